Background: an optimization exercise with open tools, aiming at small area. Do not read the settings as production practice. The RTL was checked by simulation tests, not by an equivalence proof against the original design. Order is by start time. A run may have started before the one above it ended, and the first run may already hold edits. Some runs may be left out. An edit can pass the tests and still lose a function that they never use. The clock port is modelled as an ideal driver; clocking choices that lean on that would not hold on a real chip. Power figures rest on the tool's default switching activity, not on a simulated workload.

**config.mk**
```make
export PLATFORM = sky130hd
export DESIGN_NAME = dataPath
export DESIGN_NICKNAME = dataPath
export VERILOG_FILES = /design/flow/design.v
export SDC_FILE = /design/flow/constraint.sdc
export NUM_CORES = 4
export LEC_CHECK = 0
export CAP_MARGIN = 20
export CORE_MARGIN = 2
export CORE_UTILIZATION = 40
export PLACE_DENSITY = 0.6
export SETUP_SLACK_MARGIN = 0.3
export SLEW_MARGIN = 20
```
**constraint.sdc**
```tcl
create_clock -name core_clock -period 8.0 [get_ports {clk}]
set_input_delay 1.6000 -clock core_clock [delete_from_list [all_inputs] [get_ports {clk}]]
set_output_delay 1.6000 -clock core_clock [all_outputs]
set_load 0.01 [all_outputs]
```
**design.v**
```verilog
module alu_ctrl_ckt(input [1:0] aluOp, input ff, output reg [1:0] finalaluOp);
	always@(aluOp, ff)  
		if(aluOp == 2'b11)
			if(ff == 1'b0) finalaluOp = 2'b10;
			else finalaluOp = 2'b11;
		else
			finalaluOp = aluOp;
endmodule
module alu(input [1:0] aluOp, input[31:0] in1, input[31:0] in2, output reg [31:0] res, output reg n_flag, z_flag, c_flag, o_flag);
	always@(aluOp, in1, in2)
	begin
		n_flag = 1'b0;
		z_flag = 1'b0;
		o_flag = 1'b0;
		c_flag = 1'b0;
		case(aluOp)
			2'b00:
			begin
				res = 32'd0;
			end
			2'b01:
			begin
				{c_flag, res} = in1+in2;
				n_flag = res[31];
				if(res == 32'd0) z_flag = 1'b1;
				if(in1[31] == in2[31] && in1[31] != res[31]) o_flag = 1'b1;
			end
			2'b10:
			begin
				{c_flag, res} = in1-in2;
				n_flag = res[31];
				if(res == 32'd0) z_flag = 1'b1;
				if((in1[31] != in2[31]) && (in1[31] != res[31])) o_flag = 1'b1;
			end
			2'b11:
			begin
				{c_flag, res} = in1 << in2;
				n_flag = res[31];
				if(res == 32'd0) z_flag = 1'b1;
			end
		endcase
	end
endmodule
module CtrlCkt(input [6:0] opcode1, input [4:0] opcode2, output reg regWrite1, output reg regWrite2,
               output reg g1DstReg, output reg [1:0] aluSrc1, output reg [1:0] aluSrc2, output reg [1:0] aluOp, 
               output reg memRd, output reg memWr, output reg branch, output reg jump, output reg flagWrite1, output reg flagWrite2,  
               output reg invalid, output reg cause);
	reg invalid1, invalid2;
	always @ (*)
	begin
		invalid = invalid1 | invalid2;
		cause = ~(invalid1 | invalid2);
	end
	always @ (opcode1)
	begin
		invalid1 = 1'b0;
		regWrite1 = 1'b0;
		flagWrite1 = 1'b0;
		g1DstReg = 1'b0;
		aluSrc1 = 2'b00;
		aluSrc2 = 2'b00;
		aluOp = 2'b00;
		case(opcode1[6:2])
			5'b00100:  
			begin
				regWrite1 = 1'b1;
				flagWrite1 = 1'b1;
				g1DstReg = 1'b0;
				aluSrc1 = 2'b00;  
				aluSrc2 = 2'b10;  
				aluOp = 2'b01;
			end
			5'b00011:  
			begin
				regWrite1 = 1'b1;
				flagWrite1 = 1'b1;
				g1DstReg = 1'b1;
				aluSrc1 = 2'b01;  
				aluSrc2 = 2'b00;  
				aluOp = 2'b10;
			end
			5'b01000:  
			begin
				regWrite1 = 1'b0;  
				if(opcode1[1:0]==2'b01)  
				begin
					regWrite1 = 1'b1;
				end
				flagWrite1 = 1'b1;
				g1DstReg = 1'b1;
				aluSrc1 = 2'b10;  
				aluSrc2 = 2'b01;  
				aluOp = 2'b11;
			end
			5'b00000:
			begin
				regWrite1 = 1'b0;
				flagWrite1 = 1'b0;
				aluSrc1 = 2'b00;
				aluSrc2 = 2'b00;
				aluOp = 2'b00;
			end
			default:
			begin
				regWrite1 = 1'b0;
				flagWrite1 = 1'b0;
				invalid1 = 1'b1;
			end
		endcase
	end
	always @ (opcode2)
	begin
		invalid2 = 1'b0;
		regWrite2 = 1'b0;
		flagWrite2 = 1'b0;
		memRd = 1'b0;
		memWr = 1'b0;
		branch = 1'b0;
		jump = 1'b0;
		case(opcode2)
			5'b10001:
			begin
				regWrite2 = 1'b1;
				flagWrite2 = 1'b1;
				memRd = 1'b1;
				memWr = 1'b0;
				branch = 1'b0;
				jump = 1'b0;		
			end
			5'b10000:
			begin
				regWrite2 = 1'b0;
				flagWrite2 = 1'b0;
				memRd = 1'b0;
				memWr = 1'b1;
				branch = 1'b0;
				jump = 1'b0;
			end
			5'b11100:
			begin
				regWrite2 = 1'b0;
				flagWrite2 = 1'b0;
				memRd = 1'b0;
				memWr = 1'b0;
				branch = 1'b0;
				jump = 1'b1;
			end
			5'b11010:
			begin
				regWrite2 = 1'b0;
				flagWrite2 = 1'b0;
				memRd = 1'b0;
				memWr = 1'b0;
				branch = 1'b1;
				jump = 1'b0;
			end
			5'b00000:
			begin
				regWrite2 = 1'b0;
				flagWrite2 = 1'b0;
				memWr = 1'b0;
				memRd = 1'b0;
				branch = 1'b0;
				jump = 1'b0;
			end
			default:
			begin
				regWrite2 = 1'b0;
				flagWrite2 = 1'b0;
				memWr = 1'b0;
				memRd = 1'b0;
				invalid2 = 1'b1;
			end
		endcase
	end
endmodule
module forwarding(input [2:0] rd_sw, input [2:0] lw_sw_sel, input [2:0] add_sel, input [2:0] sub_rm_sel,
	input [2:0] sub_rn_sel, input [2:0] cmp_shft_rd, input [2:0] EXMEM_rd1, input [2:0] MEMWB_rd1, input [2:0] MEMWB_rd2, 
	input EXMEM_regWrite1, input MEMWB_regWrite1, input MEMWB_regWrite2, input [1:0] ALUsrc1, input [1:0] ALUsrc2,
	input EXMEM_flagWrite1, input EXMEM_flagWrite2, input EXMEM_n_flag, output reg sel_n_flag, 
	output reg [1:0] sel_ALUsrc1, output reg [1:0] sel_ALUsrc2, output reg [1:0] sel_StoreData, output reg [1:0] sel_lw_sw_sel);
	always @(*)
	begin
		sel_ALUsrc1 = 2'b00;
		sel_ALUsrc2 = 2'b00;
		sel_lw_sw_sel = 2'b00;
		sel_n_flag = 1'b0;
		sel_StoreData = 2'b00;
		if((EXMEM_regWrite1==1'b1) && (EXMEM_rd1==rd_sw)) sel_StoreData = 2'b01;
		else
		begin
			if((MEMWB_regWrite1==1'b1) && (MEMWB_rd1==rd_sw)) sel_StoreData = 2'b10;			
			if((MEMWB_regWrite2==1'b1) && (MEMWB_rd2==rd_sw)) sel_StoreData = 2'b11;
		end
		if((EXMEM_regWrite1==1'b1) && (EXMEM_rd1==lw_sw_sel)) sel_lw_sw_sel = 2'b01;
		else
		begin
			if((MEMWB_regWrite1==1'b1) && (MEMWB_rd1==lw_sw_sel)) sel_lw_sw_sel = 2'b10;			
			if((MEMWB_regWrite2==1'b1) && (MEMWB_rd2==lw_sw_sel)) sel_lw_sw_sel = 2'b11;
		end
		if((EXMEM_regWrite1==1'b1) && ((ALUsrc1==2'b00 && EXMEM_rd1==add_sel) || 
		   (ALUsrc1==2'b01 && EXMEM_rd1==sub_rn_sel) || 
		   (ALUsrc1==2'b10 && EXMEM_rd1==cmp_shft_rd))) sel_ALUsrc1 = 2'b01; 
		else
		begin
			if((MEMWB_regWrite1==1'b1) && ((ALUsrc1==2'b00 && MEMWB_rd1==add_sel) || 
			   (ALUsrc1==2'b01 && MEMWB_rd1==sub_rn_sel) || 
			   (ALUsrc1==2'b10 && MEMWB_rd1==cmp_shft_rd))) sel_ALUsrc1 = 2'b10; 
			if((MEMWB_regWrite2==1'b1) && ((ALUsrc1==2'b00 && MEMWB_rd2==add_sel) || 
			   (ALUsrc1==2'b01 && MEMWB_rd2==sub_rn_sel) || 
			   (ALUsrc1==2'b10 && MEMWB_rd2==cmp_shft_rd))) sel_ALUsrc1 = 2'b11; 
		end
		if((EXMEM_regWrite1==1'b1) && ((ALUsrc2==2'b00 && EXMEM_rd1==sub_rm_sel) ||
		   (ALUsrc2==2'b01 && EXMEM_rd1==sub_rn_sel))) sel_ALUsrc2 = 2'b01; 
		else
		begin
			if((MEMWB_regWrite1==1'b1) && ((ALUsrc2==2'b00 && MEMWB_rd1==sub_rm_sel) || 
			  (ALUsrc2==2'b01 && MEMWB_rd1==sub_rn_sel))) sel_ALUsrc2 = 2'b10; 
			if((MEMWB_regWrite2==1'b1) && ((ALUsrc2==2'b00 && MEMWB_rd2==sub_rm_sel) || 
			  (ALUsrc2==2'b01 && MEMWB_rd2==sub_rn_sel))) sel_ALUsrc2 = 2'b11; 
		end
		if((EXMEM_flagWrite1==1'b1) && ((EXMEM_n_flag==1'b1) || (EXMEM_flagWrite2==1'b0))) sel_n_flag = 1'b1;  
	end
endmodule
module hazard_detection_ckt (input [15:0] opcodeg2, input[15:0] opcodeg1, input IDEX_MemRead,
	input EXMEM_MemRead, input IDEX_flagWrite1, input [2:0] IDEX_rd, input EXMEM_n_flag,
	output reg PCWrite, output reg IFWrite, output reg IDEX_ctrl_flush);
	always@(opcodeg1, opcodeg2, IDEX_MemRead, EXMEM_MemRead, IDEX_flagWrite1, IDEX_rd, EXMEM_n_flag)
	begin
		PCWrite = 1'b1;
		IFWrite = 1'b1;
		IDEX_ctrl_flush = 1'b0;
		if(IDEX_MemRead == 1'b1)
		begin
			if( (opcodeg1[15:11] == 5'b00100 && IDEX_rd == opcodeg1[10:8]) ||  
				(opcodeg1[15:11] == 5'b00011 && (IDEX_rd == opcodeg1[8:6] || IDEX_rd == opcodeg1[5:3])) ||  
				(opcodeg1[15:11] == 5'b01000 && (IDEX_rd == opcodeg1[5:3] || IDEX_rd == opcodeg1[2:0])) ||  
				(opcodeg2[15:11] == 5'b10001 && IDEX_rd == opcodeg2[5:3]) ||  
				(opcodeg2[15:11] == 5'b10000 && (IDEX_rd == opcodeg2[5:3] || IDEX_rd == opcodeg2[2:0])) ||  
				(opcodeg2[15:11] == 5'b11010)  
				)	
			begin
				PCWrite = 1'b0;
				IFWrite = 1'b0;
				IDEX_ctrl_flush = 1'b1;
			end
		end
		else if(opcodeg2[15:11] == 5'b11010)
		begin
			if( (EXMEM_MemRead == 1'b1 && EXMEM_n_flag == 1'b0) ||  
				(IDEX_flagWrite1 == 1'b1)  
				)
			begin
				PCWrite = 1'b0;
				IFWrite = 1'b0;
				IDEX_ctrl_flush = 1'b1;
			end
		end
	end
endmodule
module mux_4_1_32_bit(input [31:0] in1, in2, in3, in4, input [1:0] sel, output reg [31:0] muxout);
  always @ (in1 or in2 or in3 or in4 or sel)
  begin
    case(sel)
      2'b00: muxout = in1;
      2'b01: muxout = in2;
      2'b10: muxout = in3;
      2'b11: muxout = in4;
    endcase
  end
endmodule
module prio_Enc(input invalid_overflow,input branch,input jump,output reg [1:0] to_pc_sel);
  always @(invalid_overflow, branch, jump)
  begin
			if(invalid_overflow==1'b1)	
				to_pc_sel=2'b11;
			else if(branch==1'b1)
					to_pc_sel=2'b10;
			else if(jump==1'b1)
					to_pc_sel=2'b01;	
			else
				to_pc_sel=2'b00;	
    end  
  endmodule
module setflag(input [31:0] loadData, input memRd, output reg z_flag2, output reg n_flag2);
  always @(loadData, memRd)
  begin
    if(memRd==0)
    begin
        n_flag2 = 1'b0;
        z_flag2 = 1'b0;
    end
    else
    begin
        n_flag2 = loadData[31];
        z_flag2 = (loadData == 32'd0);
    end 
  end
endmodule
module mux_2_1_1_bit(input in1, input in2, input sel, output reg muxout);
  always @(in1 or in2 or sel)
  begin
    case(sel)
      1'b0: muxout = in1;
      1'b1: muxout = in2;
    endcase
  end
endmodule
module mux_2_1_3_bit(input [2:0] in1, input [2:0] in2, input sel, output reg [2:0] muxout);
  always @(in1 or in2 or sel)
  begin
    case(sel)
      1'b0: muxout = in1;
      1'b1: muxout = in2;
    endcase
  end
endmodule
module signExt_lw_sw(input [4:0] in, output reg [31:0] out);
  always @ (in)
    out = {{27{in[4]}}, in};
endmodule
module signExt_add_branch(input [7:0] in, output reg [31:0] out);
  always @ (in)
    out = {{24{in[7]}}, in};
endmodule
module signExt_jump(input [10:0] in, output reg [31:0] out);
  always @ (in)
    out = {{21{in[10]}}, in};
endmodule
module left_shift_2bit(input [31:0] in, output reg [31:0] out);
  always @(in)
    out = in << 2;
endmodule
module left_shift_1bit_branch(input [31:0] in, output reg [31:0] out);
  always @(in)
    out = in << 1;
endmodule
module left_shift_1bit_jump(input [10:0] in, output reg [11:0] out);
  always @ (in)
    out = {in[10:0], 1'b0};
endmodule
module concat(input [11:0] in1, input [19:0] in2, output reg [31:0] out);
  always @ (in1 or in2)
    out = {in2, in1};
endmodule
module D_ff_registers( input clk, input reset, input regWrite1, input regWrite2, input decOut1b1, input decOut1b2, input d1, input d2, output reg q);
		always @ (posedge clk)
			begin						  
				if(reset==1)
					q<=0;
				else
				   if(regWrite1 == 1 && decOut1b1==1)
									q<=d1;
					if(regWrite2 == 1 && decOut1b2==1)
									q<=d2;
			 end
endmodule
module register32bit_registerfile( input clk, input reset, input regWrite1, input regWrite2,
 input decOut1b1, input decOut1b2, input [31:0] writeData1, input [31:0] writeData2,
 output [31:0] outR );
  D_ff_registers d[31:0](clk, reset, regWrite1,regWrite2, decOut1b1, decOut1b2, writeData1, writeData2, outR);
endmodule
module registerSet( input clk, input reset, input regWrite1, input regWrite2, input [7:0] decOut1,
  input [7:0] decOut2, input [31:0] writeData1, input [31:0] writeData2,
  output [31:0] outR0, output [31:0] outR1, output [31:0] outR2, output [31:0] outR3,
  output [31:0] outR4, output [31:0] outR5, output [31:0] outR6, output [31:0] outR7);
		register32bit_registerfile r0 (clk, reset, regWrite1, regWrite2, decOut1[0], decOut2[0], writeData1, writeData2 , outR0 );
		register32bit_registerfile r1 (clk, reset, regWrite1, regWrite2, decOut1[1], decOut2[1], writeData1, writeData2 , outR1 );
		register32bit_registerfile r2 (clk, reset, regWrite1, regWrite2, decOut1[2], decOut2[2], writeData1, writeData2 , outR2 );
		register32bit_registerfile r3 (clk, reset, regWrite1, regWrite2, decOut1[3], decOut2[3], writeData1, writeData2 , outR3 );
		register32bit_registerfile r4 (clk, reset, regWrite1, regWrite2, decOut1[4], decOut2[4], writeData1, writeData2 , outR4 );
		register32bit_registerfile r5 (clk, reset, regWrite1, regWrite2, decOut1[5], decOut2[5], writeData1, writeData2 , outR5 );
		register32bit_registerfile r6 (clk, reset, regWrite1, regWrite2, decOut1[6], decOut2[6], writeData1, writeData2 , outR6 );
		register32bit_registerfile r7 (clk, reset, regWrite1, regWrite2, decOut1[7], decOut2[7], writeData1, writeData2 , outR7 );
endmodule
module decoder3to8( input [2:0] destReg, output reg [7:0] decOut);
	always@(destReg)
	case(destReg)
				3'b000: decOut=8'b00000001;
				3'b001: decOut=8'b00000010;
				3'b010: decOut=8'b00000100;
				3'b011: decOut=8'b00001000;
				3'b100: decOut=8'b00010000;
				3'b101: decOut=8'b00100000;
				3'b110: decOut=8'b01000000;
				3'b111: decOut=8'b10000000;
			endcase
endmodule
module mux2to1_3bits(input [2:0] in1, input [2:0] in2, input sel, output reg [2:0] muxout);
	always @(in1 or in2 or sel)
		case(sel)				
				1'b0: muxout=in1;
				1'b1: muxout=in2;	
		endcase	
endmodule
module mux8to1( input [31:0] outR0,outR1,outR2,outR3,outR4,outR5,outR6,outR7, input [2:0] Sel, output reg [31:0] outBus );
	always@(outR0 or outR1 or outR2 or outR3 or outR4 or outR5 or outR6 or outR7 or Sel)
	case (Sel)
				3'b000 : outBus=outR0;
				3'b001 : outBus=outR1;
				3'b010 : outBus=outR2;
				3'b011 : outBus=outR3;
				3'b100 : outBus=outR4;
				3'b101 : outBus=outR5;
				3'b110 : outBus=outR6;
				3'b111 : outBus=outR7;
	endcase
endmodule
module D_ff_flag (input clk, input reset, input regWrite, input d, output reg q);
	always @ (posedge clk)
	begin
	if(reset==1'b1)
		q<=0;
	else
		if(regWrite == 1'b1)
		 begin
		  q<=d;
		 end
	end
endmodule
module flagRegisterSet(input clk, input reset, input p3_n_flag, input p3_z_flag, input p3_c_flag, input p3_o_flag, input flagWrite1, input flagWrite2, output n, output z, output c, output o);
	D_ff_flag n_flag(clk, reset, flagWrite1 | flagWrite2, p3_n_flag, n);
	D_ff_flag z_flag(clk, reset, flagWrite1 | flagWrite2, p3_z_flag, z);
	D_ff_flag c_flag(clk, reset, flagWrite1, p3_c_flag, c);
	D_ff_flag o_flag(clk, reset, flagWrite1, p3_o_flag, o);
endmodule
module registerFile(input clk, input reset, input regWrite1, input regWrite2,
  input [2:0] storeDataSel, input [2:0] loadStoreAdd,input [2:0] cmpShift,input [2:0] cmpShiftSub, input [2:0] subSrc ,input [2:0] addSrc, 
  input [2:0] destReg1,input [2:0] destReg2,  input [31:0] writeData1, input [31:0] writeData2,
  output [31:0] outBus1,output [31:0] outBus2,output [31:0] outBus3,
  output [31:0] outBus4,output [31:0] outBus5,output [31:0] outBus6);
	  wire [7:0] decOut1;
	  wire [7:0] decOut2;
	  wire [31:0] outR0, outR1, outR2, outR3, outR4, outR5, outR6, outR7;
		decoder3to8 dec1(destReg1, decOut1);
		decoder3to8 dec2(destReg2, decOut2);
		registerSet regSet( clk, reset, regWrite1, regWrite2, decOut1, decOut2, writeData1, writeData2, outR0, outR1, outR2, outR3, outR4, outR5, outR6, outR7);
		mux8to1 muxStoreData( outR0,outR1,outR2,outR3,outR4,outR5,outR6,outR7, storeDataSel, outBus1 );
		mux8to1 muxLoadStoreAdd( outR0,outR1,outR2,outR3,outR4,outR5,outR6,outR7, loadStoreAdd, outBus2 );
		mux8to1 muxcmpShift( outR0,outR1,outR2,outR3,outR4,outR5,outR6,outR7, cmpShift, outBus3 );
		mux8to1 muxcmpShiftSub( outR0,outR1,outR2,outR3,outR4,outR5,outR6,outR7, cmpShiftSub, outBus4 );
		mux8to1 muxSubSrc( outR0,outR1,outR2,outR3,outR4,outR5,outR6,outR7, subSrc, outBus5 );
		mux8to1 muxAddSrc(outR0,outR1,outR2,outR3,outR4,outR5,outR6,outR7, addSrc, outBus6 );
endmodule
module D_ff_Mem (input clk, input reset, input regWrite, input decOut1b,input init, input d, output reg q);
	always @ (negedge clk)
	if(reset==1)
		q<=init;
	else
		if(regWrite == 1 && decOut1b==1) q<=d;
endmodule
module register_Mem(input clk,input reset,input regWrite,input decOut1b,input [31:0]init, input [31:0] d_in, output [31:0] q_out);
	D_ff_Mem dMem[31:0] (clk,reset,regWrite,decOut1b,init,d_in,q_out);
endmodule
module Mem(input clk, input reset,input memWrite,input memRead, input [31:0] pc, input [31:0] dataIn,
	output [31:0] IR );
	wire [31:0] Qout0, Qout1, Qout2, Qout3, Qout4, Qout5, Qout6, Qout7,
	Qout8, Qout9, Qout10, Qout11, Qout12, Qout13, Qout14, Qout15;
	wire [15:0] decOut;
	decoder4to16 dec0( pc[5:2], decOut);
	register_Mem r0(clk,reset,memWrite,decOut[0],	32'b 00100_000_00001010__10001_00011_001_001,	dataIn,Qout0);
	register_Mem r1(clk,reset,memWrite,decOut[1],	32'b 00011_01_010_000_000__11010_000_00010000,	dataIn,Qout1);
	register_Mem r2(clk,reset,memWrite,decOut[2],	32'b 0000000000000000__0000000000000000,		dataIn,Qout2);
	register_Mem r3(clk,reset,memWrite,decOut[3],	32'b 00100_001_00000010__11100_00000001100,		dataIn,Qout3);
	register_Mem r4(clk,reset,memWrite,decOut[4],	32'b 0000000000000000__0000000000000000,		dataIn,Qout4);
	register_Mem r5(clk,reset,memWrite,decOut[5],	32'b 0000000000000000__0000000000000000,		dataIn,Qout5);
	register_Mem r6(clk,reset,memWrite,decOut[6],	32'b 01000_01000_001_001__10001_00000_011_100,	dataIn,Qout6);
	register_Mem r7(clk,reset,memWrite,decOut[7],	32'b 01000_00001_000_001__10000_00000_000_001,	dataIn,Qout7);
	register_Mem r8(clk,reset,memWrite,decOut[8],	32'b 00011_01_000_001_000__11010_000_00000100,	dataIn,Qout8);	
	register_Mem r9(clk,reset,memWrite,decOut[9],	32'b 0000000000000000__0000000000000000,		dataIn,Qout9);
	register_Mem r10(clk,reset,memWrite,decOut[10],	32'b 0000000000000000__0000000000000000,		dataIn,Qout10);
	register_Mem r11(clk,reset,memWrite,decOut[11],	32'b 00100_000_00000110__0000000000000000,		dataIn,Qout11);
	register_Mem r12(clk,reset,memWrite,decOut[12],	32'b 00100_001_00000010__100000000000001,		dataIn,Qout12);
	register_Mem r13(clk,reset,memWrite,decOut[13],	32'b 00100_000_11111111__0000000000000000,		dataIn,Qout13);
	register_Mem r14(clk,reset,memWrite,decOut[14],	32'b 0000000000000000__0000000000000000,		dataIn,Qout14);
	register_Mem r15(clk,reset,memWrite,decOut[15],	32'b 0000000000000000__0000000000000000,		dataIn,Qout15);
	mux16to1 mMem (Qout0,Qout1,Qout2,Qout3,Qout4,Qout5,Qout6,Qout7,Qout8,Qout9,Qout10,Qout11,Qout12,Qout13,Qout14,Qout15,pc[5:2],IR);
endmodule
module mux16to1( input [31:0] outR0,outR1,outR2,outR3,outR4,outR5,outR6,outR7,outR8,outR9,outR10,outR11,outR12,outR13,outR14,outR15, input [3:0] Sel, output reg [31:0] outBus );
	always@(outR0 or outR1 or outR2 or outR3 or outR4 or outR5 or outR6 or outR7 or outR8 or outR9 or outR10 or outR11 or outR12 or outR13 or outR14 or outR15 or Sel)
		case (Sel)
			4'b0000: outBus=outR0;
			4'b0001: outBus=outR1;
			4'b0010: outBus=outR2;
			4'b0011: outBus=outR3;
			4'b0100: outBus=outR4;
			4'b0101: outBus=outR5;
			4'b0110: outBus=outR6;
			4'b0111: outBus=outR7;
			4'b1000: outBus=outR8;
			4'b1001: outBus=outR9;
			4'b1010: outBus=outR10;
			4'b1011: outBus=outR11;
			4'b1100: outBus=outR12;
			4'b1101: outBus=outR13;
			4'b1110: outBus=outR14;
			4'b1111: outBus=outR15;
		endcase
endmodule
module decoder4to16( input [3:0] destReg, output reg [15:0] decOut);
	always@(destReg)
		case(destReg)
			4'b0000: decOut=16'b0000000000000001; 
			4'b0001: decOut=16'b0000000000000010;
			4'b0010: decOut=16'b0000000000000100;
			4'b0011: decOut=16'b0000000000001000;
			4'b0100: decOut=16'b0000000000010000;
			4'b0101: decOut=16'b0000000000100000;
			4'b0110: decOut=16'b0000000001000000;
			4'b0111: decOut=16'b0000000010000000;
			4'b1000: decOut=16'b0000000100000000; 
			4'b1001: decOut=16'b0000001000000000;
			4'b1010: decOut=16'b0000010000000000;
			4'b1011: decOut=16'b0000100000000000;
			4'b1100: decOut=16'b0001000000000000;
			4'b1101: decOut=16'b0010000000000000;
			4'b1110: decOut=16'b0100000000000000;
			4'b1111: decOut=16'b1000000000000000;
		endcase
endmodule
module D_ff_pipeline (input clk, input reset, input regWrite, input d, output reg q);
	always @ (negedge clk)
	begin
	if(reset==1'b1)
		q<=0;
	else
		if(regWrite == 1'b1) begin q<=d; end
	end
endmodule
module register16bit( input clk, input reset, input regWrite, input [15:0] writeData, output  [15:0] outR );
	D_ff_pipeline d[15:0] (clk, reset, regWrite, writeData, outR);
endmodule
module register32bit( input clk, input reset, input regWrite, input [31:0] writeData, output  [31:0] outR );
	D_ff_pipeline d[31:0] (clk, reset, regWrite, writeData, outR);
endmodule
module register4bit( input clk, input reset, input regWrite, input [3:0] writeData, output  [3:0] outR );
	D_ff_pipeline d[3:0](clk, reset, regWrite, writeData, outR);
endmodule
module register1bit( input clk, input reset, input regWrite, input writeData, output outR );
	D_ff_pipeline d0(clk, reset, regWrite, writeData, outR);
endmodule
module register2bit( input clk, input reset, input regWrite, input [1:0]writeData, output [1:0] outR );
	D_ff_pipeline d[1:0](clk, reset, regWrite, writeData, outR);	
endmodule
module register3bit( input clk, input reset, input regWrite, input [2:0]writeData, output [2:0] outR );
	D_ff_pipeline d[2:0](clk, reset, regWrite, writeData, outR);
endmodule
module IF_ID(input clk, input reset, input flush,input IF_Write,
  input [15:0] instr_set1,input [15:0] instr_set2,input [31:0] pc, 
  output [15:0] p0_intr1,output [15:0] p0_intr2,output [31:0] p0_pc);
	register16bit set1( clk, reset|flush, IF_Write,  instr_set1, p0_intr1 );  
	register16bit set2( clk, reset|flush, IF_Write,  instr_set2, p0_intr2 );  
	register32bit pc_pipe( clk, reset|flush, IF_Write,  pc, p0_pc );  
endmodule
module ID_EX(input clk, input reset, input flush, input ID_Write, input [2:0] loadStoreAddSel, input [2:0] cmpShiftSubSel, input [2:0] subSrcSel,
  input [31:0] storeData, input [31:0] loadStoreAdd,input [31:0] cmpShift, input [31:0] cmpShiftSub, input [31:0] subSrc ,input [31:0] addSrc,
  input [31:0] sExtOut_loadstore,input [31:0] sExtOut_add, input [31:0] p0_pc, input [2:0] rd_add,input [2:0] rd_load,input [2:0] rd_remain, 
  input [1:0]ctr_aluSrcA,input [1:0]ctr_aluSrcB,input [1:0] ctr_aluOp, input ctr_g1regDst, input ctr_memRead,
  input ctr_memWrite,input ctr_regWrite1,input ctr_regWrite2,input cause, input invalid, input ctr_flagWrite1, input ctr_flagWrite2,
  output [2:0] p1_loadStoreAddSel, output [2:0] p1_cmpShiftSubSel, output [2:0] p1_subSrcSel,output [31:0] p1_storeData,
  output [31:0] p1_loadStoreAdd, output [31:0] p1_cmpShift, output [31:0] p1_cmpShiftSub, output [31:0] p1_subSrc ,
  output [31:0] p1_addSrc, output [31:0] p1_sExtOut_loadstore, output [31:0] p1_sExtOut_add, output [2:0] p1_rd_add, output [2:0] p1_rd_load, 
  output [2:0] p1_rd_remain, output [1:0] p1_aluSrcA, output [1:0] p1_aluSrcB, output [1:0] p1_aluOp, output p1_g1regDst, output p1_memRead, 
  output p1_memWrite, output p1_regWrite1, output p1_regWrite2, output p1_cause, output p1_invalid, output [31:0] p1_pc,
  output p1_flagWrite1, output p1_flagWrite2);
	register32bit r1(  clk,  reset|flush,  ID_Write, storeData, p1_storeData );
	register32bit r2(  clk,  reset|flush,  ID_Write, loadStoreAdd, p1_loadStoreAdd);
	register32bit r3(  clk,  reset|flush,  ID_Write, cmpShift,  p1_cmpShift );
	register32bit r4(  clk,  reset|flush,  ID_Write, cmpShiftSub, p1_cmpShiftSub);
	register32bit r5(  clk,  reset|flush,  ID_Write, subSrc ,  p1_subSrc );
	register32bit r6(  clk,  reset|flush,  ID_Write, addSrc, p1_addSrc );
	register32bit r7(  clk,  reset|flush,  ID_Write, sExtOut_loadstore, p1_sExtOut_loadstore );
	register32bit r8(  clk,  reset|flush,  ID_Write, sExtOut_add, p1_sExtOut_add);
	register3bit r9( clk, reset|flush,  ID_Write, rd_add,  p1_rd_add );
	register3bit r10(  clk,  reset|flush,  ID_Write, rd_load,  p1_rd_load );
	register3bit r11(  clk,  reset|flush,  ID_Write, rd_remain,  p1_rd_remain );
	register3bit r12(  clk,  reset|flush,  ID_Write, loadStoreAddSel,  p1_loadStoreAddSel );
	register3bit r13(  clk,  reset|flush,  ID_Write, cmpShiftSubSel,  p1_cmpShiftSubSel );
	register3bit r14(  clk,  reset|flush,  ID_Write, subSrcSel,  p1_subSrcSel );		
	register2bit r15(  clk,  reset|flush,  ID_Write, ctr_aluSrcA,  p1_aluSrcA );
	register2bit r16(  clk,  reset|flush,  ID_Write, ctr_aluSrcB,  p1_aluSrcB );
	register2bit r17(  clk,  reset|flush,  ID_Write, ctr_aluOp,  p1_aluOp );		
	register1bit r18(  clk,  reset|flush, ID_Write, ctr_g1regDst, p1_g1regDst );
	register1bit r19(  clk,  reset|flush, ID_Write,  ctr_memRead,p1_memRead);
	register1bit r20(  clk,  reset|flush, ID_Write,  ctr_memWrite, p1_memWrite);
	register1bit r21(  clk,  reset|flush, ID_Write,  ctr_regWrite1, p1_regWrite1);
	register1bit r22(  clk,  reset|flush, ID_Write,  ctr_regWrite2, p1_regWrite2);
	register1bit r23(  clk,  reset|flush, ID_Write,  ctr_flagWrite1, p1_flagWrite1);
	register1bit r24(  clk,  reset|flush, ID_Write,  ctr_flagWrite2, p1_flagWrite2);
	register1bit r25(  clk,  reset|flush, ID_Write,  cause, p1_cause);
	register1bit r26(  clk,  reset|flush, ID_Write,  invalid, p1_invalid);
	register32bit r27( clk,  reset|flush,  ID_Write, p0_pc, p1_pc );
endmodule	
module EX_MEM( input clk, input reset, input flush, input EX_MEMregWrite, input [31:0] aluOut,input [31:0] address_lw_sw,input [31:0] p1_storeData,
   input [2:0] g1destreg, input [2:0] p1_rd_load, input p1_memRead, input p1_memWrite, input p1_regWrite1, input p1_regWrite2,
   input g1z_flag,input g1c_flag,input g1n_flag,input g1o_flag, input p1_flagWrite1, input p1_flagWrite2, 
   output [31:0] p2_aluOut,output [31:0] p2_address_lw_sw, output [31:0] p2_storeData, output[2:0] p2_g1destreg,output[2:0] p2_rd_load,
   output p2_memRead, output p2_memWrite, output p2_regWrite1, output p2_regWrite2, output p2_g1z_flag, output p2_g1c_flag, 
   output p2_g1n_flag,output p2_g1o_flag, output p2_flagWrite1, output p2_flagWrite2);
	register32bit r1(clk, reset|flush, EX_MEMregWrite, aluOut, p2_aluOut);
	register32bit r2(clk, reset|flush, EX_MEMregWrite, address_lw_sw, p2_address_lw_sw);  
	register32bit r3(clk, reset|flush, EX_MEMregWrite, p1_storeData, p2_storeData);
	register3bit  r4(clk, reset|flush, EX_MEMregWrite, g1destreg, p2_g1destreg);
	register3bit  r5(clk, reset|flush, EX_MEMregWrite, p1_rd_load, p2_rd_load);
	register1bit r6(clk, reset|flush, EX_MEMregWrite, p1_memRead, p2_memRead);
	register1bit r7(clk, reset|flush, EX_MEMregWrite, p1_memWrite, p2_memWrite);
	register1bit r8(clk, reset|flush, EX_MEMregWrite, g1z_flag, p2_g1z_flag);
	register1bit r9(clk, reset|flush, EX_MEMregWrite, g1c_flag, p2_g1c_flag);
	register1bit r10(clk, reset|flush, EX_MEMregWrite, g1n_flag, p2_g1n_flag);
	register1bit r11(clk, reset|flush, EX_MEMregWrite, g1o_flag, p2_g1o_flag);
	register1bit r12(clk, reset|flush, EX_MEMregWrite, p1_regWrite1, p2_regWrite1);
	register1bit r13(clk, reset|flush, EX_MEMregWrite, p1_regWrite2, p2_regWrite2);
	register1bit r14(clk, reset|flush, EX_MEMregWrite, p1_flagWrite1, p2_flagWrite1);
	register1bit r15(clk, reset|flush, EX_MEMregWrite, p1_flagWrite2, p2_flagWrite2);
endmodule
module MEM_WB(input clk, input reset, input flush, input MEM_WBregWrite, input [31:0] p2_aluOut, input [31:0] loadData,
   input [2:0] p2_g1destreg, input [2:0] p2_rd_load, input p2_regWrite1, input p2_regWrite2, input p2_g1z_flag, input p2_g1c_flag,
   input p2_g1n_flag, input p2_g1o_flag, input p2_flagWrite1, input p2_flagWrite2,  
   output [31:0] p3_aluOut, output [31:0] p3_loadData, output [2:0] p3_g1destreg, output[2:0] p3_rd_load,
   output p3_regWrite1, output p3_regWrite2, output p3_g1z_flag, output p3_g1c_flag, output p3_g1n_flag, output p3_g1o_flag,
   output p3_flagWrite1, output p3_flagWrite2);
	register32bit r1(clk, reset|flush, MEM_WBregWrite, p2_aluOut, p3_aluOut);
	register32bit r2(clk, reset|flush, MEM_WBregWrite, loadData, p3_loadData);
	register1bit r3(clk, reset|flush, MEM_WBregWrite, p2_g1z_flag, p3_g1z_flag);
	register1bit r4(clk, reset|flush, MEM_WBregWrite, p2_g1c_flag, p3_g1c_flag);
	register1bit r5(clk, reset|flush, MEM_WBregWrite, p2_g1n_flag, p3_g1n_flag);
	register1bit r6(clk, reset|flush, MEM_WBregWrite, p2_g1o_flag, p3_g1o_flag);
	register1bit r7(clk, reset|flush, MEM_WBregWrite, p2_regWrite1, p3_regWrite1);
	register1bit r8(clk, reset|flush, MEM_WBregWrite, p2_regWrite2, p3_regWrite2);
	register1bit r9(clk, reset|flush, MEM_WBregWrite, p2_flagWrite1, p3_flagWrite1);
	register1bit r10(clk, reset|flush, MEM_WBregWrite, p2_flagWrite2, p3_flagWrite2);
	register3bit r11(clk, reset|flush, MEM_WBregWrite, p2_g1destreg, p3_g1destreg);
	register3bit r12(clk, reset|flush, MEM_WBregWrite, p2_rd_load, p3_rd_load);
endmodule
module adder(input [31:0] in1, input [31:0] in2, output reg [31:0] adder_out);
	always@(in1 or in2)
		adder_out = in1 +in2;
endmodule
module dataPath(input clk, input reset,
  output [31:0] imem_addr, input [31:0] imem_data,
  output wb1_en, output [2:0] wb1_rd, output [31:0] wb1_data,
  output wb2_en, output [2:0] wb2_rd, output [31:0] wb2_data,
  output dm_we, output [31:0] dm_addr, output [31:0] dm_wdata,
  output [3:0] flags);
  wire [31:0] pc_in, pc_out, p0_pc, p1_pc;
  wire [31:0] new_pc_value, jumpAddress, branchAddress, osAddress;
  wire [31:0] instr32;
  wire [15:0] p0_intr1, p0_intr2;
  wire PCWrite, IF_Write, IF_flush, id_ex_flush;
  wire [31:0] store_data, loadStore_address, add_value, sub_rm_value, subCmpShift_value, cmpShift_value;
  wire [31:0] aluSrc1_out, aluSrc2_out, aluSrc1_out_new, aluSrc2_out_new, loadStore_address_new, store_data_new;
  wire regWrite1, regWrite2, regWrite1_out, regWrite2_out, p1_regWrite1, p1_regWrite2, p2_regWrite1,
		p2_regWrite2, p3_regWrite1, p3_regWrite2, flagWrite1, flagWrite2,
       flagWrite1_out, flagWrite2_out, p1_flagWrite1, p1_flagWrite2, p2_flagWrite1, p2_flagWrite2,
	   p3_flagWrite1, p3_flagWrite2,
       memRd, memWr, memRd_out, memWr_out, p1_memRd, p1_memWr, p2_memRd, p2_memWr;
  wire [1:0] frwrd_aluSrc1_sel, frwrd_aluSrc2_sel, frwrd_lw_sw_address_sel, frwrd_store_data_sel;
  wire sel_n_flag;
  wire [31:0] load_data;
  wire n, z, c, o ;
  wire g1DstReg,  p1_g1DstReg;
  wire [1:0] aluSrc1, aluSrc2, aluOp, p1_aluSrc1, p1_aluSrc2, p1_aluOp, finalaluOp;
  wire n_flag, z_flag, c_flag, o_flag, n_flag_out, p2_n_flag, p2_z_flag, p2_c_flag, p2_o_flag, n_flag2,
	z_flag2, p3_n_flag, p3_z_flag, p3_c_flag, p3_o_flag;
  wire branch, jump;
  wire cause, invalid, p1_cause, p1_invalid;
  wire [31:0] signExtforlw_sw, signExtforadd, signExtforbranch;
  wire [31:0] leftShiftforlw_sw, leftShiftforbranch;
  wire [11:0] leftShiftforjump;
  wire [2:0] p1_loadStoreAddSel, p1_cmpShiftSubSel, p1_subSrcSel, p1_rd_add, p1_rd_load, p1_rd_remain;
  wire [31:0] p1_store_data, p1_loadStore_address, p1_cmpShift_value, p1_subCmpShift_value, p1_sub_rm_value,
	p1_add_value, p1_signExtforlw_sw, p1_signExtforadd;
  wire [1:0] to_pc_sel;
  wire [2:0] g1destreg, p2_g1destreg, p2_rd_load, p3_g1destreg, p3_rd_load;
  wire real_cause, cause_out;
  wire[31:0] aluOut, p2_aluOut, p2_address_lw_sw, p2_storeData, p3_aluOut, p3_load_data, epc_out, address_lw_sw;
  prio_Enc p_enc(invalid|o_flag, branch&n_flag_out  , jump, to_pc_sel);
  mux_4_1_32_bit mux_pc(new_pc_value, jumpAddress, branchAddress, 32'd1603, to_pc_sel, pc_in);
  register32bit pc(clk, reset, PCWrite, pc_in, pc_out);
  assign imem_addr = pc_out;
  assign instr32 = imem_data;
  adder increment_pc(pc_out, 32'd4, new_pc_value);
  IF_ID if_id(clk, reset, invalid | o_flag, IF_Write, instr32[31:16], instr32[15:0], new_pc_value, p0_intr1,
	p0_intr2, p0_pc);
  registerFile regF(clk, reset, p3_regWrite1, p3_regWrite2, p0_intr2[2:0], p0_intr2[5:3], p0_intr1[10:8],
	p0_intr1[8:6], 
  p0_intr1[5:3], p0_intr1[2:0], p3_g1destreg, p3_rd_load, p3_aluOut, p3_load_data,
  store_data, loadStore_address, add_value, sub_rm_value, subCmpShift_value, cmpShift_value);
  flagRegisterSet frs(clk, reset, p3_n_flag, p3_z_flag, p3_c_flag, p3_o_flag, p3_flagWrite1, p3_flagWrite2, n,
	z, c, o);
  mux_2_1_1_bit mux_n_flag(n, p2_n_flag, sel_n_flag, n_flag_out);
  hazard_detection_ckt hdc(p0_intr2, p0_intr1, p1_memRd, p2_memRd, p1_flagWrite1, p1_rd_load, p2_n_flag,
	                         PCWrite, IF_Write, id_ex_flush);
  CtrlCkt ckt(p0_intr1[15:9], p0_intr2[15:11], regWrite1, regWrite2, g1DstReg, aluSrc1, aluSrc2, aluOp, memRd,
	memWr, branch, jump,
          flagWrite1, flagWrite2, invalid, cause);
  signExt_lw_sw s_lw_sw(p0_intr2[10:6], signExtforlw_sw);
  signExt_add_branch s_add(p0_intr1[7:0], signExtforadd);
  signExt_add_branch s_branch(p0_intr2[7:0], signExtforbranch);
  left_shift_2bit ls21(signExtforlw_sw, leftShiftforlw_sw);
  left_shift_1bit_branch ls12(signExtforbranch, leftShiftforbranch);
  adder adderforbranch(p0_pc, leftShiftforbranch, branchAddress);
  left_shift_1bit_jump ls11(p0_intr2[10:0], leftShiftforjump); 
  concat con_jump(leftShiftforjump, p0_pc[31:12], jumpAddress);
  mux_2_1_1_bit mux1(regWrite1, 1'b0, id_ex_flush | invalid, regWrite1_out);
  mux_2_1_1_bit mux2(regWrite2, 1'b0, id_ex_flush | invalid, regWrite2_out);
  mux_2_1_1_bit mux3(flagWrite1, 1'b0, id_ex_flush | invalid, flagWrite1_out);
  mux_2_1_1_bit mux4(flagWrite2, 1'b0, id_ex_flush | invalid, flagWrite2_out);
  mux_2_1_1_bit mux5(memRd, 1'b0, id_ex_flush | invalid, memRd_out);
  mux_2_1_1_bit mux6(memWr, 1'b0, id_ex_flush | invalid, memWr_out);
  ID_EX id_ex(clk, reset, o_flag, 1'b1, p0_intr2[5:3], p0_intr1[5:3], p0_intr1[8:6], store_data, loadStore_address, cmpShift_value,
              subCmpShift_value, sub_rm_value, add_value, leftShiftforlw_sw, signExtforadd, p0_pc, p0_intr1[10:8],
              p0_intr2[2:0], p0_intr1[2:0], aluSrc1, aluSrc2, aluOp, g1DstReg, memRd_out, memWr_out, regWrite1_out,
              regWrite2_out, cause, invalid, flagWrite1_out, flagWrite2_out, p1_loadStoreAddSel, p1_cmpShiftSubSel, 
              p1_subSrcSel, p1_store_data, p1_loadStore_address, p1_cmpShift_value, p1_subCmpShift_value, p1_sub_rm_value,
              p1_add_value, p1_signExtforlw_sw, p1_signExtforadd, p1_rd_add, p1_rd_load, p1_rd_remain,
              p1_aluSrc1, p1_aluSrc2, p1_aluOp, p1_g1DstReg, p1_memRd, p1_memWr, p1_regWrite1, p1_regWrite2,
              p1_cause, p1_invalid, p1_pc, p1_flagWrite1, p1_flagWrite2);
  mux_4_1_32_bit mux_alusrc1(p1_add_value, p1_subCmpShift_value, p1_cmpShift_value, 32'd0, p1_aluSrc1, aluSrc1_out);
  mux_4_1_32_bit mux_alusrc2(p1_sub_rm_value, p1_subCmpShift_value, p1_signExtforadd, 32'd0, p1_aluSrc2, aluSrc2_out);
  mux_4_1_32_bit mux_alusrc1_new(aluSrc1_out, p2_aluOut, p3_aluOut, p3_load_data, frwrd_aluSrc1_sel, aluSrc1_out_new);
  mux_4_1_32_bit mux_alusrc2_new(aluSrc2_out, p2_aluOut, p3_aluOut, p3_load_data, frwrd_aluSrc2_sel, aluSrc2_out_new);
  mux_4_1_32_bit mux_lw_sw_address(p1_loadStore_address, p2_aluOut, p3_aluOut, p3_load_data, frwrd_lw_sw_address_sel, loadStore_address_new);
  mux_4_1_32_bit mux_store_data(p1_store_data, p2_aluOut, p3_aluOut, p3_load_data, frwrd_store_data_sel, store_data_new);
  mux_2_1_3_bit mux_dest_reg(p1_rd_add, p1_rd_remain, p1_g1DstReg, g1destreg);
  mux_2_1_1_bit mux_cause(1'b0, 1'b1, invalid, real_cause);
  register32bit epc(clk, reset, 1'b1, p1_pc, epc_out);
  register1bit cause_register(clk, reset, 1'b1, real_cause, cause_out);
  alu_ctrl_ckt alu_ctrl(p1_aluOp, p1_rd_add[1], finalaluOp);
  alu ALU( finalaluOp, aluSrc1_out_new, aluSrc2_out_new, aluOut, n_flag, z_flag, c_flag, o_flag);
  adder address(loadStore_address_new, p1_signExtforlw_sw, address_lw_sw);
forwarding forward( p1_rd_load, p1_loadStoreAddSel, p1_rd_add, p1_subSrcSel, p1_cmpShiftSubSel, p1_rd_remain, p2_g1destreg, p3_g1destreg, p3_rd_load, 
					p2_regWrite1, p3_regWrite1, p3_regWrite2, p1_aluSrc1, p1_aluSrc2, p2_flagWrite1, p2_flagWrite2, p2_n_flag, sel_n_flag, 
					frwrd_aluSrc1_sel, frwrd_aluSrc2_sel, frwrd_store_data_sel, frwrd_lw_sw_address_sel);
  EX_MEM ex_mem(clk, reset, o_flag , 1'b1, aluOut, address_lw_sw, store_data_new, g1destreg, p1_rd_load, 
                p1_memRd, p1_memWr, p1_regWrite1, p1_regWrite2, z_flag, c_flag, n_flag, o_flag, p1_flagWrite1, 
                p1_flagWrite2, p2_aluOut, p2_address_lw_sw, p2_storeData, p2_g1destreg, p2_rd_load, p2_memRd, p2_memWr,
                p2_regWrite1,  p2_regWrite2, p2_z_flag, p2_c_flag, p2_n_flag,p2_o_flag, p2_flagWrite1, p2_flagWrite2);
  Mem DM(clk,reset,p2_memWr, p2_memRd, p2_address_lw_sw, p2_storeData, load_data);
  setflag setFlag(load_data, memRd, z_flag2, n_flag2);
  MEM_WB mem_wb(clk, reset, 1'b0 , 1'b1, p2_aluOut, load_data, p2_g1destreg, p2_rd_load, p2_regWrite1, 
                p2_regWrite2, p2_z_flag || z_flag2, p2_c_flag, p2_n_flag || n_flag2, p2_o_flag, p2_flagWrite1, p2_flagWrite2,  
                p3_aluOut, p3_load_data, p3_g1destreg, p3_rd_load, p3_regWrite1, p3_regWrite2, p3_z_flag, p3_c_flag, p3_n_flag,
                p3_o_flag, p3_flagWrite1, p3_flagWrite2);
  assign wb1_en = p3_regWrite1;
  assign wb1_rd = p3_g1destreg;
  assign wb1_data = p3_aluOut;
  assign wb2_en = p3_regWrite2;
  assign wb2_rd = p3_rd_load;
  assign wb2_data = p3_load_data;
  assign dm_we = p2_memWr;
  assign dm_addr = p2_address_lw_sw;
  assign dm_wdata = p2_storeData;
  assign flags = {n, z, c, o};
endmodule
```
**run.sh**
```bash
#!/bin/bash
# synth_recipe.tcl (not shown) runs the flow's synth.tcl, then flattens the netlist and writes it again
# the make line also repeats each setting of config.mk as NAME=value (left out here)
make -C /OpenROAD-flow-scripts/flow DESIGN_CONFIG=/design/flow/config.mk WORK_HOME=/design/flow/orfs CLKGATE_MAP_FILE= SYNTH_SCRIPT=/design/flow/synth_recipe.tcl finish
```
==> results of run 1 <==
==> area by class of cell <==
cell class | instances | area share
timing repair buffer | 628 | 0.0626
clock buffer | 170 | 0.0457
tap | 2480 | 0.0351
sequential | 1310 | 0.327
clock inverter | 1163 | 0.0581
inverter | 171 | 0.00731
multi-input combinational | 6689 | 0.464
antenna | 13 | 0.000368
==> placed cells by master, fill, tap and decap left out, drive strengths merged, types with 70 or more instances in the layout <==
master and count:
nand2 1597, nand3 171, nand4 80, nor2 721, mux2i 353, and2 84, buf 423, ha 124
a211oi 135, mux4 113, xnor2 129, a22oi 242, o22ai 205, xor2 70, dfxtp 1054, o21ai 444
nor3 203, inv 1253, clkbuf 170, a21oi 1014, edfxtp 256, clkdlybuf4s50 181, a221oi 139
==> worst max-delay path by stage <==
stage	startpoint	to	slack, ns	depth (start not counted)
floorplan	mem_wb.r8.d0.q$_SDFF_NP0_	regF.regSet.r1.d[0].q$_DFFE_PP_	0.67	9
global placement	reset	DM.dec0.decOut[8]$_SDFF_NN0_	0.59	7
detailed placement	reset	DM.dec0.decOut[6]$_SDFF_NP0_	0.57	7
CTS	mem_wb.r2.d[24].q$_SDFF_NP0_	wb2_data[24]	0.21	1
global route	mem_wb.r12.d[2].q$_SDFF_NP0_	wb2_rd[2]	0.28	2
finish	mem_wb.r2.d[5].q$_SDFF_NP0_	wb2_data[5]	0.28	2
==> power groups by stage <==
| stage | combinational (W) | clock (W) | sequential [W] |
|---|---|---|---|
| global route | 0.0185 | 0.0102 | 0.00898 |
| floorplan | 0.0109 | 0.000791 | 0.00804 |
| CTS | 0.0170 | 0.00956 | 0.00887 |
| finish | 0.0180 | 0.00946 | 0.00898 |
| detailed placement | 0.0170 | 0.000791 | 0.00896 |
| global placement | 0.0169 | 0.000791 | 0.00895 |
==> kinds of logic after synthesis <==
kind of cell | Yosys count | synth area share
other | 1 | 0.0000501
buffers and inverters | 1182 | 0.0703
xor gates and xnor gates | 199 | 0.0233
adders and majority gates | 128 | 0.0218
DFF | 1310 | 0.385
muxes | 520 | 0.0894
AOI/OAI and AO/OA | 2690 | 0.227
and+or+nand+nor | 3151 | 0.183
==> through the flow <==
step | util | std cells | instance area (sq um)
6_report | 0.477 | 12600 | 88500
3_5_place_dp | 0.426 | 11300 | 79100
3_3_place_gp | 0.426 | 11300 | 79100
5_1_grt | 0.476 | 12600 | 88400
4_1_cts | 0.476 | 12600 | 88300
2_1_floorplan | - | 9181 | 74800
==> routing by layer <==
layer	vias up	part of all wire
li1	34400	-
met1	38100	0.35
met2	6336	0.42
met3	1706	0.14
met4	30	0.088
met5	-	0.00063
==> repair_timing <==
item | in CTS | in global routing
setup endpoints to repair | 38 | 13
hold endpoints to repair | 0 | 0
gates resized for setup | 42 | 13
hold buffers | 0 | 0
cloned | 0 | 0
==> impl_metrics.prom, run 1 <==
# TYPE chip_impl_metric gauge
chip_impl_info{name="outcome",value="complete, no violations"} 1
chip_impl_metric{name="numCtsBuffers",unit=""} 155
chip_impl_metric{name="async_flop_share",unit=""} 0
chip_impl_metric{name="maxSlewHeadroom",unit=""} 0.151
chip_impl_metric{name="synth_enable_flop_cells",unit=""} 256
chip_impl_metric{name="grt_pass1_vias",unit=""} 76500
chip_impl_metric{name="multi_input_area",unit="sq um"} 41100
chip_impl_metric{name="hold-path-cell-count",unit=""} 1
chip_impl_metric{name="detailed_place_hpwl",unit="microns"} 243000
chip_impl_info{name="ys_top_cells_by_count",value="1596 x sky130_fd_sc_hd__nand2_1, 1054 x sky130_fd_sc_hd__dfxtp_1, 1013 x sky130_fd_sc_hd__a21oi_1"} 1
chip_impl_info{name="synthTopCellsByArea",value="sky130_fd_sc_hd__dfxtp_1 28%, sky130_fd_sc_hd__edfxtp_1 10%, sky130_fd_sc_hd__nand2_1 8.0%"} 1
chip_impl_metric{name="cts.clk_slew.worst_paths",unit="ns"} 0.04
chip_impl_metric{name="chipWidth",unit="microns"} 437
chip_impl_metric{name="critical_path_rt",unit="ns"} 6.40
chip_impl_metric{name="regArea",unit="sq um"} 28900
chip_impl_metric{name="netsw",unit="W"} 0.0180
chip_impl_metric{name="maxCapViolCount",unit=""} 0
chip_impl_info{name="worst_hold_path_type",value="flop to flop"} 1
chip_impl_metric{name="vdd.ir_drop.worst",unit="uV"} 211
chip_impl_metric{name="p_seq_frac",unit=""} 0.246
chip_impl_metric{name="hold_violations",unit=""} 0
chip_impl_info{name="cpMaxStageDelayCell",value="sky130_fd_sc_hd__clkdlybuf4s50_1"} 1
chip_impl_metric{name="fin_total_pwr",unit="W"} 0.0365
chip_impl_metric{name="htreeDepth",unit=""} 4
chip_impl_metric{name="ff2ff_path_depth",unit=""} 25
chip_impl_info{name="timing.critical_path.to_type",value="output pin"} 1
chip_impl_info{name="reg_to_reg_startpoint",value="ex_mem.r4.d[0].q$_SDFF_NP0_"} 1
chip_impl_metric{name="synth_seq_cells",unit=""} 1310
chip_impl_metric{name="final.hold.worst_slack",unit="ns"} 0.406
chip_impl_metric{name="grt_antenna_before_repair",unit=""} 28
chip_impl_metric{name="wl_per_cell",unit="microns"} 29.9
chip_impl_metric{name="maximum_number_of_pins_on_one_net_before_global_route_repair",unit=""} 184
chip_impl_metric{name="grt_pass1_wl",unit="microns"} 532000
chip_impl_metric{name="syn_avg_cell_area",unit="sq um"} 8.15
chip_impl_metric{name="r2r_slack",unit="ns"} 0.75
chip_impl_metric{name="p_comb_frac",unit=""} 0.494
chip_impl_metric{name="via_count",unit=""} 80600
chip_impl_metric{name="use_met2",unit=""} 0.550
chip_impl_metric{name="die_area",unit="sq um"} 191000
chip_impl_metric{name="clock_power_share",unit=""} 0.260
chip_impl_info{name="gr-max-usage-layer",value="met2"} 1
chip_impl_info{name="worstReg2RegEnd",value="DM.dec0.decOut[6]$_SDFF_NP0_"} 1
chip_impl_metric{name="synth_top_cell_area_share",unit=""} 0.282
chip_impl_metric{name="final.setup.worst_slack",unit="ns"} 0.280
chip_impl_info{name="kind_of_cell_adding_the_most_delay_to_the_critical_path",value="buffers and inverters"} 1
chip_impl_metric{name="post_route_cells_drive_above_1_share",unit=""} 0.102
chip_impl_metric{name="power.density",unit="nW/um^2"} 412
chip_impl_metric{name="dpl_worst_slack",unit="ns"} 0.571
chip_impl_metric{name="worst_skew_pair.late_latency",unit="ns"} 0.88
chip_impl_info{name="tritoncts",value="yes"} 1
chip_impl_metric{name="timing.setup.tns",unit="ns"} 0
chip_impl_metric{name="report.final.slew_viol_count",unit=""} 0
chip_impl_metric{name="count_of_mapped_cells_out_of_synthesis",unit=""} 9181
chip_impl_info{name="cts-root-buf",value="sky130_fd_sc_hd__clkbuf_16"} 1
chip_impl_metric{name="row_cnt",unit=""} 158
chip_impl_metric{name="detail_route.iter0.violations",unit=""} 13300
chip_impl_metric{name="synth.yosys.seq_area_share",unit=""} 0.385
chip_impl_metric{name="detailedRoute.firstPassIterationCount",unit=""} 8
chip_impl_info{name="critical_path_cell_by_cell",value="buf_4, clkdlybuf4s50_1"} 1
chip_impl_metric{name="cts_buffer_depth",unit=""} 3
chip_impl_metric{name="cpPeakStageDelay",unit="ns"} 0.69
chip_impl_metric{name="syn_to_final_growth",unit="%"} 18.2
chip_impl_info{name="synthMostInstantiatedCell",value="sky130_fd_sc_hd__nand2_1"} 1
chip_impl_metric{name="synth_nets",unit=""} 9343
chip_impl_metric{name="globalRoute.totalOverflow",unit=""} 0
chip_impl_metric{name="port-buffer-count",unit=""} 206
chip_impl_info{name="whs_endpoint",value="regF.dec2.decOut[1]$_SDFF_NP0_"} 1
chip_impl_metric{name="num_io_pins",unit=""} 207
chip_impl_info{name="synth-main-ff-cell",value="sky130_fd_sc_hd__dfxtp_1"} 1
chip_impl_info{name="dominant_cell_type_by_area_after_synthesis",value="sky130_fd_sc_hd__dfxtp_1"} 1
chip_impl_metric{name="setup-violations-final",unit=""} 0
chip_impl_info{name="rsz0062_at_grt",value="no"} 1
chip_impl_info{name="holdCritStartpoint",value="ex_mem.r5.d[1].q$_SDFF_NP0_"} 1
chip_impl_metric{name="n_fill_cell",unit=""} 18000
chip_impl_metric{name="yosys_warnings",unit=""} 25
chip_impl_metric{name="start_util",unit=""} 0.403
chip_impl_metric{name="antenna_violation_net_count_after_detailed_routing",unit=""} 0
chip_impl_metric{name="cp.arrival",unit="ns"} 6.12
chip_impl_metric{name="worst-path-max-fanout",unit=""} 13
chip_impl_metric{name="post_cts_setup_bufs",unit=""} 0
chip_impl_metric{name="grtUsageMet3",unit=""} 0.150
chip_impl_metric{name="post-route-drc-count",unit=""} 0
chip_impl_metric{name="final_nets",unit=""} 10200
chip_impl_metric{name="synthesis.area",unit="sq um"} 74800
chip_impl_metric{name="gp_congestion",unit=""} 1.10
chip_impl_metric{name="worst-path-buf-inv",unit=""} 2
chip_impl_metric{name="cts.sink_count",unit=""} 1310
chip_impl_metric{name="cell_internal_pwr",unit="W"} 0.0185
chip_impl_metric{name="vias_per_cell",unit=""} 6.38
chip_impl_metric{name="yosysUniqueCellTypes",unit=""} 102
chip_impl_metric{name="die_h",unit="microns"} 437
chip_impl_metric{name="worst_pin_slew",unit="ns"} 1.27
chip_impl_info{name="critical_path_class",value="flop to output pin"} 1
chip_impl_metric{name="placeableCoreArea",unit="sq um"} 186000
chip_impl_metric{name="power.leakage",unit="nW"} 36.6
chip_impl_metric{name="grt.met1_usage",unit=""} 0.444
chip_impl_metric{name="fin_worst_skew",unit="ns"} 0.125
chip_impl_metric{name="switching_share",unit=""} 0.493
chip_impl_metric{name="routed_wirelength",unit="microns"} 377000
chip_impl_metric{name="track_usage",unit=""} 0.379
chip_impl_info{name="worstSetupStartpointType",value="flop"} 1
==> run 2: changes to the inputs <==
==> design.v (replaced) <==
module dataPath(input clk, input reset,
  output [31:0] imem_addr, input [31:0] imem_data,
  output wb1_en, output [2:0] wb1_rd, output [31:0] wb1_data,
  output wb2_en, output [2:0] wb2_rd, output [31:0] wb2_data,
  output dm_we, output [31:0] dm_addr, output [31:0] dm_wdata,
  output [3:0] flags);
  reg [31:0] pc;
  reg [6:0]  d_op1;     
  reg [4:0]  d_op2;     
  reg [8:0]  d_f1;      
  reg [10:0] d_f2;      
  reg [31:0] d_pc;      
  reg [1:0]  e_op;      
  reg        e_sub;
  reg        e_rw1, e_rw2, e_fw1, e_fw2, e_mr, e_mw;
  reg [10:0] e_f1;
  reg [10:0] e_f2;
  reg        m_rw1, m_rw2, m_fw1, m_fw2, m_mr, m_mw;
  reg [31:0] m_alu, m_addr, m_sd;
  reg [2:0]  m_rd1, m_rdl;
  reg        m_z, m_c, m_n;
  reg        w_rw1, w_rw2, w_fw1, w_fw2;
  reg [31:0] w_alu, w_ld;
  reg [2:0]  w_rd1, w_rdl;
  reg        w_z, w_c, w_n;
  reg        f_n, f_z, f_c;
  reg [31:0] rf [0:7];
  reg [31:0] dm [0:15];
  wire [4:0] op1 = d_op1[6:2];
  wire i_add  = op1 == 5'b00100;
  wire i_sub  = op1 == 5'b00011;
  wire i_cs   = op1 == 5'b01000;
  wire i_nop1 = op1 == 5'b00000;
  wire i_lw   = d_op2 == 5'b10001;
  wire i_sw   = d_op2 == 5'b10000;
  wire i_jmp  = d_op2 == 5'b11100;
  wire i_br   = d_op2 == 5'b11010;
  wire i_nop2 = d_op2 == 5'b00000;
  wire invalid = ~(i_add | i_sub | i_cs | i_nop1) | ~(i_lw | i_sw | i_jmp | i_br | i_nop2);
  wire c_rw1 = i_add | i_sub | (i_cs & d_op1[1:0] == 2'b01);
  wire c_fw1 = i_add | i_sub | i_cs;
  wire [1:0] c_op = i_add ? 2'b01 : i_sub ? 2'b10 : i_cs ? {1'b1, d_op1[0]} : 2'b00;
  wire [10:0] f1 = {d_op1[1:0], d_f1};
  wire [2:0] e_rdl = e_f2[2:0];
  wire ld_use = e_mr & (
      (i_add & e_rdl == f1[10:8]) ||
      (i_sub & (e_rdl == f1[8:6] || e_rdl == f1[5:3])) ||
      (i_cs  & (e_rdl == f1[5:3] || e_rdl == f1[2:0])) ||
      (i_lw  & e_rdl == d_f2[5:3]) ||
      (i_sw  & (e_rdl == d_f2[5:3] || e_rdl == d_f2[2:0])) ||
      i_br);
  wire br_stall = ~e_mr & i_br & ((m_mr & ~m_n) | e_fw1);
  wire stall = ld_use | br_stall;
  wire kill = stall | invalid;
  wire ovf;
  wire n_fwd = (m_fw1 & (m_n | ~m_fw2)) ? m_n : f_n;
  wire [31:0] pc4 = pc + 32'd4;
  wire [31:0] br_tgt = d_pc + {{23{d_f2[7]}}, d_f2[7:0], 1'b0};
  wire [31:0] j_tgt = {d_pc[31:12], d_f2[10:0], 1'b0};
  wire [31:0] pc_in = (invalid | ovf) ? 32'd1603 :
                      (i_br & n_fwd) ? br_tgt :
                      i_jmp ? j_tgt : pc4;
  wire [2:0] a1 = (e_op == 2'b01) ? e_f1[10:8] : e_sub ? e_f1[5:3] : e_f1[2:0];
  wire [2:0] a2 = e_sub ? e_f1[8:6] : e_f1[5:3];
  function [31:0] rdp(input [2:0] a, input [255:0] flat);
    integer k;
    reg [7:0] oh;
    begin
      oh = 8'b1 << a;
      rdp = 32'd0;
      for (k = 0; k < 8; k = k + 1) rdp = rdp | ({32{oh[k]}} & flat[32*k +: 32]);
    end
  endfunction
  wire [255:0] rff = {rf[7], rf[6], rf[5], rf[4], rf[3], rf[2], rf[1], rf[0]};
  wire [31:0] r1 = rdp(a1, rff);
  wire [31:0] r2 = rdp(a2, rff);
  wire [31:0] ra = rdp(e_f2[5:3], rff);
  wire [31:0] rs = rdp(e_f2[2:0], rff);
  wire [31:0] opb = (e_op == 2'b01) ? {{24{e_f1[7]}}, e_f1[7:0]} : r2;
  wire is_sub = e_op == 2'b10;
  wire [32:0] sum = {1'b0, r1} + {1'b0, opb ^ {32{is_sub}}} + {32'd0, is_sub};
  wire [32:0] shl = (|opb[31:6]) ? 33'd0 : ({1'b0, r1} << opb[5:0]);
  reg [31:0] res;
  reg c_f;
  always @(*) begin
    case (e_op)
      2'b01: begin res = sum[31:0]; c_f = sum[32]; end
      2'b10: begin res = sum[31:0]; c_f = ~sum[32]; end
      2'b11: begin res = shl[31:0]; c_f = shl[32]; end
      default: begin res = 32'd0; c_f = 1'b0; end
    endcase
  end
  wire bx = opb[31] ^ is_sub;
  assign ovf = (e_op == 2'b01 || e_op == 2'b10) & (r1[31] == bx) & (r1[31] != sum[31]);
  wire n_f = (e_op != 2'b00) & res[31];
  wire z_f = (e_op != 2'b00) & (res == 32'd0);
  wire [2:0] rd1 = (e_op == 2'b01) ? e_f1[10:8] : e_f1[2:0];
  wire [31:0] addr = ra + {{25{e_f2[10]}}, e_f2[10:6], 2'b00};
  wire [31:0] ld = dm[m_addr[5:2]];
  wire zf2 = i_lw & (ld == 32'd0);
  wire nf2 = i_lw & ld[31];
  always @(negedge clk) begin
    if (reset) pc <= 32'd0;
    else if (~stall) pc <= pc_in;
  end
  always @(negedge clk) begin
    if (reset | invalid | ovf) begin
      d_op1 <= 7'd0; d_op2 <= 5'd0;
    end else if (~stall) begin
      d_op1 <= imem_data[31:25]; d_op2 <= imem_data[15:11];
    end
    if (~stall) begin
      d_f1 <= imem_data[24:16]; d_f2 <= imem_data[10:0]; d_pc <= pc4;
    end
  end
  always @(negedge clk) begin
    if (reset | ovf) begin
      e_op <= 2'd0; e_rw1 <= 1'b0; e_rw2 <= 1'b0; e_fw1 <= 1'b0; e_fw2 <= 1'b0;
      e_mr <= 1'b0; e_mw <= 1'b0;
    end else begin
      e_op <= c_op;
      e_rw1 <= c_rw1 & ~kill; e_rw2 <= i_lw & ~kill;
      e_fw1 <= c_fw1 & ~kill; e_fw2 <= i_lw & ~kill;
      e_mr <= i_lw & ~kill;   e_mw <= i_sw & ~kill;
    end
    e_sub <= i_sub;
    e_f1 <= f1;
    e_f2 <= d_f2;
  end
  always @(negedge clk) begin
    if (reset | ovf) begin
      m_rw1 <= 1'b0; m_rw2 <= 1'b0; m_fw1 <= 1'b0; m_fw2 <= 1'b0; m_mr <= 1'b0; m_mw <= 1'b0;
    end else begin
      m_rw1 <= e_rw1; m_rw2 <= e_rw2; m_fw1 <= e_fw1; m_fw2 <= e_fw2; m_mr <= e_mr; m_mw <= e_mw;
    end
    m_alu <= res; m_addr <= addr; m_sd <= rs;
    m_rd1 <= rd1; m_rdl <= e_f2[2:0];
    m_z <= z_f; m_c <= c_f; m_n <= n_f;
  end
  always @(negedge clk) begin
    if (reset) begin
      w_rw1 <= 1'b0; w_rw2 <= 1'b0; w_fw1 <= 1'b0; w_fw2 <= 1'b0;
    end else begin
      w_rw1 <= m_rw1; w_rw2 <= m_rw2; w_fw1 <= m_fw1; w_fw2 <= m_fw2;
    end
    w_alu <= m_alu; w_ld <= ld; w_rd1 <= m_rd1; w_rdl <= m_rdl;
    w_z <= m_z | zf2; w_c <= m_c; w_n <= m_n | nf2;
  end
  always @(posedge clk) begin
    if (reset) begin
      f_n <= 1'b0; f_z <= 1'b0; f_c <= 1'b0;
    end else begin
      if (w_fw1 | w_fw2) begin f_n <= w_n; f_z <= w_z; end
      if (w_fw1) f_c <= w_c;
    end
  end
  wire wa = e_rw1 & ~ovf & ~reset;
  wire wb = m_rw2 & ~reset;
  wire [7:0] sel_a = wa ? (8'b1 << rd1) : 8'd0;
  wire [7:0] sel_b = wb ? ((8'b1 << m_rdl) & ~sel_a) : 8'd0;
  wire [7:0] hold = ~(sel_a | sel_b) & {8{~reset}};
  genvar g;
  generate for (g = 0; g < 8; g = g + 1) begin : rfw
    always @(negedge clk)
      rf[g] <= ({32{sel_a[g]}} & res) | ({32{sel_b[g]}} & ld) | ({32{hold[g]}} & rf[g]);
  end endgenerate
  localparam [511:0] DM_INIT = {
      32'b0, 32'b0,
      32'b00100_000_11111111__0000000000000000,
      32'b00100_001_00000010__100000000000001,
      32'b00100_000_00000110__0000000000000000,
      32'b0, 32'b0,
      32'b00011_01_000_001_000__11010_000_00000100,
      32'b01000_00001_000_001__10000_00000_000_001,
      32'b01000_01000_001_001__10001_00000_011_100,
      32'b0, 32'b0,
      32'b00100_001_00000010__11100_00000001100,
      32'b0,
      32'b00011_01_010_000_000__11010_000_00010000,
      32'b00100_000_00001010__10001_00011_001_001};
  wire [31:0] wd0 = m_sd & {32{~reset}};
  wire [31:0] wd1 = m_sd | {32{reset}};
  generate for (g = 0; g < 16; g = g + 1) begin : dmw
    wire en = reset | (m_mw & m_addr[5:2] == g);
    wire [31:0] wd = (DM_INIT[32*g +: 32] & wd1) | (~DM_INIT[32*g +: 32] & wd0);
    always @(negedge clk) if (en) dm[g] <= wd;
  end endgenerate
  assign imem_addr = pc;
  assign wb1_en = w_rw1;
  assign wb1_rd = w_rd1;
  assign wb1_data = w_alu;
  assign wb2_en = w_rw2;
  assign wb2_rd = w_rdl;
  assign wb2_data = w_ld;
  assign dm_we = m_mw;
  assign dm_addr = m_addr;
  assign dm_wdata = m_sd;
  assign flags = {f_n, f_z, f_c, 1'b0};
endmodule
==> impl_metrics.prom, run 2 <==
# TYPE chip_impl_metric gauge
chip_impl_info{name="synthMostInstantiatedCell",value="sky130_fd_sc_hd__edfxtp_1"} 1
chip_impl_metric{name="clock_power_share",unit=""} 0.476
chip_impl_metric{name="maxSlewHeadroom",unit=""} 0.205
chip_impl_metric{name="vias_per_cell",unit=""} 6.22
chip_impl_metric{name="via_count",unit=""} 51200
chip_impl_info{name="kind_of_cell_adding_the_most_delay_to_the_critical_path",value="buffers and inverters"} 1
chip_impl_metric{name="cell_internal_pwr",unit="W"} 0.0112
chip_impl_info{name="rsz0062_at_grt",value="no"} 1
chip_impl_metric{name="power.density",unit="nW/um^2"} 254
chip_impl_metric{name="yosysUniqueCellTypes",unit=""} 102
chip_impl_metric{name="synth_top_cell_area_share",unit=""} 0.315
chip_impl_metric{name="cts.clk_slew.worst_paths",unit="ns"} 0.04
chip_impl_info{name="tritoncts",value="yes"} 1
chip_impl_metric{name="maxCapViolCount",unit=""} 0
chip_impl_metric{name="chipWidth",unit="microns"} 371
chip_impl_info{name="mostFrequentLayoutCell",value="sky130_fd_sc_hd__inv_1"} 1
chip_impl_info{name="worst_hold_path_type",value="flop to flop"} 1
chip_impl_metric{name="fin_worst_skew",unit="ns"} 0.0750
chip_impl_metric{name="post-route-drc-count",unit=""} 0
chip_impl_info{name="largest-register",value="dm"} 1
chip_impl_metric{name="power.leakage",unit="nW"} 30.8
chip_impl_metric{name="syn_avg_cell_area",unit="sq um"} 10.6
chip_impl_metric{name="final_util",unit=""} 0.505
chip_impl_metric{name="post_cts_setup_bufs",unit=""} 0
chip_impl_metric{name="n_fill_cell",unit=""} 12400
chip_impl_metric{name="critical_path_rt",unit="ns"} 6.40
chip_impl_info{name="cpMaxStageDelayCell",value="sky130_fd_sc_hd__clkdlybuf4s50_1"} 1
chip_impl_metric{name="num_io_pins",unit=""} 207
chip_impl_metric{name="worst_pin_slew",unit="ns"} 1.19
chip_impl_info{name="critical_path_cell_by_cell",value="clkdlybuf4s50_1"} 1
chip_impl_metric{name="vdd.ir_drop.worst",unit="uV"} 216
chip_impl_info{name="ys_top_cells_by_count",value="564 x sky130_fd_sc_hd__edfxtp_1, 517 x sky130_fd_sc_hd__dfxtp_1, 447 x sky130_fd_sc_hd__a22oi_1"} 1
chip_impl_info{name="dominant_cell_type_by_area_after_synthesis",value="sky130_fd_sc_hd__edfxtp_1"} 1
chip_impl_metric{name="die_area",unit="sq um"} 137000
chip_impl_info{name="critical_path_class",value="flop to output pin"} 1
chip_impl_metric{name="detailedRoute.firstPassIterationCount",unit=""} 7
chip_impl_metric{name="cts_buffer_depth",unit=""} 3
chip_impl_metric{name="start_util",unit=""} 0.403
chip_impl_metric{name="detail_route.iter0.violations",unit=""} 7233
chip_impl_metric{name="grt_antenna_before_repair",unit=""} 20
chip_impl_metric{name="synth_enable_flop_cells",unit=""} 564
chip_impl_info{name="outcome",value="complete, no violations"} 1
chip_impl_metric{name="p_seq_frac",unit=""} 0.366
chip_impl_info{name="worstSetupStartpointType",value="flop"} 1
chip_impl_metric{name="largest_register_ff_count",unit=""} 512
chip_impl_metric{name="maximum_number_of_pins_on_one_net_before_global_route_repair",unit=""} 123
chip_impl_metric{name="worst_skew_pair.late_latency",unit="ns"} 0.79
chip_impl_metric{name="report.final.slew_viol_count",unit=""} 0
chip_impl_metric{name="synth.yosys.seq_area_share",unit=""} 0.508
chip_impl_info{name="cts-root-buf",value="sky130_fd_sc_hd__clkbuf_16"} 1
chip_impl_metric{name="gp_congestion",unit=""} 1.03
chip_impl_metric{name="track_usage",unit=""} 0.337
chip_impl_metric{name="syn_to_final_growth",unit="%"} 25.4
chip_impl_metric{name="yosys_warnings",unit=""} 3
chip_impl_metric{name="numCtsBuffers",unit=""} 121
chip_impl_metric{name="placeableCoreArea",unit="sq um"} 133000
chip_impl_info{name="synthTopCellsByArea",value="sky130_fd_sc_hd__edfxtp_1 32%, sky130_fd_sc_hd__dfxtp_1 19%, sky130_fd_sc_hd__a22oi_1 6.2%"} 1
chip_impl_metric{name="synth_nets",unit=""} 5215
chip_impl_metric{name="worst-path-max-fanout",unit=""} 3
chip_impl_metric{name="netsw",unit="W"} 0.00592
chip_impl_metric{name="synthesis.area",unit="sq um"} 53700
chip_impl_info{name="reg.largest.list",value="dm x512, rf x256"} 1
chip_impl_metric{name="cpPeakStageDelay",unit="ns"} 0.63
chip_impl_metric{name="die_h",unit="microns"} 371
chip_impl_info{name="timing.critical_path.to_type",value="output pin"} 1
chip_impl_info{name="commonest_cells_after_routing_fill_and_taps_aside",value="1168 x sky130_fd_sc_hd__inv_1, 564 x sky130_fd_sc_hd__edfxtp_1, 512 x sky130_fd_sc_hd__dfxtp_1"} 1
chip_impl_metric{name="timing.setup.tns",unit="ns"} 0
chip_impl_metric{name="cp.arrival",unit="ns"} 6.01
chip_impl_metric{name="wl_per_cell",unit="microns"} 29.1
chip_impl_metric{name="antenna_violation_net_count_after_detailed_routing",unit=""} 0
chip_impl_metric{name="setup-violations-final",unit=""} 0
chip_impl_metric{name="hold_violations",unit=""} 0
chip_impl_metric{name="port-buffer-count",unit=""} 205
chip_impl_metric{name="routed_wirelength",unit="microns"} 239000
chip_impl_metric{name="cts.sink_count",unit=""} 1081
chip_impl_metric{name="row_cnt",unit=""} 134
chip_impl_metric{name="globalRoute.totalOverflow",unit=""} 0
chip_impl_metric{name="htreeDepth",unit=""} 3
chip_impl_metric{name="worst-path-buf-inv",unit=""} 1
chip_impl_metric{name="switching_share",unit=""} 0.346
chip_impl_metric{name="synth_seq_cells",unit=""} 1081
chip_impl_metric{name="final_nets",unit=""} 6484
chip_impl_metric{name="async_flop_share",unit=""} 0
chip_impl_metric{name="p_comb_frac",unit=""} 0.159
chip_impl_metric{name="detailed_place_hpwl",unit="microns"} 152000
chip_impl_metric{name="grt_pass1_vias",unit=""} 50400
chip_impl_info{name="synth-main-ff-cell",value="sky130_fd_sc_hd__edfxtp_1"} 1
chip_impl_metric{name="count_of_mapped_cells_out_of_synthesis",unit=""} 5081
chip_impl_metric{name="grt_pass1_wl",unit="microns"} 337000
chip_impl_metric{name="post_route_cells_drive_above_1_share",unit=""} 0.114
==> run 2: changes by cell type after synthesis, sizes merged, moves of 144 or more <==
cell	delta
a21oi	-734
a22oi	+207
dfxtp	-537
buf	-260
edfxtp	+308
nand2	-1202
o21ai	-144
clkbuf	-353
nor2	-467
o22ai	-181
==> run 2: path summary, 6_finish.rpt <==
check                    start                end  slack, ns  depth (start not counted)
max            m_sd[4]$_DFF_N_        dm_wdata[4]       0.39                          1
min          m_alu[30]$_DFF_N_  w_alu[30]$_DFF_N_       0.31                          0
max reg2reg      e_sub$_DFF_N_  rf[7][22]$_DFF_N_       0.54                         21
min reg2reg  m_alu[30]$_DFF_N_  w_alu[30]$_DFF_N_       0.31                          0
==> run 2: final cells by class <==
type	instances	area, sq um	area share
sequential	1081	27300	0.405
multi-input combinational	3524	24800	0.368
clock inverter	1178	5300	0.0786
timing repair buffer	466	4420	0.0656
clock buffer	121	3030	0.0449
tap	1768	2210	0.0328
inverter	78	298	0.00442
antenna	8	20.0	0.000297
==> run 2: what timing repair did <==
item,4_1_cts,5_1_grt
setup endpoints to repair,4,0
endpoints found under the hold margin,0,0
resized for setup,4,0
hold buffers,0,0
==> run 2: layer usage <==
layer,global-route usage,wire length (microns)
met1,0.404,90200
met2,0.503,105000
met3,0.119,27800
met4,0.233,15800
met5,0,105
==> run 2: cells by family (layout without fill, tap and decap cells) <==
family / count (synthesis) / after routing / share of synthesized area
AND/OR/NAND/NOR: 1326 / 1326 / 0.124
other: 1 / 9 / 0.0000698
buffers and inverters: 476 / 1843 / 0.0371
adder cells (fa/ha/maj): 100 / 100 / 0.0237
flip-flops: 1081 / 1081 / 0.508
multiplexers: 472 / 472 / 0.0968
AO/OA/AOI/OAI: 1482 / 1482 / 0.187
XOR/XNOR: 143 / 143 / 0.0233
==> run 2: metrics by stage <==
step	instance area, sq um	total power, W	cells	setup WS, ns	hold slack (ns)
3_5_place_dp	59000	0.00974	6917	0.433	0.312
6_report	67400	0.0171	8224	0.392	0.312
3_3_place_gp	59000	0.00973	6917	0.436	0.310
2_1_floorplan	53700	0.00860	5081	0.111	0.310
4_1_cts	67400	0.0172	8215	0.336	0.311
5_1_grt	67400	0.0180	8217	0.313	0.316
==> run 2: power groups by stage <==
stage                     Sequential, W  Clock [W]  Combinational, W
after floorplan                 0.00627   0.000804           0.00153
after global placement          0.00631   0.000804           0.00261
after detailed placement        0.00632   0.000804           0.00261
after CTS                       0.00625    0.00832           0.00263
after global routing            0.00626    0.00892           0.00282
final                           0.00625    0.00814           0.00272
==> run 3: changes to the inputs <==
--- a/design.v
+++ b/design.v
@@ -24,7 +24,7 @@
   reg [2:0]  w_rd1, w_rdl;
   reg        w_z, w_c, w_n;
   reg        f_n, f_z, f_c;
-  reg [31:0] rf [0:7];
+  reg [31:0] rfn [0:7];
   reg [31:0] dm [0:15];
   wire [4:0] op1 = d_op1[6:2];
   wire i_add  = op1 == 5'b00100;
@@ -71,14 +71,35 @@
       for (k = 0; k < 8; k = k + 1) rdp = rdp | ({32{oh[k]}} & flat[32*k +: 32]);
     end
   endfunction
-  wire [255:0] rff = {rf[7], rf[6], rf[5], rf[4], rf[3], rf[2], rf[1], rf[0]};
+  wire [255:0] rff = ~{rfn[7], rfn[6], rfn[5], rfn[4], rfn[3], rfn[2], rfn[1], rfn[0]};
   wire [31:0] r1 = rdp(a1, rff);
   wire [31:0] r2 = rdp(a2, rff);
   wire [31:0] ra = rdp(e_f2[5:3], rff);
   wire [31:0] rs = rdp(e_f2[2:0], rff);
   wire [31:0] opb = (e_op == 2'b01) ? {{24{e_f1[7]}}, e_f1[7:0]} : r2;
+  function [32:0] bk_add(input [31:0] a, input [31:0] b, input cin);
+    reg [31:0] gg, pp, hp;
+    integer i, d;
+    begin
+      hp = a ^ b;
+      gg = a & b;
+      pp = hp;
+      gg[0] = gg[0] | (pp[0] & cin);
+      for (d = 1; d < 32; d = d * 2)
+        for (i = 2 * d - 1; i < 32; i = i + 2 * d) begin
+          gg[i] = gg[i] | (pp[i] & gg[i - d]);
+          pp[i] = pp[i] & pp[i - d];
+        end
+      for (d = 8; d >= 1; d = d / 2)
+        for (i = 3 * d - 1; i < 32; i = i + 2 * d) begin
+          gg[i] = gg[i] | (pp[i] & gg[i - d]);
+          pp[i] = pp[i] & pp[i - d];
+        end
+      bk_add = {gg[31], hp ^ {gg[30:0], cin}};
+    end
+  endfunction
   wire is_sub = e_op == 2'b10;
-  wire [32:0] sum = {1'b0, r1} + {1'b0, opb ^ {32{is_sub}}} + {32'd0, is_sub};
+  wire [32:0] sum = bk_add(r1, opb ^ {32{is_sub}}, is_sub);
   wire [32:0] shl = (|opb[31:6]) ? 33'd0 : ({1'b0, r1} << opb[5:0]);
   reg [31:0] res;
   reg c_f;
@@ -97,8 +118,13 @@
   wire [2:0] rd1 = (e_op == 2'b01) ? e_f1[10:8] : e_f1[2:0];
   wire [31:0] addr = ra + {{25{e_f2[10]}}, e_f2[10:6], 2'b00};
   wire [31:0] ld = dm[m_addr[5:2]];
-  wire zf2 = i_lw & (ld == 32'd0);
-  wire nf2 = i_lw & ld[31];
+  reg ld_z, ld_n;
+  always @(posedge clk) begin
+    ld_z <= ld == 32'd0;
+    ld_n <= ld[31];
+  end
+  wire zf2 = i_lw & ld_z;
+  wire nf2 = i_lw & ld_n;
   always @(negedge clk) begin
     if (reset) pc <= 32'd0;
     else if (~stall) pc <= pc_in;
@@ -162,7 +188,7 @@
   genvar g;
   generate for (g = 0; g < 8; g = g + 1) begin : rfw
     always @(negedge clk)
-      rf[g] <= ({32{sel_a[g]}} & res) | ({32{sel_b[g]}} & ld) | ({32{hold[g]}} & rf[g]);
+      rfn[g] <= ~(({32{sel_a[g]}} & res) | ({32{sel_b[g]}} & ld) | ({32{hold[g]}} & ~rfn[g]));
   end endgenerate
   localparam [511:0] DM_INIT = {
       32'b0, 32'b0,
@@ -183,7 +209,7 @@
   generate for (g = 0; g < 16; g = g + 1) begin : dmw
     wire en = reset | (m_mw & m_addr[5:2] == g);
     wire [31:0] wd = (DM_INIT[32*g +: 32] & wd1) | (~DM_INIT[32*g +: 32] & wd0);
-    always @(negedge clk) if (en) dm[g] <= wd;
+    always @(posedge clk) if (en) dm[g] <= wd;
   end endgenerate
   assign imem_addr = pc;
   assign wb1_en = w_rw1;
==> flow/run.sh (new file) <==
#!/bin/bash
# The standard layout (standard.sh), with three changes made through ORFS's
# own variables and hooks:
#  - synthesis runs the standard flow's synthesis script through flow/synth.tcl, which only
#    swaps the ABC script used for combinational mapping (flow/abc_map.script);
#  - flow/pre_cts.tcl keeps a single clock inverter for the falling-edge
#    registers instead of cloning one inverter per register before CTS;
#  - the port buffers start as buf_1 (the resizer may upsize them).
# Each tool's output goes to a log file in this folder (ORFS also keeps its
# per-step logs under orfs/logs).
set -euo pipefail
W=$(pwd)
cat >> "$W/config.mk" <<EOF
export PRE_CTS_TCL = $W/flow/pre_cts.tcl
export BUFFER_PORTS_ARGS = -buffer_cell sky130_fd_sc_hd__buf_1
EOF
ORIG=$(grep -o 'SYNTH_SCRIPT=[^ ]*' "$W/standard.sh" | head -1 | cut -d= -f2-)
sed -e "s#SYNTH_SCRIPT=[^ ]*#SYNTH_SCRIPT=$W/flow/synth.tcl#" "$W/standard.sh" > "$W/synth_step.sh"
FLOW_SYNTH_TCL="$ORIG" FLOW_ABC_SCRIPT="$W/flow/abc_map.script" \
  bash "$W/synth_step.sh" synth > "$W/synth_step.log" 2>&1
bash "$W/standard.sh" > "$W/standard_flow.log" 2>&1
==> flow/abc_map.script (new file) <==
&get -n
&st
&dch
&nf
&put
buffer -c
topo
stime -c
upsize -c
dnsize -c
==> flow/pre_cts.tcl (new file) <==
# Keep one clock inverter in front of the falling-edge registers instead of
# cloning an inverter next to every one of them; CTS buffers the inverted
# clock net like any other clock net. The shared inverter gets a clock-strength
# cell since it now drives a clock tree.
proc repair_clock_inverters {args} {
  puts "flow/pre_cts.tcl: repair_clock_inverters skipped"
  set block [ord::get_db_block]
  set clknet [$block findNet clk]
  foreach it [$clknet getITerms] {
    set inst [$it getInst]
    set master [[$inst getMaster] getName]
    if {[string match "*__inv_*" $master] || [string match "*__clkinv_*" $master]} {
      puts "flow/pre_cts.tcl: clock inverter [$inst getName] $master -> sky130_fd_sc_hd__clkinv_4"
      replace_cell [$inst getName] sky130_fd_sc_hd__clkinv_4
    }
  }
}
==> flow/synth.tcl (new file) <==
# The standard flow's synthesis script (its path comes in FLOW_SYNTH_TCL), with one
# change: ABC maps the combinational logic with flow/abc_map.script (a single
# &dch/&nf mapping pass) instead of ORFS's abc_speed.script. Registers are
# mapped before ABC runs, so they are exactly the standard synthesis's.
proc abc {args} {
  set i [lsearch -exact $args -script]
  if {$i >= 0} {
    set args [lreplace $args [expr {$i + 1}] [expr {$i + 1}] $::env(FLOW_ABC_SCRIPT)]
  }
  yosys abc {*}$args
}
source $::env(FLOW_SYNTH_TCL)
==> standard.sh (new file) <==
#!/bin/bash
# synth_recipe.tcl (not shown) runs the flow's synth.tcl, then flattens the netlist and writes it again
# the make line also repeats each setting of config.mk as NAME=value (left out here)
make -C /OpenROAD-flow-scripts/flow DESIGN_CONFIG=/design/flow/config.mk WORK_HOME=/design/flow/orfs CLKGATE_MAP_FILE= SYNTH_SCRIPT=/design/flow/synth_recipe.tcl "${@:-finish}"
--- a/config.mk
+++ b/config.mk
@@ -8,6 +8,11 @@
 export CAP_MARGIN = 20
 export CORE_MARGIN = 2
 export CORE_UTILIZATION = 40
+export CTS_BUF_LIST = sky130_fd_sc_hd__clkbuf_8
+export CTS_CLUSTER_DIAMETER = 50
+export CTS_CLUSTER_SIZE = 12
 export PLACE_DENSITY = 0.6
 export SETUP_SLACK_MARGIN = 0.3
 export SLEW_MARGIN = 20
+export PRE_CTS_TCL = /design/flow/flow/pre_cts.tcl
+export BUFFER_PORTS_ARGS = -buffer_cell sky130_fd_sc_hd__buf_1
removed: run.sh
==> impl_metrics.prom, run 3 <==
# TYPE chip_impl_metric gauge
chip_impl_info{name="critical_path_class",value="flop to output pin"} 1
chip_impl_metric{name="chipWidth",unit="microns"} 355
chip_impl_metric{name="track_usage",unit=""} 0.327
chip_impl_metric{name="critical_path_rt",unit="ns"} 6.40
chip_impl_info{name="worst_hold_path_type",value="flop to flop"} 1
chip_impl_metric{name="hold_violations",unit=""} 0
chip_impl_metric{name="wl_per_cell",unit="microns"} 32.6
chip_impl_metric{name="synth_nets",unit=""} 4727
chip_impl_metric{name="vdd.ir_drop.worst",unit="uV"} 168
chip_impl_metric{name="port-buffer-count",unit=""} 205
chip_impl_metric{name="post_dp_cell_area",unit="sq um"} 53200
chip_impl_metric{name="via_count",unit=""} 44300
chip_impl_metric{name="detail_route.iter0.violations",unit=""} 7694
chip_impl_metric{name="num_io_pins",unit=""} 207
chip_impl_metric{name="cts_hold_repair.buffers",unit=""} 0
chip_impl_metric{name="synth_seq_cells",unit=""} 1083
chip_impl_metric{name="report.final.slew_viol_count",unit=""} 0
chip_impl_metric{name="yosys_warnings",unit=""} 3
chip_impl_metric{name="post-route-cell-area",unit="sq um"} 57100
chip_impl_metric{name="count_of_mapped_cells_out_of_synthesis",unit=""} 4579
chip_impl_metric{name="cpPeakStageDelay",unit="ns"} 0.36
chip_impl_metric{name="post-route-drc-count",unit=""} 0
chip_impl_info{name="cpMaxStageDelayCell",value="sky130_fd_sc_hd__dfxtp_4"} 1
chip_impl_metric{name="antenna_violation_net_count_after_detailed_routing",unit=""} 0
chip_impl_metric{name="ff2ff_path_depth",unit=""} 12
chip_impl_metric{name="async_flop_share",unit=""} 0
chip_impl_info{name="kind_of_cell_adding_the_most_delay_to_the_critical_path",value="flip-flops"} 1
chip_impl_metric{name="switching_share",unit=""} 0.333
chip_impl_metric{name="synth.yosys.seq_area_share",unit=""} 0.555
chip_impl_info{name="rsz0062_at_grt",value="yes"} 1
chip_impl_metric{name="power.leakage",unit="nW"} 20.6
chip_impl_info{name="reg.largest.list",value="dm x512, rfn x256"} 1
chip_impl_metric{name="netsw",unit="W"} 0.00461
chip_impl_info{name="critical_path_launch_point",value="m_addr[5]$_DFF_N_"} 1
chip_impl_metric{name="maximum_number_of_pins_on_one_net_before_global_route_repair",unit=""} 49
chip_impl_info{name="tritoncts",value="yes"} 1
chip_impl_info{name="commonest_cells_after_routing_fill_and_taps_aside",value="592 x sky130_fd_sc_hd__nor2_1, 564 x sky130_fd_sc_hd__edfxtp_1, 461 x sky130_fd_sc_hd__dfxtp_1"} 1
chip_impl_metric{name="worst_skew_pair.late_latency",unit="ns"} 1.68
chip_impl_info{name="critical_path_sink",value="dm_addr[5]"} 1
chip_impl_metric{name="cp.arrival",unit="ns"} 6.07
chip_impl_metric{name="yosysUniqueCellTypes",unit=""} 85
chip_impl_info{name="dominant_cell_type_by_area_after_synthesis",value="sky130_fd_sc_hd__edfxtp_1"} 1
chip_impl_info{name="worstReg2RegEnd",value="ld_z$_DFF_P_"} 1
chip_impl_info{name="largest-register",value="dm"} 1
chip_impl_metric{name="maxCapViolCount",unit=""} 0
chip_impl_metric{name="cts.clk_slew.worst_paths",unit="ns"} 0.07
chip_impl_metric{name="cell_internal_pwr",unit="W"} 0.00925
chip_impl_info{name="synth-main-ff-cell",value="sky130_fd_sc_hd__edfxtp_1"} 1
chip_impl_metric{name="fin_total_pwr",unit="W"} 0.0139
chip_impl_metric{name="p_seq_frac",unit=""} 0.445
chip_impl_metric{name="p_comb_frac",unit=""} 0.199
chip_impl_info{name="critical_path_cell_by_cell",value="buf_6, buf_8"} 1
chip_impl_info{name="worstSetupStartpointType",value="flop"} 1
chip_impl_info{name="timing.critical_path.to_type",value="output pin"} 1
chip_impl_metric{name="row_cnt",unit=""} 128
chip_impl_metric{name="fin_worst_skew",unit="ns"} 0.327
chip_impl_info{name="routed.top_layer",value="met5"} 1
chip_impl_metric{name="worst_pin_slew",unit="ns"} 1.24
chip_impl_metric{name="synth_top_cell_area_share",unit=""} 0.344
chip_impl_metric{name="globalRoute.totalOverflow",unit=""} 0
chip_impl_metric{name="final.setup.worst_slack",unit="ns"} 0.330
chip_impl_metric{name="syn_to_final_growth",unit="%"} 16.0
chip_impl_metric{name="largest_register_ff_count",unit=""} 512
chip_impl_metric{name="final_nets",unit=""} 5018
chip_impl_info{name="synthMostInstantiatedCell",value="sky130_fd_sc_hd__nor2_1"} 1
chip_impl_metric{name="grt_antenna_before_repair",unit=""} 17
chip_impl_info{name="synthTopCellsByArea",value="sky130_fd_sc_hd__edfxtp_1 34%, sky130_fd_sc_hd__dfxtp_1 21%, sky130_fd_sc_hd__o22ai_1 5.3%"} 1
chip_impl_metric{name="timing.setup.tns",unit="ns"} 0
chip_impl_metric{name="worst-path-max-fanout",unit=""} 2
chip_impl_metric{name="die_area",unit="sq um"} 126000
chip_impl_metric{name="dpl_worst_slack",unit="ns"} 0.362
chip_impl_metric{name="r2r_slack",unit="ns"} 0.49
chip_impl_metric{name="syn_avg_cell_area",unit="sq um"} 10.8
chip_impl_metric{name="grt_pass1_wl",unit="microns"} 300000
chip_impl_info{name="outcome",value="complete, no violations"} 1
chip_impl_metric{name="detailedRoute.firstPassIterationCount",unit=""} 10
chip_impl_metric{name="grt_pass1_vias",unit=""} 41400
chip_impl_metric{name="post_route_cells_drive_above_1_share",unit=""} 0.168
chip_impl_metric{name="detailed_place_hpwl",unit="microns"} 136000
chip_impl_metric{name="start_util",unit=""} 0.404
chip_impl_metric{name="worst-path-buf-inv",unit=""} 2
chip_impl_info{name="ys_top_cells_by_count",value="601 x sky130_fd_sc_hd__nor2_1, 564 x sky130_fd_sc_hd__edfxtp_1, 519 x sky130_fd_sc_hd__dfxtp_1"} 1
chip_impl_metric{name="final_util",unit=""} 0.468
chip_impl_metric{name="synth_enable_flop_cells",unit=""} 564
chip_impl_info{name="mostFrequentLayoutCell",value="sky130_fd_sc_hd__nor2_1"} 1
chip_impl_metric{name="met2_wirelength",unit="microns"} 90000
chip_impl_metric{name="placeableCoreArea",unit="sq um"} 122000
chip_impl_metric{name="wl_met1",unit="microns"} 79800
chip_impl_info{name="reg_to_reg_startpoint",value="m_addr[2]$_DFF_N_"} 1
chip_impl_metric{name="synthesis.area",unit="sq um"} 49300
chip_impl_metric{name="power.density",unit="nW/um^2"} 243
chip_impl_metric{name="vias_per_cell",unit=""} 6.71
chip_impl_metric{name="die_h",unit="microns"} 355
chip_impl_metric{name="path_depth",unit=""} 2
chip_impl_metric{name="routed_wirelength",unit="microns"} 215000
chip_impl_metric{name="gp_congestion",unit=""} 1.00
chip_impl_metric{name="clock_power_share",unit=""} 0.356
chip_impl_metric{name="setup-violations-final",unit=""} 0
chip_impl_metric{name="maxSlewHeadroom",unit=""} 0.169
chip_impl_metric{name="wl_met3",unit="microns"} 29900
-- run 3: cell count changes in the layout (fill, tap and decap cells not counted), sizes merged, moves of 135 or more --
cell	previous run	this run
clkdlybuf4s50	204	0
nor2	254	607
nand2	395	260
a22oi	449	96
inv	1186	99
o21ai	300	61
buf	261	498
o22ai	24	416
mux2i	316	59
a221oi	58	292
-- run 3: kinds of logic (layout without fill, tap and decap cells) --
family / count (synthesis) / in the layout / synth area share
other cells: 1 / 8 / 0.0000761
mux: 91 / 91 / 0.0195
buf+inv: 432 / 824 / 0.0367
xor+xnor: 141 / 141 / 0.0251
flops: 1083 / 1083 / 0.555
compound gates: 1386 / 1386 / 0.205
simple gates: 1331 / 1331 / 0.127
fa+ha+maj: 114 / 114 / 0.0317
-- run 3: final cells by class --
type                       instances  area [sq um]
antenna                            7          17.5
sequential                      1083         27500
tap                             1625          2030
fill                           11300         64900
clock inverter                    95           951
timing repair buffer             501          3510
inverter                          56           215
multi-input combinational       3064         20600
clock buffer                     172          2370
-- run 3: per-stage QoR --
| stage | hold slack [ns] | std cells |
|---|---|---|
| after global placement | 0.312 | 6309 |
| final | 0.327 | 6603 |
| after global routing | 0.331 | 6597 |
| after CTS | 0.323 | 6587 |
| after detailed placement | 0.312 | 6309 |
| after floorplan | 0.310 | 4579 |
-- run 3: routing by layer --
layer / up-vias / track usage
met1: 21400 / 0.422
li1: 18400 / -
met3: 876 / 0.108
met5: - / 0
met4: 6 / 0.184
met2: 3583 / 0.481
-- run 3: worst min path at each step --
| stage | from | to | cells after the start |
|---|---|---|---|
| after global routing | m_alu[7]$_DFF_N_ | w_alu[7]$_DFF_N_ | 0 |
| after floorplan | m_alu[0]$_DFF_N_ | w_alu[0]$_DFF_N_ | 0 |
| final | m_alu[18]$_DFF_N_ | w_alu[18]$_DFF_N_ | 0 |
| after detailed placement | m_alu[25]$_DFF_N_ | w_alu[25]$_DFF_N_ | 0 |
| after CTS | m_alu[7]$_DFF_N_ | w_alu[7]$_DFF_N_ | 0 |
| after global placement | m_alu[2]$_DFF_N_ | w_alu[2]$_DFF_N_ | 0 |
-- run 3: power by group through the flow --
stage                     Sequential, W  Clock, W  Combinational [W]
after floorplan                 0.00627  0.000426            0.00150
after global placement          0.00629  0.000426            0.00257
after detailed placement        0.00629  0.000426            0.00257
after CTS                       0.00616   0.00500            0.00260
after global routing            0.00619   0.00522            0.00283
final                           0.00616   0.00494            0.00276
-- run 3: what timing repair did --
item | CTS | global route
cloned | 0 | 1
setup buffers | 11 | 7
pin swaps | 0 | 5
endpoints found under the setup margin | 69 | 290
gates resized for setup | 157 | 22
==> run 4: changes to the inputs <==
--- a/config.mk
+++ b/config.mk
@@ -7,11 +7,11 @@
 export LEC_CHECK = 0
 export CAP_MARGIN = 20
 export CORE_MARGIN = 2
-export CORE_UTILIZATION = 40
+export CORE_UTILIZATION = 55
 export CTS_BUF_LIST = sky130_fd_sc_hd__clkbuf_8
-export CTS_CLUSTER_DIAMETER = 50
-export CTS_CLUSTER_SIZE = 12
-export PLACE_DENSITY = 0.6
+export CTS_CLUSTER_DIAMETER = 55
+export CTS_CLUSTER_SIZE = 16
+export PLACE_DENSITY = 0.7
 export SETUP_SLACK_MARGIN = 0.3
 export SLEW_MARGIN = 20
 export PRE_CTS_TCL = /design/flow/flow/pre_cts.tcl
==> impl_metrics.prom, run 4 <==
# TYPE chip_impl_metric gauge
chip_impl_metric{name="worst-path-buf-inv",unit=""} 1
chip_impl_metric{name="syn_to_final_growth",unit="%"} 12.0
chip_impl_info{name="outcome",value="complete, no violations"} 1
chip_impl_info{name="timing.critical_path.to_type",value="output pin"} 1
chip_impl_metric{name="yosysUniqueCellTypes",unit=""} 85
chip_impl_info{name="commonest_cells_after_routing_fill_and_taps_aside",value="592 x sky130_fd_sc_hd__nor2_1, 564 x sky130_fd_sc_hd__edfxtp_1, 500 x sky130_fd_sc_hd__dfxtp_1"} 1
chip_impl_info{name="critical_path_cell_by_cell",value="buf_1"} 1
chip_impl_info{name="ys_top_cells_by_count",value="601 x sky130_fd_sc_hd__nor2_1, 564 x sky130_fd_sc_hd__edfxtp_1, 519 x sky130_fd_sc_hd__dfxtp_1"} 1
chip_impl_metric{name="via_count",unit=""} 43800
chip_impl_metric{name="wl_per_cell",unit="microns"} 32.3
chip_impl_metric{name="num_io_pins",unit=""} 207
chip_impl_info{name="rsz0062_at_grt",value="no"} 1
chip_impl_info{name="mostFrequentLayoutCell",value="sky130_fd_sc_hd__nor2_1"} 1
chip_impl_metric{name="cp.arrival",unit="ns"} 6.09
chip_impl_metric{name="critical_path_rt",unit="ns"} 6.40
chip_impl_metric{name="setup-violations-final",unit=""} 0
chip_impl_metric{name="power.density",unit="nW/um^2"} 235
chip_impl_info{name="worst_hold_path_type",value="flop to flop"} 1
chip_impl_metric{name="dpl_worst_slack",unit="ns"} -0.0707
chip_impl_metric{name="start_util",unit=""} 0.556
chip_impl_metric{name="synth_nets",unit=""} 4727
chip_impl_info{name="worstReg2RegEnd",value="ld_z$_DFF_P_"} 1
chip_impl_metric{name="fin_worst_skew",unit="ns"} 0.174
chip_impl_metric{name="synth.yosys.seq_area_share",unit=""} 0.555
chip_impl_metric{name="die_area",unit="sq um"} 92000
chip_impl_metric{name="yosys_warnings",unit=""} 3
chip_impl_metric{name="detailed_place_hpwl",unit="microns"} 125000
chip_impl_metric{name="synth_seq_cells",unit=""} 1083
chip_impl_info{name="gr-max-usage-layer",value="met2"} 1
chip_impl_metric{name="worst_pin_slew",unit="ns"} 1.16
chip_impl_info{name="synthTopCellsByArea",value="sky130_fd_sc_hd__edfxtp_1 34%, sky130_fd_sc_hd__dfxtp_1 21%, sky130_fd_sc_hd__o22ai_1 5.3%"} 1
chip_impl_info{name="kind_of_cell_adding_the_most_delay_to_the_critical_path",value="flip-flops"} 1
chip_impl_info{name="synth-main-ff-cell",value="sky130_fd_sc_hd__edfxtp_1"} 1
chip_impl_metric{name="detailedRoute.firstPassIterationCount",unit=""} 11
chip_impl_metric{name="globalRoute.totalOverflow",unit=""} 0
chip_impl_metric{name="port-buffer-count",unit=""} 205
chip_impl_metric{name="cts.clk_slew.worst_paths",unit="ns"} 0.10
chip_impl_metric{name="final_nets",unit=""} 4950
chip_impl_metric{name="n_fill_cell",unit=""} 7129
chip_impl_metric{name="largest_register_ff_count",unit=""} 512
chip_impl_info{name="reg_to_reg_startpoint",value="m_addr[3]$_DFF_N_"} 1
chip_impl_metric{name="async_flop_share",unit=""} 0
chip_impl_info{name="holdCritStartpoint",value="m_rd1[1]$_DFF_N_"} 1
chip_impl_info{name="largest-register",value="dm"} 1
chip_impl_metric{name="row_cnt",unit=""} 109
chip_impl_info{name="reg.largest.list",value="dm x512, rfn x256"} 1
chip_impl_metric{name="chipWidth",unit="microns"} 303
chip_impl_metric{name="synth_top_cell_area_share",unit=""} 0.344
chip_impl_metric{name="hold_violations",unit=""} 0
chip_impl_metric{name="report.final.slew_viol_count",unit=""} 0
chip_impl_metric{name="grtUsageMet3",unit=""} 0.147
chip_impl_metric{name="layout.cells.non_filler",unit=""} 6032
chip_impl_metric{name="placedCellCount",unit=""} 5817
chip_impl_metric{name="die_h",unit="microns"} 303
chip_impl_metric{name="worst_skew_pair.late_latency",unit="ns"} 1.49
chip_impl_info{name="synthMostInstantiatedCell",value="sky130_fd_sc_hd__nor2_1"} 1
chip_impl_info{name="cpMaxStageDelayCell",value="sky130_fd_sc_hd__dfxtp_2"} 1
chip_impl_metric{name="detail_route.iter0.violations",unit=""} 7639
chip_impl_metric{name="maxCapViolCount",unit=""} 0
chip_impl_metric{name="ff2ff_path_depth",unit=""} 10
chip_impl_metric{name="post-route-drc-count",unit=""} 0
chip_impl_metric{name="grt_antenna_before_repair",unit=""} 10
chip_impl_metric{name="hold-path-cell-count",unit=""} 0
chip_impl_metric{name="maxSlewHeadroom",unit=""} 0.227
chip_impl_metric{name="synthesis.area",unit="sq um"} 49300
chip_impl_metric{name="use_met2",unit=""} 0.618
chip_impl_metric{name="grt_pass1_wl",unit="microns"} 278000
chip_impl_metric{name="final.setup.worst_slack",unit="ns"} 0.314
chip_impl_metric{name="cpPeakStageDelay",unit="ns"} 0.49
chip_impl_metric{name="cts_hold_repair.buffers",unit=""} 0
chip_impl_metric{name="post_route_cells_drive_above_1_share",unit=""} 0.133
chip_impl_info{name="dominant_cell_type_by_area_after_synthesis",value="sky130_fd_sc_hd__edfxtp_1"} 1
chip_impl_metric{name="vdd.ir_drop.worst",unit="uV"} 192
chip_impl_info{name="whs_endpoint",value="w_rd1[1]$_DFF_N_"} 1
chip_impl_metric{name="vias_per_cell",unit=""} 7.27
chip_impl_metric{name="routed_wirelength",unit="microns"} 195000
chip_impl_metric{name="antenna_violation_net_count_after_detailed_routing",unit=""} 0
chip_impl_info{name="tritoncts",value="yes"} 1
chip_impl_metric{name="grt.met1_usage",unit=""} 0.510
chip_impl_metric{name="syn_avg_cell_area",unit="sq um"} 10.8
chip_impl_metric{name="placeableCoreArea",unit="sq um"} 88600
chip_impl_metric{name="gp_congestion",unit=""} 1.02
chip_impl_metric{name="r2r_slack",unit="ns"} 0.41
chip_impl_metric{name="grt_pass1_vias",unit=""} 41400
chip_impl_info{name="critical_path_class",value="flop to output pin"} 1
chip_impl_metric{name="worst-path-max-fanout",unit=""} 3
chip_impl_metric{name="synth_enable_flop_cells",unit=""} 564
chip_impl_info{name="worstSetupStartpointType",value="flop"} 1
chip_impl_metric{name="track_usage",unit=""} 0.411
chip_impl_metric{name="power.leakage",unit="nW"} 19.7
chip_impl_metric{name="count_of_mapped_cells_out_of_synthesis",unit=""} 4579
chip_impl_metric{name="maximum_number_of_pins_on_one_net_before_global_route_repair",unit=""} 82
==> run 4: cell counts after synthesis <==
Identical to the previous run, type by type.
==> run 4: layout make-up <==
| class | instances | area, sq um | area share |
|---|---|---|---|
| Timing Repair Buffer | 464 | 2960 | 0.0537 |
| Sequential cell | 1083 | 27400 | 0.496 |
| Clock inverter | 64 | 806 | 0.0146 |
| Inverter | 56 | 215 | 0.00390 |
| Multi-Input combinational cell | 3065 | 20600 | 0.373 |
| Clock buffer | 132 | 1820 | 0.0329 |
| Tap cell | 1165 | 1460 | 0.0264 |
| Antenna cell | 3 | 7.51 | 0.000136 |
==> run 4: where the power goes <==
group          switching (W)  total (W)  leakage [nW]  internal, W
logic                0.00180    0.00258          8.27     0.000777
registers           0.000124    0.00617          10.1      0.00604
clock network        0.00232    0.00420          1.35      0.00188
==> run 4: cells by family (layout without fill, tap and decap cells) <==
family | count (synthesis) | count (layout) | share of synthesized area
adders and majority gates | 114 | 114 | 0.0317
buffers and inverters | 432 | 716 | 0.0367
DFF | 1083 | 1083 | 0.555
other | 1 | 4 | 0.0000761
xor gates and xnor gates | 141 | 141 | 0.0251
muxes | 91 | 91 | 0.0195
and+or+nand+nor | 1331 | 1332 | 0.127
AOI/OAI and AO/OA | 1386 | 1386 | 0.205
==> run 4: through the flow <==
step / instance area [sq um] / total power, W / util / hold WS (ns) / setup TNS [ns]
final: 55200 / 0.0129 / 0.622 / 0.310 / 0
after global routing: 55200 / 0.0133 / 0.622 / 0.307 / 0
after CTS: 54900 / 0.0128 / 0.620 / 0.310 / 0
after detailed placement: 52200 / 0.00913 / 0.589 / 0.312 / -1.12
after global placement: 52200 / 0.00912 / 0.589 / 0.311 / 0
after floorplan: 49400 / 0.00820 / - / 0.310 / 0
==> run 4: worst max path at each step <==
| stage | start | to | slack, ns | cells after the start |
|---|---|---|---|---|
| after floorplan | e_sub$_DFF_N_ | rfn[3][14]$_DFF_N_ | 0.33 | 37 |
| after global placement | reset | rfn[3][16]$_DFF_N_ | 0.13 | 9 |
| after detailed placement | e_sub$_DFF_N_ | rfn[3][30]$_DFF_N_ | -0.07 | 31 |
| after CTS | pc[22]$_SDFFE_NP0N_ | imem_addr[22] | 0.30 | 1 |
| after global routing | e_op[1]$_SDFF_NP0_ | rfn[2][16]$_DFF_N_ | 0.26 | 33 |
| final | m_sd[25]$_DFF_N_ | dm_wdata[25] | 0.31 | 1 |
==> run 4: what timing repair did <==
item | CTS | global route
gates cloned | 0 | 1
setup buffers | 1 | 14
resized for setup | 23 | 34
pin swaps | 2 | 12
setup endpoints to repair | 272 | 259
==> run 4: routing by layer <==
layer  part of all wire  routed length (microns)
met3               0.15                    28400
met4              0.074                    14500
met1               0.35                    68300
met2               0.43                    83400
met5            0.00054                      105
==> run 5: changes to the inputs <==
--- a/config.mk
+++ b/config.mk
@@ -7,11 +7,11 @@
 export LEC_CHECK = 0
 export CAP_MARGIN = 20
 export CORE_MARGIN = 2
-export CORE_UTILIZATION = 55
+export CORE_UTILIZATION = 60
 export CTS_BUF_LIST = sky130_fd_sc_hd__clkbuf_8
 export CTS_CLUSTER_DIAMETER = 55
 export CTS_CLUSTER_SIZE = 16
-export PLACE_DENSITY = 0.7
+export PLACE_DENSITY = 0.75
 export SETUP_SLACK_MARGIN = 0.3
 export SLEW_MARGIN = 20
 export PRE_CTS_TCL = /design/flow/flow/pre_cts.tcl
==> impl_metrics.prom, run 5 <==
# TYPE chip_impl_metric gauge
chip_impl_metric{name="cell_internal_pwr",unit="W"} 0.00874
chip_impl_metric{name="post_route_cells_drive_above_1_share",unit=""} 0.133
chip_impl_metric{name="via_count",unit=""} 44500
chip_impl_metric{name="cts.clk_slew.worst_paths",unit="ns"} 0.10
chip_impl_metric{name="post-route-drc-count",unit=""} 0
chip_impl_metric{name="maxCapViolCount",unit=""} 0
chip_impl_info{name="worstSetupStartpointType",value="flop"} 1
chip_impl_metric{name="syn_avg_cell_area",unit="sq um"} 10.8
chip_impl_metric{name="num_io_pins",unit=""} 207
chip_impl_metric{name="count_of_mapped_cells_out_of_synthesis",unit=""} 4579
chip_impl_info{name="routed.top_layer",value="met5"} 1
chip_impl_metric{name="grt_pass1_vias",unit=""} 41900
chip_impl_metric{name="fin_total_pwr",unit="W"} 0.0131
chip_impl_info{name="synthTopCellsByArea",value="sky130_fd_sc_hd__edfxtp_1 34%, sky130_fd_sc_hd__dfxtp_1 21%, sky130_fd_sc_hd__o22ai_1 5.3%"} 1
chip_impl_metric{name="worst-path-max-fanout",unit=""} 3
chip_impl_metric{name="final.hold.worst_slack",unit="ns"} 0.330
chip_impl_metric{name="synthesis.area",unit="sq um"} 49300
chip_impl_metric{name="routed_wirelength",unit="microns"} 196000
chip_impl_metric{name="vdd.ir_drop.worst",unit="uV"} 224
chip_impl_metric{name="setup-violations-final",unit=""} 0
chip_impl_info{name="tritoncts",value="yes"} 1
chip_impl_metric{name="detailedRoute.firstPassIterationCount",unit=""} 10
chip_impl_metric{name="p_comb_frac",unit=""} 0.200
chip_impl_metric{name="worst_pin_slew",unit="ns"} 1.19
chip_impl_info{name="ys_top_cells_by_count",value="601 x sky130_fd_sc_hd__nor2_1, 564 x sky130_fd_sc_hd__edfxtp_1, 519 x sky130_fd_sc_hd__dfxtp_1"} 1
chip_impl_metric{name="fin_worst_skew",unit="ns"} 0.288
chip_impl_metric{name="post_dp_cell_area",unit="sq um"} 52200
chip_impl_info{name="commonest_cells_after_routing_fill_and_taps_aside",value="592 x sky130_fd_sc_hd__nor2_1, 564 x sky130_fd_sc_hd__edfxtp_1, 510 x sky130_fd_sc_hd__dfxtp_1"} 1
chip_impl_metric{name="hold_violations",unit=""} 0
chip_impl_info{name="synth-main-ff-cell",value="sky130_fd_sc_hd__edfxtp_1"} 1
chip_impl_metric{name="timing.setup.tns",unit="ns"} 0
chip_impl_info{name="worst_hold_path_type",value="flop to flop"} 1
chip_impl_metric{name="clock_power_share",unit=""} 0.328
chip_impl_info{name="cpMaxStageDelayCell",value="sky130_fd_sc_hd__dfxtp_1"} 1
chip_impl_metric{name="cp.arrival",unit="ns"} 6.05
chip_impl_info{name="dominant_cell_type_by_area_after_synthesis",value="sky130_fd_sc_hd__edfxtp_1"} 1
chip_impl_metric{name="met2_wirelength",unit="microns"} 82300
chip_impl_metric{name="die_area",unit="sq um"} 84400
chip_impl_info{name="rsz0062_at_grt",value="no"} 1
chip_impl_info{name="synthMostInstantiatedCell",value="sky130_fd_sc_hd__nor2_1"} 1
chip_impl_info{name="critical_path_cell_by_cell",value="buf_1"} 1
chip_impl_metric{name="largest_register_ff_count",unit=""} 512
chip_impl_metric{name="p_seq_frac",unit=""} 0.472
chip_impl_info{name="largest-register",value="dm"} 1
chip_impl_metric{name="die_h",unit="microns"} 291
chip_impl_metric{name="maximum_number_of_pins_on_one_net_before_global_route_repair",unit=""} 66
chip_impl_info{name="kind_of_cell_adding_the_most_delay_to_the_critical_path",value="flip-flops"} 1
chip_impl_info{name="mostFrequentLayoutCell",value="sky130_fd_sc_hd__nor2_1"} 1
chip_impl_metric{name="grt_pass1_wl",unit="microns"} 281000
chip_impl_metric{name="synth_enable_flop_cells",unit=""} 564
chip_impl_info{name="timing.critical_path.to_type",value="output pin"} 1
chip_impl_metric{name="syn_to_final_growth",unit="%"} 12.0
chip_impl_metric{name="detail_route.iter0.violations",unit=""} 7777
chip_impl_metric{name="worst_skew_pair.late_latency",unit="ns"} 1.51
chip_impl_metric{name="power.leakage",unit="nW"} 19.8
chip_impl_metric{name="globalRoute.totalOverflow",unit=""} 0
chip_impl_metric{name="gp_congestion",unit=""} 1.03
chip_impl_metric{name="wl_per_cell",unit="microns"} 32.9
chip_impl_metric{name="cts_hold_repair.buffers",unit=""} 0
chip_impl_metric{name="yosys_warnings",unit=""} 3
chip_impl_metric{name="async_flop_share",unit=""} 0
chip_impl_metric{name="synth_seq_cells",unit=""} 1083
chip_impl_info{name="critical_path_class",value="flop to output pin"} 1
chip_impl_metric{name="grt_antenna_before_repair",unit=""} 8
chip_impl_metric{name="chipWidth",unit="microns"} 291
chip_impl_metric{name="yosysUniqueCellTypes",unit=""} 85
chip_impl_metric{name="port-buffer-count",unit=""} 205
chip_impl_metric{name="post-route-cell-area",unit="sq um"} 55200
chip_impl_metric{name="switching_share",unit=""} 0.331
chip_impl_metric{name="synth.yosys.seq_area_share",unit=""} 0.555
chip_impl_info{name="outcome",value="complete, no violations"} 1
chip_impl_metric{name="synth_top_cell_area_share",unit=""} 0.344
chip_impl_metric{name="row_cnt",unit=""} 105
chip_impl_metric{name="wl_met3",unit="microns"} 30400
chip_impl_metric{name="antenna_violation_net_count_after_detailed_routing",unit=""} 0
chip_impl_metric{name="report.final.slew_viol_count",unit=""} 0
chip_impl_metric{name="placeableCoreArea",unit="sq um"} 81700
chip_impl_metric{name="maxSlewHeadroom",unit=""} 0.202
chip_impl_metric{name="netsw",unit="W"} 0.00432
chip_impl_info{name="reg.largest.list",value="dm x512, rfn x256"} 1
chip_impl_metric{name="final_nets",unit=""} 4955
chip_impl_metric{name="cpPeakStageDelay",unit="ns"} 0.56
chip_impl_metric{name="power.density",unit="nW/um^2"} 237
chip_impl_metric{name="start_util",unit=""} 0.603
chip_impl_metric{name="wl_met1",unit="microns"} 67100
chip_impl_metric{name="vias_per_cell",unit=""} 7.47
chip_impl_metric{name="track_usage",unit=""} 0.448
chip_impl_metric{name="critical_path_rt",unit="ns"} 6.40
chip_impl_metric{name="synth_nets",unit=""} 4727
chip_impl_metric{name="detailed_place_hpwl",unit="microns"} 127000
chip_impl_metric{name="worst-path-buf-inv",unit=""} 1
run 5: changes by cell type in the layout (fill, tap and decap cells not counted), moves of 6 or more:
cell                       change
sky130_fd_sc_hd__dfxtp_2      -10
sky130_fd_sc_hd__inv_1         +9
sky130_fd_sc_hd__inv_6         +6
sky130_fd_sc_hd__clkbuf_8     +11
sky130_fd_sc_hd__dfxtp_1      +10
run 5: kinds of logic (layout without fill, tap and decap cells):
family          after synthesis  count (layout)  synth area share
flops                      1083            1083             0.555
buf+inv                     432             738            0.0367
compound gates             1386            1386             0.205
simple gates               1331            1331             0.127
mux                          91              91            0.0195
xor+xnor                    141             141            0.0251
other cells                   1               6         0.0000761
fa+ha+maj                   114             114            0.0317
run 5: path summary, 6_finish.rpt:
kind	cells past startpoint	startpoint	slack (ns)	end
worst min-delay path	0	m_alu[21]$_DFF_N_	0.33	w_alu[21]$_DFF_N_
worst max register to register	33	e_sub$_DFF_N_	0.58	rfn[7][2]$_DFF_N_
worst max-delay path	1	m_sd[21]$_DFF_N_	0.35	dm_wdata[21]
worst min register to register	0	m_alu[21]$_DFF_N_	0.33	w_alu[21]$_DFF_N_
run 5: per-layer routing:
layer  global-route usage  up-vias
met3                0.165     1110
met4                0.307        6
met5                    0        -
met2                0.652     4141
met1                0.557    21000
li1                     -    18300
run 5: timing repair:
action / 4_1_cts / 5_1_grt
pin swaps: 1 / 13
endpoints found under the setup margin: 199 / 258
resized for setup: 7 / 31
buffers inserted: 2 / 13
run 5: power by group through the flow:
stage / Combinational, W / Sequential (W) / Clock, W
after global placement: 0.00241 / 0.00628 / 0.000426
final: 0.00261 / 0.00617 / 0.00429
after CTS: 0.00244 / 0.00617 / 0.00428
after detailed placement: 0.00242 / 0.00629 / 0.000426
after floorplan: 0.00150 / 0.00627 / 0.000426
after global routing: 0.00268 / 0.00619 / 0.00450
run 5: through the flow:
| step | util | setup slack (ns) | instances |
|---|---|---|---|
| after CTS | 0.672 | 0.311 | 5942 |
| after detailed placement | 0.638 | 0.101 | 5723 |
| after global placement | 0.638 | 0.220 | 5723 |
| after global routing | 0.675 | 0.248 | 5956 |
| final | 0.675 | 0.355 | 5960 |
| after floorplan | - | 0.328 | 4579 |
run 5: area by class of cell:
class                   count  area, sq um
flip-flops and latches   1083        27300
diodes                      5         12.5
clock buffers             143         1970
repair buffers            465         2960
multi-input cells        3064        20600
clock inverters            74          790
fillers                  6184        26500
inverters                  56          215
well taps                1070         1340
